Background: an optimization exercise with open tools, aiming at small area. Do not read the settings as production practice.
RTL that was checked went through simulation tests only; none was proved equivalent to the original.
The runs stand in the order in which they began. Some may have run side by side, so a run need not build on the results above it, and the first need not be the original design.
The series may have gaps, and a smaller design here may also do less where the tests do not look.
For run 3, only the layout was checked, not whether the RTL still works.
The clock cells of runs 6 and 7 come from the design's own scripts or RTL, not from TritonCTS.
No driver is modelled on the clock port, so clock power and skew are understated where the tree is cut down; a real chip needs a root buffer or a tree.
Power and IR drop assume default switching activity.

<file path="constraint.sdc">
create_clock -name core_clock -period 10.0 [get_ports {clock}]
set_input_delay 2.0000 -clock core_clock [delete_from_list [all_inputs] [get_ports {clock}]]
set_output_delay 2.0000 -clock core_clock [all_outputs]
set_load 0.01 [all_outputs]
</file>
<file path="run.sh">
#!/bin/bash
# synth_recipe.tcl (not shown) runs the flow's synth.tcl, then flattens the netlist and writes it again
# the make line also repeats each setting of config.mk as NAME=value (left out here)
make -C /OpenROAD-flow-scripts/flow DESIGN_CONFIG=/design/flow/config.mk WORK_HOME=/design/flow/orfs CLKGATE_MAP_FILE= SYNTH_SCRIPT=/design/flow/synth_recipe.tcl finish
</file>
<file path="design.v">
`timescale 1ns / 1ps
module counter_up(   
    input clock, reset,
    input [27:0] counterPeriod,
    output [27:0] countedUpTo
    );
    reg [27:0] countedUpTo_reg;
    always@(posedge clock) begin
        if ( !reset && !(counterPeriod == 28'd0 ) && ( countedUpTo_reg < ( counterPeriod - 1) ) )
            countedUpTo_reg <= countedUpTo_reg + 1;
        else
            countedUpTo_reg <= 0;
    end
 assign countedUpTo = countedUpTo_reg;
endmodule
`timescale 1ns / 1ps
module counterUp_32bit(  
    input clock, reset,
    input [31:0] counterPeriod,
    output [31:0] countedUpTo
    );
    reg [31:0] countedUpTo_reg;
    always@(posedge clock) begin
        if ( !reset && !(counterPeriod == 32'd0 ) && ( countedUpTo_reg < ( counterPeriod - 1) ) )
            countedUpTo_reg <= countedUpTo_reg + 1;
        else
            countedUpTo_reg <= 0;
    end
 assign countedUpTo = countedUpTo_reg;
endmodule
`timescale 1ns / 1ps
module signalSync(
    input clock,
    input reset,
    input asynchronous_signal,
    output rising_edge,
    output falling_edge
);
  reg [1:3] resync;
  reg fall, rise;
  always @(posedge clock)
  begin
    if (reset) begin
      fall <= 0;
      rise <= 0;
      resync <= 0;
    end
    else begin
      fall <= resync[3] & !resync[2];
      rise <= resync[2] & !resync[3];
      resync <= {asynchronous_signal , resync[1:2]};
    end
  end
  assign rising_edge = rise;
  assign falling_edge = fall;
endmodule
`timescale 1ns / 1ps
module sync_rebuiltSignal(
    input clock,
    input reset,
    input [3:0] sensors,
    output [3:0] rebuiltSignal
    );
    reg [3:0] rebuiltSignal_reg;
    wire [3:0] rising_edge_wire;
    wire [3:0] falling_edge_wire;
    genvar k;
    generate
        for (k = 0; k < 4; k = k + 1) begin : sync_reb
            signalSync sync_bit(
                .clock(clock),
                .reset(reset),
                .asynchronous_signal(sensors[k]),
                .rising_edge(rising_edge_wire[k]),
                .falling_edge(falling_edge_wire[k])  
            );
            always@(posedge clock) begin
                if (reset)
                    rebuiltSignal_reg[k] <= 0;
                else if (rising_edge_wire[k])
                    rebuiltSignal_reg[k] <= 1;
                else if (falling_edge_wire[k])
                    rebuiltSignal_reg[k] <= 0;
            end
        end
    endgenerate
    assign rebuiltSignal = rebuiltSignal_reg;
endmodule
`timescale 1ns / 1ps
module sensor_IP_v2(
    input clock,
    input reset,
    input [3:0]  IPsensFront_in,
    input [3:0]  IPsensBack_in,
    output [3:0] IPsensFront_out,
    output [3:0] IPsensBack_out
);
    reg [3:0] IPsensFront_reg;
    reg [3:0] IPsensBack_reg;
    wire [3:0] IPsensFront_synced_wire;
    wire [3:0] IPsensBack_synced_wire;
    always@(posedge clock) begin
        if (reset) begin
            IPsensFront_reg <= 4'b0000;
            IPsensBack_reg <= 4'b0000;
        end
        else begin
            IPsensFront_reg <= ~IPsensFront_in;
            IPsensBack_reg <= ~IPsensBack_in;
        end
    end
    sync_rebuiltSignal sycIP_front(
        .clock(clock),
        .reset(reset),
        .sensors(IPsensFront_reg),
        .rebuiltSignal(IPsensFront_synced_wire)
        );
    sync_rebuiltSignal sycIP_back(
        .clock(clock),
        .reset(reset),
        .sensors(IPsensBack_reg),
        .rebuiltSignal(IPsensBack_synced_wire)
        );
    assign IPsensFront_out = IPsensFront_synced_wire; 
    assign IPsensBack_out = IPsensBack_synced_wire;
endmodule
`timescale 1ns / 1ps
module sensorIR(
    input clock,
    input reset,
    input [1:0] IR_sensors,
    output reg IR_sensed
    );
    reg [1:0] rebuiltSignal_reg;
    wire [1:0] rising_edge_wire;
    wire [1:0] falling_edge_wire;
    signalSync sync_IR0(
            .clock(clock),
            .reset(reset),
            .asynchronous_signal(~IR_sensors[0]),
            .rising_edge(rising_edge_wire[0]),
            .falling_edge(falling_edge_wire[0])  
        );
     signalSync sync_IR1(
            .clock(clock),
            .reset(reset),
            .asynchronous_signal(~IR_sensors[1]),
            .rising_edge(rising_edge_wire[1]),
            .falling_edge(falling_edge_wire[1])  
        );
    always@(posedge clock) begin
            if (reset)
                rebuiltSignal_reg[0] <= 0;
            else if (rising_edge_wire[0])
                rebuiltSignal_reg[0] <= 1;
            else if (falling_edge_wire[0])
                rebuiltSignal_reg[0] <= 0;
    end
    always@(posedge clock) begin
            if (reset)
                rebuiltSignal_reg[1] <= 0;
            else if (rising_edge_wire[1])
                rebuiltSignal_reg[1] <= 1;
            else if (falling_edge_wire[1])
                rebuiltSignal_reg[1] <= 0;
    end
    always@(posedge clock) begin
        if (reset)
            IR_sensed <= 0;
        else if ( rebuiltSignal_reg != 2'b00 )
            IR_sensed <= 1;
        else
            IR_sensed <= 0;
    end
endmodule
`timescale 1ns / 1ps
module PWM_v3 #( parameter [27:0] PERIOD = 250
    )  
    (
        input clock,
        input reset,
        input [2:0] dutyCycle,
        output PWM_pulse
    );
     parameter HALF_PERIOD = PERIOD >> 1;  
     parameter QUARTER_PERIOD = PERIOD >> 2;  
     parameter HALF_QUARTER_PERIOD = PERIOD >> 3;  
     parameter PERC38_PERIOD = HALF_PERIOD - HALF_QUARTER_PERIOD; 
     parameter PERC62_PERIOD = HALF_PERIOD + HALF_QUARTER_PERIOD;  
     parameter PERC75_PERIOD = HALF_PERIOD + QUARTER_PERIOD;  
     parameter PERC88_PERIOD = PERC75_PERIOD + HALF_QUARTER_PERIOD;  
    reg [27:0] PWM_duty_reg;
    reg PWM_high_reg;
    wire [27:0]  countedUpTo_wire;
      always@(posedge clock)
      begin
          if (reset)
              PWM_duty_reg <= 28'd0;
          else
          case(dutyCycle)
              3'b000 : PWM_duty_reg <= 28'd0;             
              3'b001 : PWM_duty_reg <= QUARTER_PERIOD;    
              3'b010 : PWM_duty_reg <= PERC38_PERIOD;     
              3'b011 : PWM_duty_reg <= HALF_PERIOD;       
              3'b100 : PWM_duty_reg <= PERC62_PERIOD;     
              3'b101 : PWM_duty_reg <= PERC75_PERIOD;     
              3'b110 : PWM_duty_reg <= PERC88_PERIOD;      
              3'b111 : PWM_duty_reg <= PERIOD;            
              default : PWM_duty_reg <= 28'd0;
          endcase
      end
      always@(posedge clock) begin
          if (reset)
            PWM_high_reg <= 0;
          else if ( countedUpTo_wire > 0 && countedUpTo_wire < PWM_duty_reg ) begin
            PWM_high_reg <= 1;
          end
          else begin
            PWM_high_reg <= 0;
          end
      end
      counter_up PWM_counterUp1(   
          .clock(clock),
          .reset(reset),
          .counterPeriod(PERIOD),
          .countedUpTo(countedUpTo_wire)
          );
assign PWM_pulse = PWM_high_reg;
endmodule
`timescale 1ns / 1ps
module turn(
    input clock,
    input reset,
    input [1:0] isTurning_leftOrRight,
    input stopLongTurning,
    output [3:0] sendToH_Bridge_turn,
    output [3:0] sendToH_Bridge_turn_long,
    output isTurning_long_out
    );
    parameter TURN_RIGHT   =       4'b0101;
    parameter TURN_LEFT    =      4'b1010;
    reg [3:0] sendToH_Bridge_turn_reg;
    reg [3:0] sendToH_Bridge_turn_long_reg;
    wire [27:0] countedUpTo_wire;
    wire [27:0] countedUpTo2_wire;
    reg isturning_long_reg;
    always@(posedge clock) begin
        if (reset)
            sendToH_Bridge_turn_reg <= 4'b0000;
        else if ( countedUpTo_wire < (28'd5000) ) begin
            if (isTurning_leftOrRight[1]) begin
                    if ( ~isTurning_leftOrRight[0]) begin
                        sendToH_Bridge_turn_reg <= TURN_LEFT;
                    end
                    else begin
                        sendToH_Bridge_turn_reg <= TURN_RIGHT;
                    end
            end
        end
    end
   always@(posedge clock) begin
        if (reset) begin
            isturning_long_reg <= 0;
            sendToH_Bridge_turn_long_reg <= 4'b0000;
        end
        else if ( countedUpTo2_wire < (28'd10000) ) begin
            if (isTurning_leftOrRight[1]) begin
                    if ( ~isTurning_leftOrRight[0]) begin
                        sendToH_Bridge_turn_long_reg <= TURN_LEFT;
                    end
                    else begin
                        sendToH_Bridge_turn_long_reg <= TURN_RIGHT;
                    end
            end
            if (stopLongTurning)
                isturning_long_reg <= 0;
            else
                isturning_long_reg <= 1;
        end
    end
    counter_up counter_turn(   
        .clock(clock),
        .reset(reset),
        .counterPeriod(28'd5000),
        .countedUpTo(countedUpTo_wire)
    );
    counter_up counter_turn_long(   
         .clock(clock),
         .reset(reset),
         .counterPeriod(28'd20000),
         .countedUpTo(countedUpTo2_wire)
     );
    assign sendToH_Bridge_turn = sendToH_Bridge_turn_reg;
    assign sendToH_Bridge_turn_long = sendToH_Bridge_turn_long_reg;
    assign isTurning_long_out = isturning_long_reg;
endmodule
`timescale 1ns / 1ps
module stopping(
        input clock,
        input reset,
        input [3:0] present_INs,
        output stoppedAndWaitingForDetection  
    );
    reg waitingForAudioSignal_reg;
    wire [27:0] countedUpTo_wire;
    reg [3:0] isStopped;
    parameter COUNT_PERIOD_HALF_SEC = 28'd100000;
    parameter P_25_MILLI_SEC = COUNT_PERIOD_HALF_SEC >> 1;
    parameter P_12_MILLI_SEC = COUNT_PERIOD_HALF_SEC >> 2;
    parameter P_38_MILLI_SEC = P_12_MILLI_SEC + P_25_MILLI_SEC;  
    always@(posedge clock)begin  
        if (reset) begin
            isStopped <= 4'b0000;
            waitingForAudioSignal_reg <= 1'b0;
        end
        else begin
        if ( countedUpTo_wire > 0 && countedUpTo_wire < P_12_MILLI_SEC ) begin
            if ( present_INs == 4'b0000 )
                isStopped[0] <= 1;
            else
                isStopped[0] <= 0;
        end
        else if ( countedUpTo_wire > P_12_MILLI_SEC && countedUpTo_wire < P_25_MILLI_SEC ) begin
            if ( present_INs == 4'b0000 )
                isStopped[1] <= 1;
            else
                isStopped[1] <= 0;
        end
        else if ( countedUpTo_wire > P_25_MILLI_SEC && countedUpTo_wire < P_38_MILLI_SEC ) begin
            if ( present_INs == 4'b0000 )
                isStopped[2] <= 1;
            else
                isStopped[2] <= 0;
        end
        else if ( P_38_MILLI_SEC > P_25_MILLI_SEC && countedUpTo_wire < COUNT_PERIOD_HALF_SEC ) begin
            if ( present_INs == 4'b0000 )
                isStopped[3] <= 1;
            else
                isStopped[3] <= 0;
        end
        if ( isStopped == 4'b1111 )
            waitingForAudioSignal_reg <= 1'b1;
        else
            waitingForAudioSignal_reg <= 1'b0;
        end
    end
    counter_up stopCounter(   
        .clock(clock),
        .reset(reset),
        .counterPeriod(COUNT_PERIOD_HALF_SEC),
        .countedUpTo(countedUpTo_wire)
    );
    assign stoppedAndWaitingForDetection = waitingForAudioSignal_reg;
endmodule
`timescale 1ns / 1ps
module freqDetect(
    input clock,
    input reset,
    input micInput,
    input stoppedAndWaitingForDetection,
    input [7:0] IP_sensors,
    output [3:0] virtual_IPsensors,
    output isStoppedAndDetecting_out,
    output reverse
    );
    parameter PERIOD = 28'd5000;
    parameter PERIOD_PREVENTING_FAST_TOGGLING = 32'd25000;
    parameter HALF_PERIOD = PERIOD >> 1;
    parameter QUARTER_PERIOD = PERIOD >> 2;
    parameter T_2X_PERIOD = PERIOD << 1;
    parameter T_3X_PERIOD = PERIOD + T_2X_PERIOD;
    parameter T_4X_PERIOD = PERIOD << 2;
    reg [3:0] virtual_IPsensors_reg;
    reg isStoppedAndDetecting_out_reg;
    reg [27:0]  micHighs_0_reg;
    reg [27:0]  micHighs_1_reg;
    reg [27:0]  micHighs_2_reg;
    reg reverse_reg;
    wire [27:0] countedUpTo_wire;
    wire rising_edge_wire, falling_edge_wire;
    wire [31:0] countedUpTo_32bit_wire;
    signalSync sync_reb1(
        .clock(clock),
        .reset(reset),
        .asynchronous_signal(micInput),
        .rising_edge(rising_edge_wire),
        .falling_edge(falling_edge_wire)
    );
    always@(posedge clock) begin
        if (reset) begin
            virtual_IPsensors_reg <= 4'b0000;
            isStoppedAndDetecting_out_reg <= 1'b0;
            micHighs_0_reg <= 28'd0;
            micHighs_1_reg <= 28'd0;
            micHighs_2_reg <= 28'd0;
            reverse_reg <= 1'b0;
        end
        else if (~IP_sensors ) begin  
            if (stoppedAndWaitingForDetection) begin
                isStoppedAndDetecting_out_reg <= 1'b1;
                if ( (countedUpTo_wire > 25 ) && (countedUpTo_wire < PERIOD ) ) begin
                     if (rising_edge_wire)
                        micHighs_0_reg <= micHighs_0_reg + 1;
                     else
                        micHighs_0_reg <= micHighs_0_reg;
                end
                else if ( (countedUpTo_wire > PERIOD ) && (countedUpTo_wire < T_2X_PERIOD ) ) begin
                     if (rising_edge_wire)
                       micHighs_1_reg <= micHighs_1_reg + 1;
                     else
                       micHighs_1_reg <= micHighs_1_reg;
                end
                else if ( (countedUpTo_wire > T_2X_PERIOD ) && (countedUpTo_wire < T_3X_PERIOD  ) ) begin
                     if (rising_edge_wire)
                       micHighs_2_reg <= micHighs_2_reg + 1;
                     else
                       micHighs_2_reg <= micHighs_2_reg;
                end
                else if ( (countedUpTo_wire > T_3X_PERIOD ) && (countedUpTo_wire < (T_4X_PERIOD-200) ) ) begin
                    if ( ( micHighs_0_reg > 28'd45 && micHighs_0_reg < 28'd60 ) && ( micHighs_1_reg > 28'd45 && micHighs_1_reg < 28'd60)  && ( micHighs_2_reg > 28'd45 && micHighs_2_reg < 28'd60) )
                    begin
                        if (~reverse_reg)
                            virtual_IPsensors_reg <= 4'b0110;
                        else
                            virtual_IPsensors_reg <= 4'b1001;  
                    end
                    else if ( ( micHighs_0_reg > 28'd85 && micHighs_0_reg < 28'd120 ) && ( micHighs_1_reg > 28'd85 && micHighs_1_reg < 28'd120) && ( micHighs_2_reg > 28'd85 && micHighs_2_reg < 28'd120)  )
                    begin
                        if (~reverse_reg)
                            virtual_IPsensors_reg <= 4'b1000;
                        else
                            virtual_IPsensors_reg <= 4'b0001;  
                    end
                    else if ( ( micHighs_0_reg > 28'd180 && micHighs_0_reg < 28'd220 ) && ( micHighs_1_reg > 28'd180 && micHighs_1_reg < 28'd220) && ( micHighs_2_reg > 28'd180 && micHighs_2_reg < 28'd220)  )
                    begin
                        if (~reverse_reg)
                            virtual_IPsensors_reg <= 4'b0001;
                        else
                            virtual_IPsensors_reg <= 4'b1000;  
                   end
                   else if ( ( micHighs_0_reg > 28'd280 && micHighs_0_reg < 28'd320 ) && ( micHighs_1_reg > 28'd280 && micHighs_1_reg < 28'd320) && ( micHighs_2_reg > 28'd280 && micHighs_2_reg < 28'd320)  )
                   begin
                        if ( countedUpTo_32bit_wire > 32'd1 && countedUpTo_32bit_wire < 32'd3  ) begin
                             if (~reverse_reg) begin
                                reverse_reg <= 1;
                                virtual_IPsensors_reg <= IP_sensors[7:4];
                            end
                            else begin
                                reverse_reg <= 0;
                                virtual_IPsensors_reg <= IP_sensors[3:0];
                            end
                        end
                        else begin
                            virtual_IPsensors_reg <= virtual_IPsensors_reg;
                            reverse_reg <= reverse_reg;
                        end
                    end
                    else begin  
                        if (~reverse_reg)
                            virtual_IPsensors_reg <= IP_sensors[3:0];
                        else
                            virtual_IPsensors_reg <= IP_sensors[7:4];
                    end
                end
                else if (  (countedUpTo_wire > (T_4X_PERIOD-199) ) && ( countedUpTo_wire < T_4X_PERIOD-100 ) ) begin
                    micHighs_0_reg <= 28'd0;
                    micHighs_1_reg <= 28'd0;
                    micHighs_2_reg <= 28'd0;
                end
            end
            else begin
                isStoppedAndDetecting_out_reg <= 1'b0;
            end
        end
    end
    counter_up counter_freqDetect(   
        .clock(clock),
        .reset(reset),
        .counterPeriod(T_4X_PERIOD),
        .countedUpTo(countedUpTo_wire)
    );
    counterUp_32bit counter_32bit_freqDetect2(   
            .clock(clock),
            .reset(reset),
            .counterPeriod(PERIOD_PREVENTING_FAST_TOGGLING),
            .countedUpTo(countedUpTo_32bit_wire)
        );
    assign virtual_IPsensors = virtual_IPsensors_reg;
   assign isStoppedAndDetecting_out = isStoppedAndDetecting_out_reg;
   assign reverse = reverse_reg;
endmodule
`timescale 1ns / 1ps
module currentSensing(
    input clock,
    input reset,
    input [1:0] currentSensA_B,
    input isTurning,
    output currentOverload
    );
    parameter [27:0] TENTH_of_PERIOD = 28'd500;
    parameter [27:0] PERIOD = ( TENTH_of_PERIOD << 3 ) + ( TENTH_of_PERIOD << 1);
    parameter [27:0] T_2X_PERIOD = PERIOD << 1;
    reg max_current_period_reg;
    wire [1:0] rising_edge_wire;
    wire [1:0] falling_edge_wire;
    reg [1:0] rebuild_Sense;
    reg [27:0] counter_currentOverlo_reg_0_0;
    reg [27:0] counter_currentOverlo_reg_0_1;
    reg currentOverloadOut;
    wire [27:0] countedUpTo_wire;
    signalSync sync_currentOver0(
        .clock(clock),
        .reset(reset),
        .asynchronous_signal(currentSensA_B[0]),
        .rising_edge(rising_edge_wire[0]),
        .falling_edge(falling_edge_wire[0])
    );
    signalSync sync_currentOver1(
        .clock(clock),
        .reset(reset),
        .asynchronous_signal(currentSensA_B[1]),
        .rising_edge(rising_edge_wire[1]),
        .falling_edge(falling_edge_wire[1])
    );
    always@(posedge clock) begin
        if (reset)
            rebuild_Sense <= 2'b00;
        else begin
        if (rising_edge_wire[0])
            rebuild_Sense[0] <= 1;
        else if (falling_edge_wire[0])
            rebuild_Sense[0] <= 0;
        else
            rebuild_Sense[0] <= rebuild_Sense[0];
        if (rising_edge_wire[1])
            rebuild_Sense[1] <= 1;
        else if (falling_edge_wire[0])
            rebuild_Sense[1] <= 0;
        else
            rebuild_Sense[1] <= rebuild_Sense[1];
        end
    end
    always@(posedge clock) begin
        if (reset) begin
            counter_currentOverlo_reg_0_0 <= 0;
            counter_currentOverlo_reg_0_1 <= 0;
            max_current_period_reg <= 0;
            currentOverloadOut <= 0;
        end
        else if ( (countedUpTo_wire > 25 ) && (countedUpTo_wire < PERIOD ) ) begin
            if (rebuild_Sense[0])
                counter_currentOverlo_reg_0_0 <= counter_currentOverlo_reg_0_0 + 1;
            else begin
                counter_currentOverlo_reg_0_0 <= counter_currentOverlo_reg_0_0;
            end
            if (rebuild_Sense[1])
                counter_currentOverlo_reg_0_1 <= counter_currentOverlo_reg_0_1 + 1;
            else begin
                counter_currentOverlo_reg_0_1 <= counter_currentOverlo_reg_0_1;
            end
        end
        else if ( (countedUpTo_wire > PERIOD ) && (countedUpTo_wire < (T_2X_PERIOD-500) ) ) begin
                 if (isTurning)
                    max_current_period_reg <= 1'b0;      
                else
                    max_current_period_reg <= 1'b0;      
            if ( ( counter_currentOverlo_reg_0_0 > {27'd0, max_current_period_reg}
                   || counter_currentOverlo_reg_0_1 > {27'd0, max_current_period_reg} ) )begin
                currentOverloadOut <= 1'b1;
            end
            else
                currentOverloadOut <= 1'b0;
        end
        else if (  (countedUpTo_wire > (T_2X_PERIOD-499) ) && ( countedUpTo_wire < T_2X_PERIOD ) ) begin
            counter_currentOverlo_reg_0_0 <= 0;
            counter_currentOverlo_reg_0_1 <= 0;
        end
    end
    counter_up currentSens_counterUp(   
        .clock(clock),
        .reset(reset),
        .counterPeriod(T_2X_PERIOD),
        .countedUpTo(countedUpTo_wire)
    );
    assign currentOverload = currentOverloadOut;
endmodule
`timescale 1ns / 1ps
module decisionMaking_v2(
    input clock,
    input reset,
    input [7:0] IPsensors,  
    input IR_sensors, mic,
    input [3:0] previousH_Bridge_INs,
    input [5:0] previousSpeeds,
    input [3:0] previous_movDirec_isTurning_leftRight_fromHBridge,
    output [3:0] sendToH_Bridge_INs,
    output [3:0] movDirec_isTurning_leftRight,
    output [5:0] previousSpeedToH_Bridge,  
    output [6:0] LED_debug
    );
    parameter INTERTIAL_STOP  =   4'b0000;
    parameter HARD_STOP    =      4'b1111;
    parameter REVERSE =           4'b0110;
    parameter FORWARD   =         4'b1001;
    reg [3:0] movDirec_isTurning_leftRight_reg;
    parameter MOVING_FORWARD = 4'b1100;
    parameter TURNING_LEFT = 4'b1110;
    parameter TURNING_RIGHT = 4'b1111;
    parameter STOPPING  =   4'b0100;  
    parameter WEIRD_COMBINATIONS  =   4'b1001;  
    parameter MOVING_REVERSE = 4'b1000;
    parameter TURNING_LEFT_REVERSE = 4'b1011;
    parameter TURNING_RIGHT_REVERSE = 4'b1010;
    reg [3:0] IPsensors_reg;
    reg [5:0] previousSpeeds_reg;
    reg [3:0] sendToH_BridgeINs_reg;
    reg [5:4] LED_debug_reg;
    reg stoppedAndWaitingForDetection_reg;
    reg reverse_wire_reg;
    reg IR_sensed;
    reg turning_long_reg;
    reg stopLongTurning_reg;
    wire [3:0] sendToH_BridgeINs_reg_turning_wire;
    wire [3:0] sendToH_Bridge_turn_long_wire;
    wire stoppedAndWaitingForDetection_wire;
    wire isStoppedAndDetecting_wire;
    wire [3:0] virtual_IPsensors_wire;
    wire reverse_wire;
    wire isTurning_long_out_wire;
    wire [3:0] IPsensors_cur = (isStoppedAndDetecting_wire && (IPsensors_reg != 4'b1111)) ?
                               virtual_IPsensors_wire : IPsensors_reg;
    always@(posedge clock) begin
      if (reset) begin
        IR_sensed <= 0;
        turning_long_reg <= 0;
        stoppedAndWaitingForDetection_reg <= 0;
        IPsensors_reg <= 4'b0000;
        reverse_wire_reg <= 0;
        movDirec_isTurning_leftRight_reg <= 4'b0000;
        sendToH_BridgeINs_reg <= 4'b0000;
        stopLongTurning_reg <= 0;
        LED_debug_reg <= 2'b00;
        previousSpeeds_reg <= 6'b000000;
      end
      else begin
        if (IR_sensors)
            IR_sensed <= 1;
        else
            IR_sensed <= 0;
        if (stoppedAndWaitingForDetection_wire)
            stoppedAndWaitingForDetection_reg <= 1'b1;
         else
            stoppedAndWaitingForDetection_reg <= 1'b0;
        if (~reverse_wire) begin
            IPsensors_reg <= IPsensors[3:0];
            reverse_wire_reg <= 0;
        end
        else begin
            reverse_wire_reg <= 1;
            IPsensors_reg <= IPsensors[7:4];
        end
     if(~isTurning_long_out_wire)
        turning_long_reg <=1;
     else
        turning_long_reg <=0;
        if(~turning_long_reg) begin
            if (~IR_sensed) begin
                case(IPsensors_cur)  
                    4'b0000 : begin
                            movDirec_isTurning_leftRight_reg <= STOPPING;
                            sendToH_BridgeINs_reg <= INTERTIAL_STOP;
                    end
                    4'b0110 : begin
                        if(reverse_wire_reg) begin
                            movDirec_isTurning_leftRight_reg <= MOVING_REVERSE;  
                            sendToH_BridgeINs_reg <= REVERSE;  
                        end
                        else begin
                            movDirec_isTurning_leftRight_reg <= MOVING_FORWARD;
                            sendToH_BridgeINs_reg <= FORWARD;  
                        end
                    end
                    4'b0010 : begin
                        if(reverse_wire_reg) begin
                            movDirec_isTurning_leftRight_reg <= TURNING_RIGHT_REVERSE;
                            sendToH_BridgeINs_reg <= sendToH_BridgeINs_reg_turning_wire;  
                        end
                        else begin
                            movDirec_isTurning_leftRight_reg <= TURNING_RIGHT;
                            sendToH_BridgeINs_reg <= sendToH_BridgeINs_reg_turning_wire;  
                        end
                    end
                    4'b0001,
                    4'b0011,
                    4'b0111,
                    4'b0101,
                    4'b1011 : begin  
                        if(reverse_wire_reg) begin
                            movDirec_isTurning_leftRight_reg <= TURNING_RIGHT_REVERSE;
                            sendToH_BridgeINs_reg <= sendToH_Bridge_turn_long_wire;  
                        end
                        else begin
                            movDirec_isTurning_leftRight_reg <= TURNING_RIGHT;
                            sendToH_BridgeINs_reg <= sendToH_Bridge_turn_long_wire;  
                        end
                    end
                    4'b0100 : begin
                        if(reverse_wire_reg) begin
                            movDirec_isTurning_leftRight_reg <= TURNING_LEFT_REVERSE;
                            sendToH_BridgeINs_reg <= sendToH_BridgeINs_reg_turning_wire;
                        end
                        else begin
                            movDirec_isTurning_leftRight_reg <= TURNING_LEFT;
                            sendToH_BridgeINs_reg <= sendToH_BridgeINs_reg_turning_wire;
                        end
                    end
                    4'b1001 : begin
                        if(reverse_wire_reg) begin
                            movDirec_isTurning_leftRight_reg <= MOVING_REVERSE;
                            sendToH_BridgeINs_reg <= REVERSE;
                        end
                        else begin
                            movDirec_isTurning_leftRight_reg <= MOVING_FORWARD;
                            sendToH_BridgeINs_reg <= FORWARD;
                        end
                    end
                    4'b1000,
                    4'b1100,
                    4'b1110,
                    4'b1101,
                    4'b1010 : begin  
                        if(reverse_wire_reg) begin
                            movDirec_isTurning_leftRight_reg <= TURNING_LEFT_REVERSE;
                            sendToH_BridgeINs_reg <= sendToH_Bridge_turn_long_wire;
                        end
                        else begin
                            movDirec_isTurning_leftRight_reg <= TURNING_LEFT;
                            sendToH_BridgeINs_reg <= sendToH_Bridge_turn_long_wire;
                        end
                    end
                    default  : begin  
                        movDirec_isTurning_leftRight_reg <= WEIRD_COMBINATIONS;
                        sendToH_BridgeINs_reg <= previousH_Bridge_INs;
                    end
                endcase
            end  
            else begin  
                sendToH_BridgeINs_reg <= HARD_STOP;
            end
        end
        else begin
          stopLongTurning_reg <= 0;
                      case(previous_movDirec_isTurning_leftRight_fromHBridge)
                          4'b1010,
                          4'b1111 : begin  
                              if(reverse_wire_reg) begin
                                      movDirec_isTurning_leftRight_reg <= TURNING_RIGHT_REVERSE;
                                      sendToH_BridgeINs_reg <= sendToH_Bridge_turn_long_wire;
                              end
                              else begin
                                      movDirec_isTurning_leftRight_reg <= TURNING_RIGHT;
                                      sendToH_BridgeINs_reg <= sendToH_Bridge_turn_long_wire;
                              end
                          end
                          4'b1110,  
                          4'b1011 : begin  
                              if(reverse_wire_reg) begin
                                      movDirec_isTurning_leftRight_reg <= TURNING_LEFT_REVERSE;
                                      sendToH_BridgeINs_reg <= sendToH_Bridge_turn_long_wire;
                              end
                              else begin
                                      movDirec_isTurning_leftRight_reg <= TURNING_LEFT;
                                      sendToH_BridgeINs_reg <= sendToH_Bridge_turn_long_wire;
                              end
                          end
                          default : begin
                             movDirec_isTurning_leftRight_reg <= previous_movDirec_isTurning_leftRight_fromHBridge;
                             sendToH_BridgeINs_reg <= previousH_Bridge_INs;
                          end
                      endcase
        end
        LED_debug_reg[4] <= stoppedAndWaitingForDetection_reg;
        LED_debug_reg[5] <= isStoppedAndDetecting_wire;
        previousSpeeds_reg <= previousSpeeds;  
      end
    end  
    turn turn_movFrwrd(
        .clock(clock),
        .reset(reset),
        .isTurning_leftOrRight(movDirec_isTurning_leftRight_reg[1:0]), 
        .stopLongTurning(stopLongTurning_reg),
        .sendToH_Bridge_turn(sendToH_BridgeINs_reg_turning_wire),
        .sendToH_Bridge_turn_long(sendToH_Bridge_turn_long_wire),
        .isTurning_long_out(isTurning_long_out_wire)
    );
    stopping stopping_inst(
        .clock(clock),
        .reset(reset),
        .present_INs(IPsensors_reg),
        .stoppedAndWaitingForDetection(stoppedAndWaitingForDetection_wire)  
    );
    freqDetect freqDetect_inst(
        .clock(clock),
        .reset(reset),
        .micInput(mic),
        .stoppedAndWaitingForDetection(stoppedAndWaitingForDetection_wire),
        .IP_sensors({4'b0000, IPsensors_reg}),
        .virtual_IPsensors(virtual_IPsensors_wire),
        .isStoppedAndDetecting_out(isStoppedAndDetecting_wire),
        .reverse(reverse_wire)
    );
    assign sendToH_Bridge_INs = sendToH_BridgeINs_reg;
    assign movDirec_isTurning_leftRight = movDirec_isTurning_leftRight_reg;
    assign previousSpeedToH_Bridge = previousSpeeds_reg;
    assign LED_debug[5:4] = LED_debug_reg[5:4];
    assign LED_debug[3:0] = virtual_IPsensors_wire;
    assign LED_debug[6] = reverse_wire;
endmodule
`timescale 1ns / 1ps
module H_Bridge_v3(
    input clock,
    input reset,
    input [1:0] currentSensing_in,
    input [3:0] INs_from_decisionMakin,
    input [2:0] forwardSpeed,
    input [5:0] turningSpeeds,
    input [3:0] movDirec_isTurning_leftRight,
    input [5:0] previousSpeedFromDecisionMaking,
    output [5:0] previousSpeedToDecisionMakin,
    output enA, enB, in1, in2, in3, in4,
    output LED_currentSense_debug,
    output[3:0]  previous_movDirec_isTurning_leftRight_toDecMak
    );
    parameter [27:0] UPDATE_PERIOD = 28'd20;  
    reg [3:0] INs_from_decisionMakin_reg;
    reg [3:0] movDirec_isTurning_leftRight_reg;
    reg [5:0] motorSpeeds_reg;
    reg currentSensing_reg;
    wire currentSensing_wire;
    wire [27:0] updateCount_wire;
    wire update_tick = (updateCount_wire == 28'd1);
    always@(posedge clock) begin
      if (reset) begin
        currentSensing_reg <= 0;
        motorSpeeds_reg <= 6'b000000;
        INs_from_decisionMakin_reg <= 4'b0000;
        movDirec_isTurning_leftRight_reg <= 4'b0000;
      end
      else if (update_tick) begin
        currentSensing_reg <= currentSensing_wire;
        movDirec_isTurning_leftRight_reg <= movDirec_isTurning_leftRight;
        if (currentSensing_reg) begin
            motorSpeeds_reg <= 6'b000000;
            INs_from_decisionMakin_reg <= 4'b0000;
        end
        else begin
            INs_from_decisionMakin_reg <= INs_from_decisionMakin;
                  case(movDirec_isTurning_leftRight)
                    4'b1110 : begin  
                        motorSpeeds_reg <= {turningSpeeds[2:0], turningSpeeds[5:3]};
                    end
                    4'b1111 : begin  
                        motorSpeeds_reg <= turningSpeeds;
                    end
                    4'b0000,
                    4'b0001,
                    4'b0010,
                    4'b0011,
                    4'b0100,  
                    4'b0101,
                    4'b0110,
                    4'b0111 : begin  
                        motorSpeeds_reg <= 6'b000000;
                    end
                    4'b1100,
                    4'b1101 : begin  
                        motorSpeeds_reg <= {forwardSpeed,forwardSpeed};
                    end
                    4'b1000 : begin  
                        motorSpeeds_reg <= {forwardSpeed,forwardSpeed};
                    end
                    4'b1001 : begin  
                        motorSpeeds_reg <= previousSpeedFromDecisionMaking;
                    end
                    4'b1011 : begin  
                        motorSpeeds_reg <= {turningSpeeds[2:0], turningSpeeds[5:3]};
                    end
                    default : begin  
                        motorSpeeds_reg <= turningSpeeds;
                    end
                  endcase
        end
      end
    end
    PWM_v3 #(.PERIOD(28'd250)) pwmH_Bridge1(
        .clock(clock),
        .reset(reset),
        .dutyCycle(motorSpeeds_reg[2:0]),
        .PWM_pulse(enA)
     );
     PWM_v3 #(.PERIOD(28'd62)) pwmH_Bridge2(
        .clock(clock),
        .reset(reset),
        .dutyCycle(motorSpeeds_reg[5:3]),
        .PWM_pulse(enB)
      );
    counter_up updateCounter(
        .clock(clock),
        .reset(reset),
        .counterPeriod(UPDATE_PERIOD),
        .countedUpTo(updateCount_wire)
    );
    currentSensing currentSense(
        .clock(clock),
        .reset(reset),
        .currentSensA_B(~currentSensing_in),
        .isTurning(movDirec_isTurning_leftRight[1]),
        .currentOverload(currentSensing_wire)
     );
      assign {in4,in3,in2,in1} = INs_from_decisionMakin_reg;
      assign previousSpeedToDecisionMakin = motorSpeeds_reg;
      assign LED_currentSense_debug = currentSensing_reg;
      assign previous_movDirec_isTurning_leftRight_toDecMak = movDirec_isTurning_leftRight_reg;
endmodule
`timescale 1ns / 1ps
module basysConnections(
    input clock,
    input reset,
    input [15:0] SW,
    input JC4,JC3,JC2,JC1,    
    input JC10,JC9,JC8,JC7,  
    input JB7, JB8,
    input JB1, 
    input JB3, JB4,  
    output JA8,JA7, 
    output JA4,JA3,JA2,JA1,  
    output [7:0] LED  
    );
    wire [3:0] IPsensFront_out_wire;
    wire [3:0] IPsensBack_out_wire;
    wire [3:0] sendToH_BridgeINs_wire;
    wire [5:0] previousSpeedFromDecisionMaking_wire;
    wire [5:0] previousSpeedToDecisionMakinFromH_Bridge_wire;
    wire [3:0] movDirec_isTurning_leftRight_wire;
    wire [3:0] previous_movDirec_isTurning_leftRight_toDecMak_wire;
    wire IR_sensed_wire;
    sensor_IP_v2 sensor_IP_v2(
        .clock(clock),
        .reset(reset),
        .IPsensFront_in({JC1,JC2,JC3,JC4}),
        .IPsensBack_in({JC10,JC9,JC8,JC7}),
        .IPsensFront_out(IPsensFront_out_wire),
        .IPsensBack_out(IPsensBack_out_wire)
    );
    sensorIR sensorIR(
        .clock(clock),
        .reset(reset),
        .IR_sensors({JB8,JB7}),
        .IR_sensed(IR_sensed_wire)
    );
    decisionMaking_v2 decisionMaking_v2(
        .clock(clock),
        .reset(reset),
        .IPsensors({IPsensBack_out_wire,IPsensFront_out_wire}),  
        .IR_sensors(IR_sensed_wire),
        .mic(JB1),
        .previousH_Bridge_INs({JA4,JA3,JA2,JA1}),
        .previousSpeeds(previousSpeedToDecisionMakinFromH_Bridge_wire),
        .previous_movDirec_isTurning_leftRight_fromHBridge(previous_movDirec_isTurning_leftRight_toDecMak_wire),
        .sendToH_Bridge_INs(sendToH_BridgeINs_wire),
        .movDirec_isTurning_leftRight(movDirec_isTurning_leftRight_wire),
        .previousSpeedToH_Bridge(previousSpeedFromDecisionMaking_wire),
        .LED_debug({LED[7],LED[5:0]})
    );
    H_Bridge_v3 H_Bridge_v3(
       .clock(clock),
       .reset(reset),
       .currentSensing_in({JB4, JB3}),
       .INs_from_decisionMakin(sendToH_BridgeINs_wire),
       .forwardSpeed(SW[2:0]), 
       .turningSpeeds({SW[8:6],SW[5:3]}),
       .movDirec_isTurning_leftRight(movDirec_isTurning_leftRight_wire),
       .previousSpeedFromDecisionMaking(previousSpeedFromDecisionMaking_wire),
       .previousSpeedToDecisionMakin(previousSpeedToDecisionMakinFromH_Bridge_wire),
       .enA(JA7),
       .enB(JA8),
       .in1(JA1),
       .in2(JA2),
       .in3(JA3),
       .in4(JA4),
       .LED_currentSense_debug(LED[6]),
       .previous_movDirec_isTurning_leftRight_toDecMak(previous_movDirec_isTurning_leftRight_toDecMak_wire)
     );
endmodule
</file>
<file path="config.mk">
export PLATFORM = sky130hd
export DESIGN_NAME = basysConnections
export DESIGN_NICKNAME = basysConnections
export VERILOG_FILES = /design/flow/design.v
export SDC_FILE = /design/flow/constraint.sdc
export NUM_CORES = 4
export LEC_CHECK = 0
export CAP_MARGIN = 20
export CORE_MARGIN = 2
export CORE_UTILIZATION = 40
export SLEW_MARGIN = 20
</file>
==> results of run 1 <==
==> metrics by stage <==
step	util	std cells
detailed placement	0.432	3188
global placement	0.432	3188
global route	0.465	3288
CTS	0.465	3288
floorplan	-	2551
finish	0.465	3288
==> placed cells by master, fill, tap and decap left out, types with 10 or more instances in the layout <==
| master | Yosys | layout |
|---|---|---|
| dfxtp_1 | 544 | 544 |
| nor2_1 | 347 | 347 |
| nand2_1 | 156 | 156 |
| conb_1 | 1 | 147 |
| nand3_1 | 128 | 128 |
| inv_1 | 106 | 106 |
| xnor2_1 | 98 | 98 |
| nor4_1 | 97 | 97 |
| xor2_1 | 93 | 93 |
| a21oi_1 | 87 | 87 |
| o21ai_0 | 65 | 65 |
| nor2b_1 | 60 | 60 |
| nor3_1 | 58 | 58 |
| nand4_1 | 57 | 57 |
| clkbuf_16 | 0 | 56 |
| ha_1 | 52 | 52 |
| clkdlybuf4s50_1 | 0 | 36 |
| and3_1 | 31 | 31 |
| or3_1 | 30 | 30 |
| mux2i_1 | 30 | 30 |
| nor3b_1 | 19 | 19 |
| and2_1 | 18 | 18 |
| nand2b_1 | 16 | 16 |
| or4_1 | 15 | 15 |
| o21a_1 | 12 | 12 |
| a211oi_1 | 12 | 12 |
| and4_1 | 11 | 11 |
| clkbuf_8 | 0 | 11 |
| a31oi_1 | 10 | 10 |
==> area by class of cell <==
type	instances	area [sq um]	share of cell area
tap	696	871	0.0347
sequential	544	10900	0.434
multi-input combinational	1798	10700	0.426
inverter	106	398	0.0159
clock buffer	75	1580	0.0631
timing repair buffer	44	420	0.0168
clock inverter	25	243	0.00967
==> worst paths after layout <==
path,to,cells past startpoint
worst max register to register,flop,8
worst min-delay path,decisionMaking_v2.freqDetect_inst.sync_reb1.rise,1
worst min register to register,decisionMaking_v2.freqDetect_inst.sync_reb1.rise,1
worst max-delay path,LED[7],1
==> layer usage <==
| layer | part of all wire | track usage | vias up |
|---|---|---|---|
| li1 | - | - | 8461 |
| met1 | 0.47 | 0.199 | 7695 |
| met2 | 0.46 | 0.256 | 296 |
| met3 | 0.042 | 0.0279 | 87 |
| met4 | 0.026 | 0.0534 | 0 |
| met5 | 0 | 0 | - |
==> cell usage after synthesis (10+ instances only) <==
master / number / area share
o21a_1: 12 / 0.0041
nand3_1: 128 / 0.029
nand4_1: 57 / 0.016
dfxtp_1: 544 / 0.50
o21ai_0: 65 / 0.015
nand2b_1: 16 / 0.0046
a211oi_1: 12 / 0.0041
buf_1: 10 / 0.0017
nor4_1: 97 / 0.028
nand2_1: 156 / 0.027
buf_2: 11 / 0.0025
a21oi_1: 87 / 0.020
xor2_1: 93 / 0.037
inv_1: 106 / 0.018
and2_1: 18 / 0.0052
clkbuf_1: 77 / 0.013
nor2b_1: 60 / 0.017
and3_1: 31 / 0.0089
or3_1: 30 / 0.0086
and4_1: 11 / 0.0044
xnor2_1: 98 / 0.039
nor3b_1: 19 / 0.0065
ha_1: 52 / 0.030
nor3_1: 58 / 0.013
nor2_1: 347 / 0.060
mux2i_1: 30 / 0.014
a31oi_1: 10 / 0.0029
or4_1: 15 / 0.0052
==> logic make-up after synthesis <==
logic type / Yosys count
xor+xnor: 191
compound gates: 270
mux: 35
simple gates: 1103
other cells: 1
fa+ha+maj: 52
buf+inv: 209
flops: 544
==> where the power goes <==
part / internal, uW / total (uW) / switching [uW]
logic: 21.2 / 60.2 / 39.0
clock network: 1170 / 2030 / 859
registers: 2210 / 2230 / 14.6
total: 3400 / 4310 / 912
==> run notes, run 1 <==
status - complete, no violations
Die Ht - 238 microns
H-tree Lvls - 2
Mapped Cells - 2,405
DR DRC count - 0
Initial Utilization - 0.405
Hold Buf Count CTS - 0
asr flop ratio synth - 0
GPL Wtd Cong - 0.877
clock slew seen by the registers of the worst setup and hold paths - 0.06 ns
drt via density - 5.03
worst min-delay path category - flop to flop
Post-CTS Resized - 0
post-synthesis xor/xnor area fraction - 0.0765
Tcrit/Tclk final - 0.408
area share of fa/ha/maj cells after synthesis - 0.0298
crit path max fanout - 12
WP data arrival - 2.08 ns
initial antenna violation count - 0
layout cell share with drive strength beyond 1 - 0.0532
detailed placer's ending HPWL - 29,600 microns
Achievable Freq - 245 MHz
max-slew violations - 0
# fillers - 5,123
post-route ant nets - 0
clk latency of the worst-skew pair - 0.61 ns
CP Cell Sequence - clkdlybuf4s50_1
final worst slack - 5.92 ns
area delta synth->final - 14.8%
worst hold slack - 0.377 ns
clock tree buffer depth - 3
final WL - 43,200 microns
setup TNS - 0 ns
Max rail drop VDD - 0.136 mV
# nets final - 2,633
synthesized flop and latch total - 544
Synthesis Warnings - 14
Pwr Total - 4310 uW
via count - 16,539
Total GRT Usage - 0.153
buffer type at the clock tree root - clkbuf_16
dpl ws - 5.58 ns
CP top delay family - buffers and inverters
sequential-to-total area share from yosys stat - 0.498
CP max stage delay - 0.74 ns
Worst-Margin Slew - 1.02 ns
grt ovf - 0
I/O pin cnt - 45
Top FF cell, synth - dfxtp_1
pin count of the biggest net entering global routing - 91
vias in the first global route - 15,784
Yosys cell types - 83
slowest CP cell - clkdlybuf4s50_1
Pleak - 0.00915 uW
crit path capture type - output port
CTS tree - done
Max Cap Viol - 0
global-route wire length before repair - 73,800 microns
WL/cell - 13.2 microns
mapped cell area - 21,900 sq um
Initial DRC Count - 924
R2R Setup Slk - 6.40 ns
Hold Vio Cnt, Final - 0
# setup viols final - 0
Mapped Avg Cell Area - 9.09 sq um
Slew HR - 0.312
ant diodes - 0
core area - 53,900 sq um
CTS sink count - 544
cell area after layout - 25,100 sq um
startpoint types - flop
First-pass DRT Iterations - 7
largest family of logic cells by synthesized area - simple AND/OR/NAND/NOR gates
Rows - 85
Post-synth EDFFs - 0
pwr dens - 172 nW/um^2
PortBufs - 37
Area after DPL - 23,300 sq um
Die W - 238 microns
simple-gate share of the synthesized area - 0.261
Critical Path RT - 8.00 ns
Buf/Inv on CP - 1
CP startpoint - decisionMaking_v2.freqDetect_inst.reverse_reg
multiplexer area fraction after synthesis - 0.0163
TritonCTS Buffers - 56
Tmin final - 4.08 ns
RSZ-0062 raised after global routing - no
Synth Area in Compound Gates - 0.0801
Setup Buffers After CTS - 0
Setup CP Type - flop to output port
clock skew - 0.0181 ns
die area - 56,500 sq um
==> run 2, diff against run 1 <==
==> design.v (replaced) <==
`timescale 1ns / 1ps
module basysConnections(
    input clock,
    input reset,
    input [15:0] SW,
    input JC4,JC3,JC2,JC1,    
    input JC10,JC9,JC8,JC7,  
    input JB7, JB8,
    input JB1, 
    input JB3, JB4,  
    output JA8,JA7, 
    output JA4,JA3,JA2,JA1,  
    output [7:0] LED  
    );
    reg [3:0] tE;    
    reg [4:0] tF;    
    reg [4:0] tA;    
    reg [4:0] tK;    
    reg [5:0] cB;    
    wire eW = tE[3] & tE[0];                  
    wire fW = tF[4] & tF[3];                  
    wire aW = tA[4] & tA[1] & tA[0];          
    wire kW = tK[4] & tK[1] & tK[0];          
    wire bW = &cB[5:2] & cB[0];               
    always @(posedge clock) begin
        if (reset) begin
            tE <= 4'd0; tF <= 5'd0; tA <= 5'd0; tK <= 5'd0; cB <= 6'd0;
        end else begin
            tE <= eW ? 4'd0 : tE + 4'd1;
            if (eW) tF <= fW ? 5'd0 : tF + 5'd1;
            if (eW & fW) tA <= aW ? 5'd0 : tA + 5'd1;
            if (eW & fW & aW) tK <= kW ? 5'd0 : tK + 5'd1;
            cB <= bW ? 6'd0 : cB + 6'd1;
        end
    end
    wire u0    = (tA == 5'd0) & (tF == 5'd0) & (tE == 4'd0);               
    wire u_le25 = (tA == 5'd0) & ((tF < 5'd2) | ((tF == 5'd2) & (tE < 4'd6)));
    wire [1:0] q = tK[1:0];                  
    wire w_f0  = (q == 2'd0) & ~u_le25;                                    
    wire w_f1  = (q == 2'd1) & ~u0;                                        
    wire w_f2  = (q == 2'd2) & ~u0;                                        
    wire w_ev  = (q == 2'd3) & ~u0 & ~((tA == 5'd19) & (tF >= 5'd5));      
    wire w_clr = (q == 2'd3) & (tA == 5'd19) &
                 (((tF == 5'd5) & (tE >= 4'd2)) | ((tF >= 5'd6) & (tF <= 5'd14)));  
    wire toggle_pt = (tK == 5'd15) & (tA == 5'd0) & (tF == 5'd0) & (tE == 4'd2);
    wire bnd = u0 & ((tK == 5'd0) | (tK == 5'd5) | (tK == 5'd10) | (tK == 5'd15));
    wire s_w0 = (tK < 5'd5) & ~bnd;
    wire s_w1 = (tK >= 5'd5) & (tK < 5'd10) & ~bnd;
    wire s_w2 = (tK >= 5'd10) & (tK < 5'd15) & ~bnd;
    wire tick = (tE == 4'd1) & (tF[0] == tA[0]);
    wire c_acc  = ~tK[0] & ~u_le25;
    wire c_load = tK[0] & (tA == 5'd0) & (tF == 5'd2) & (tE == 4'd1);
    reg F;                           
    reg [3:0] fr1, fr2, fr3, fr4, fr5;   
    reg [3:0] bk1, bk2, bk3, bk4, bk5;   
    reg ir1, ir2, ir3, ir4, ir5, ir6;    
    reg m1, m2, m3, m4;                  
    reg [3:0] ca, cb;                    
    reg reb1;                            
    always @(posedge clock) begin
        fr1 <= {JC1, JC2, JC3, JC4};
        bk1 <= {JC10, JC9, JC8, JC7};
        fr2 <= fr1; fr3 <= fr2; fr4 <= fr3; fr5 <= fr4;
        bk2 <= bk1; bk3 <= bk2; bk4 <= bk3; bk5 <= bk4;
        ir1 <= ~(JB7 & JB8);
        ir2 <= ir1; ir3 <= ir2; ir4 <= ir3; ir5 <= ir4;
        m1 <= JB1; m2 <= m1; m3 <= m2; m4 <= m3;
    end
    wire rise = m3 & ~m4;
    always @(posedge clock) begin
        if (reset) begin
            F <= 1'b0;
            ir6 <= 1'b0;
            ca <= 4'd0;
            cb <= 4'd0;
            reb1 <= 1'b0;
        end else begin
            F <= F | tE[2];
            ir6 <= F & ir5;
            ca <= {ca[2:0], ~JB3};
            cb <= {cb[2:0], ~JB4};
            if (cb[2] & ~cb[3])
                reb1 <= 1'b1;
            else if (ca[3] & ~ca[2])
                reb1 <= 1'b0;
        end
    end
    reg [3:0] IPS;           
    reg rev;                 
    reg rev_d;               
    reg [3:0] iS;            
    reg wt;                  
    reg isSD;                
    reg led45;
    reg [8:0] mh0, mh1, mh2;    
    reg [3:0] virt;          
    reg S;                   
    reg cs;                  
    reg [2:0] M;
    reg [2:0] SH;            
    reg [2:0] INs;           
    reg T1v, T1l, T2v, T2l;  
    reg [2:0] msA, msB;      
    reg pA, hA, pB, hB;      
    wire Z = (IPS == 4'd0);
    function in_band;
        input [8:0] m;
        input [8:0] lo, hi;
        in_band = (m > lo) & (m < hi);
    endfunction
    wire b0 = in_band(mh0, 9'd45, 9'd60) & in_band(mh1, 9'd45, 9'd60) & in_band(mh2, 9'd45, 9'd60);
    wire b1 = in_band(mh0, 9'd85, 9'd120) & in_band(mh1, 9'd85, 9'd120) & in_band(mh2, 9'd85, 9'd120);
    wire b2 = in_band(mh0, 9'd180, 9'd220) & in_band(mh1, 9'd180, 9'd220) & in_band(mh2, 9'd180, 9'd220);
    wire b3 = in_band(mh0, 9'd280, 9'd320) & in_band(mh1, 9'd280, 9'd320) & in_band(mh2, 9'd280, 9'd320);
    wire sat0 = mh0[8] & mh0[6];
    wire sat1 = mh1[8] & mh1[6];
    wire sat2 = mh2[8] & mh2[6];
    wire [3:0] cur = (isSD & (IPS != 4'b1111)) ? virt : IPS;
    wire cR = (cur == 4'b0010) | (cur == 4'b0001) | (cur == 4'b0011) | (cur == 4'b0111) |
              (cur == 4'b0101) | (cur == 4'b1011);
    wire cL = (cur == 4'b0100) | (cur == 4'b1000) | (cur == 4'b1100) | (cur == 4'b1110) |
              (cur == 4'b1101) | (cur == 4'b1010);
    wire cShort = (cur == 4'b0010) | (cur == 4'b0100);
    wire cFwd = (cur == 4'b0110) | (cur == 4'b1001);
    wire cW = (cur == 4'b1111);
    reg ltA, ltB;
    always @* begin
        case (msA)
            3'd0: ltA = 1'b0;
            3'd1: ltA = (tF < 5'd6)  | ((tF == 5'd6)  & (tE < 4'd1));    
            3'd2: ltA = (tF < 5'd9)  | ((tF == 5'd9)  & (tE < 4'd3));    
            3'd3: ltA = (tF < 5'd12) | ((tF == 5'd12) & (tE < 4'd4));    
            3'd4: ltA = (tF < 5'd15) | ((tF == 5'd15) & (tE < 4'd5));    
            3'd5: ltA = (tF < 5'd18) | ((tF == 5'd18) & (tE < 4'd6));    
            3'd6: ltA = (tF < 5'd21) | ((tF == 5'd21) & (tE < 4'd7));    
            default: ltA = ~(fW & eW);                                   
        endcase
        case (msB)
            3'd0: ltB = 1'b0;
            3'd1: ltB = cB < 6'd14;
            3'd2: ltB = cB < 6'd23;
            3'd3: ltB = cB < 6'd30;
            3'd4: ltB = cB < 6'd37;
            3'd5: ltB = cB < 6'd45;
            3'd6: ltB = cB < 6'd52;
            default: ltB = ~bW;
        endcase
    end
    always @(posedge clock) begin
        if (reset) begin
            IPS <= 4'd0; rev <= 1'b0; rev_d <= 1'b0;
            iS <= 4'd0; wt <= 1'b0; isSD <= 1'b0; led45 <= 1'b0;
            mh0 <= 9'd0; mh1 <= 9'd0; mh2 <= 9'd0;
            virt <= 4'd0; S <= 1'b0; cs <= 1'b0;
            M <= 3'd0; SH <= 3'd0; INs <= 3'd0;
            T1v <= 1'b0; T1l <= 1'b0; T2v <= 1'b0; T2l <= 1'b0;
            msA <= 3'd0; msB <= 3'd0;
            pA <= 1'b0; hA <= 1'b0; pB <= 1'b0; hB <= 1'b0;
        end else begin
            IPS <= F ? ~(rev ? bk5 : fr5) : 4'd0;
            rev_d <= rev;
            if (s_w0) iS[0] <= Z;
            else if (s_w1) iS[1] <= Z;
            else if (s_w2) iS[2] <= Z;
            else iS[3] <= Z;
            wt <= &iS;
            isSD <= wt;
            led45 <= isSD;
            if (wt) begin
                if (w_f0 & rise & ~sat0) mh0 <= mh0 + 9'd1;
                if (w_f1 & rise & ~sat1) mh1 <= mh1 + 9'd1;
                if (w_f2 & rise & ~sat2) mh2 <= mh2 + 9'd1;
                if (w_clr) begin
                    mh0 <= 9'd0; mh1 <= 9'd0; mh2 <= 9'd0;
                end
                if (w_ev) begin
                    if (b0)
                        virt <= rev ? 4'b1001 : 4'b0110;
                    else if (b1)
                        virt <= rev ? 4'b0001 : 4'b1000;
                    else if (b2)
                        virt <= rev ? 4'b1000 : 4'b0001;
                    else if (b3) begin
                        if (toggle_pt) begin
                            rev <= ~rev;
                            virt <= rev ? IPS : 4'b0000;
                        end
                    end
                    else
                        virt <= rev ? 4'b0000 : IPS;
                end
            end
            if (c_load) begin
                cs <= S;
                S <= 1'b0;
            end else if (c_acc)
                S <= S | ca[3] | reb1;
            if (ir6)
                SH <= 3'b011;                        
            else if (cFwd)
                SH <= {1'b1, ~rev_d, rev_d};         
            else if (cShort)
                SH <= {T1v, T1l, T1l};
            else if (cR | cL)
                SH <= {T2v, T2l, T2l};
            else if (cW)
                SH <= INs;
            else
                SH <= 3'b000;
            if (~ir6) begin
                if (cR)
                    M <= {2'b11, ~rev_d};
                else if (cL)
                    M <= {2'b10, rev_d};
                else if (cFwd)
                    M <= 3'b001;
                else if (cW)
                    M <= 3'b010;
                else
                    M <= 3'b000;
            end
            if (M[2]) begin
                T1v <= 1'b1; T1l <= ~M[0];
                if (~tK[1]) begin
                    T2v <= 1'b1; T2l <= ~M[0];
                end
            end
            if (tick) begin
                if (cs) begin
                    INs <= 3'b000;
                    msA <= 3'd0; msB <= 3'd0;
                end else begin
                    INs <= SH;
                    if (M[2]) begin
                        if (M[1]) begin msA <= SW[5:3]; msB <= SW[8:6]; end
                        else      begin msA <= SW[8:6]; msB <= SW[5:3]; end
                    end else if (M[0]) begin
                        msA <= SW[2:0]; msB <= SW[2:0];
                    end else if (~M[1]) begin
                        msA <= 3'd0; msB <= 3'd0;
                    end
                end
            end
            pA <= ltA; hA <= pA;
            pB <= ltB; hB <= pB;
        end
    end
    assign JA7 = hA;
    assign JA8 = hB;
    assign JA4 = INs[1];
    assign JA3 = INs[1] ^ INs[2];
    assign JA2 = INs[0];
    assign JA1 = INs[0] ^ INs[2];
    assign LED = {rev, cs, led45, led45, virt};
endmodule
==> run 2 against run 1 <==
Effect of this change:
- still clean on timing, DRC and antenna
- combinational power fell by 11%
- via count decreased by 67%
- clock-buffer cell count decreased by 57
- flip-flop and latch count is 390 lower
- wire length fell by 66%
- area after synthesis is 68% lower
- worst setup slack better by 0.39 ns
- register-to-register slack better by 0.76 ns
- clock skew decreased by 0.0088 ns
- power decreased by 69%
- critical endpoint unchanged
==> run notes, run 2 <==
status - complete, no violations
buffer type at the clock tree root - clkbuf_16
CTS tree - done
Sequential Power Share - 0.482
dominant cell type by area after synthesis - dfxtp_1
commonest cells after routing, fill and taps aside - dfxtp_1, nor2_1, a21oi_1
sequential-to-total area share from yosys stat - 0.438
Critical Path RT - 8.00 ns
Setup Buffers After CTS - 0
Mapped Cells - 773
Total GRT Usage - 0.164
core area - 17,200 sq um
GRT met1 Usage - 0.216
global-route wire length before repair - 24,200 microns
crit path max fanout - 13
vias in the first global route - 5,048
synth cell count leaders - dfxtp_1, nor2_1, a21oi_1
Die Ht - 137 microns
Gate power share - 0.040
Die W - 137 microns
TritonCTS Buffers - 17
# fillers - 1,622
CP startpoint - rev
Post-CTS Resized - 0
Area contributors post-synth - dfxtp_1, nor2_1, ha_1
beginning of the worst hold path - bk4[2]
crit path capture type - output port
Levels on crit path - 1
met3 usage - 0.0419
CP max stage delay - 0.64 ns
RSZ-0062 raised after global routing - no
clk latency of the worst-skew pair - 0.43 ns
asr flop ratio synth - 0
Mapped Avg Cell Area - 9.11 sq um
Hold Path Depth - 0
WL/cell - 14.2 microns
Initial Utilization - 0.409
pin count of the biggest net entering global routing - 77
via count - 5,527
most common cell after layout, fill and taps aside - dfxtp_1
clock slew seen by the registers of the worst setup and hold paths - 0.07 ns
CP top delay family - buffers and inverters
Top FF cell, synth - dfxtp_1
Clk pwr share - 0.478
Rows - 48
mapped cell area - 7040 sq um
Hold Vio Cnt, Final - 0
WP data arrival - 1.69 ns
Synthesis Warnings - 1
Achievable Freq - 271 MHz
most frequent cell after synthesis - dfxtp_1
Switching Power - 333 uW
die area - 18,700 sq um
Reg2Reg Depth - 6
Int Power - 1000 uW
worst min-delay path category - flop to flop
top cell type's share of synthesized area - 0.438
Pleak - 0.00291 uW
GRT Max-Usage Layer - met2
Slew HR - 0.441
max-slew violations - 0
Tcrit/Tclk final - 0.369
pwr dens - 166 nW/um^2
Max rail drop VDD - 0.127 mV
# setup viols final - 0
Final Util - 0.466
PortBufs - 37
Post-synth EDFFs - 0
worst r2r src - tA[0]
area delta synth->final - 14.0%
Tmin final - 3.69 ns
DR DRC count - 0
ant diodes - 0
CTS sink count - 154
Buf/Inv on CP - 1
GPL Wtd Cong - 0.879
Worst-Margin Slew - 0.836 ns
synthesized flop and latch total - 154
H-tree Lvls - 4
Top Registers - mh0: 9 flops, mh1: 9 flops, mh2: 9 flops
Hold Buf Count CTS - 0
# nets final - 838
final WL - 14,500 microns
layout cell share with drive strength beyond 1 - 0.0942
I/O pin cnt - 45
detailed placer's ending HPWL - 10,400 microns
switch share - 0.249
startpoint types - flop
clock tree buffer depth - 2
Initial DRC Count - 350
post-route ant nets - 0
Max Cap Viol - 0
setup TNS - 0 ns
initial antenna violation count - 0
First-pass DRT Iterations - 4
clock skew - 0.00926 ns
CP Cell Sequence - clkdlybuf4s50_1
Yosys cell types - 87
Setup CP Type - flop to output port
met2 usage - 0.254
drt via density - 5.41
grt ovf - 0
slowest CP cell - clkdlybuf4s50_1
-- run 2: cell count changes after synthesis, moves of 60 or more --
cell      change
clkbuf_1     -60
nand3_1     -110
dfxtp_1     -390
nor4_1       -93
inv_1        -72
xnor2_1      -77
xor2_1       -80
nor2_1      -253
nand2_1     -116
-- run 2: power groups by stage --
stage,Sequential [uW],Combinational [uW],Clock [uW]
floorplan,652,40.0,0
global placement,657,52.1,0
detailed placement,658,53.9,0
CTS,644,54.1,656
global route,646,60.1,684
finish,644,53.5,637
-- run 2: per-stage QoR --
step,cell area [sq um],std cells,hold WS [ns],setup WS (ns),total power (uW)
final,8030,1021,0.327,6.31,1330
after CTS,8030,1021,0.329,6.28,1350
after detailed placement,7420,989,0.312,6.12,712
after global placement,7420,989,0.310,6.16,709
after global routing,8030,1021,0.331,6.22,1390
after floorplan,7040,773,0.310,7.30,692
-- run 2: cell type report --
| cell class | count | area (sq um) | area share |
|---|---|---|---|
| multi-input cells | 537 | 3550 | 0.442 |
| inverters | 34 | 128 | 0.0159 |
| well taps | 225 | 282 | 0.0351 |
| repair buffers | 39 | 380 | 0.0474 |
| clock inverters | 14 | 166 | 0.0207 |
| clock buffers | 18 | 439 | 0.0547 |
| flip-flops and latches | 154 | 3080 | 0.384 |
-- run 2: cells by family after synthesis --
family,Yosys count,synth area share
simple gates,287,0.217
compound gates,176,0.178
fa+ha+maj,25,0.0441
flops,154,0.438
xor+xnor,34,0.0423
buf+inv,82,0.0583
mux,15,0.0224
-- run 2: worst register-to-register path, stage by stage (launching register included) --
cell and delay (ns):
dfxtp_1 0.47, ha_1 0.27, or4bb_1 0.64, nor3_4 0.37
or2_0 0.52, buf_4 0.29, o21ba_2 0.17
-- run 2: path summary, 6_finish.rpt --
path            end  slack (ns)
min          bk5[2]        0.33
max          LED[7]        6.31
min reg2reg  bk5[2]        0.33
max reg2reg  mh0[8]        7.16
-- run 2: per-layer routing --
layer,part of all wire,vias up
li1,-,2767
met1,0.47,2596
met2,0.45,139
met3,0.047,25
met4,0.024,0
met5,0,-
==> run 3, diff against run 2 <==
--- a/design.v
+++ b/design.v
@@ -34,14 +34,17 @@
         end
     end
-    wire u0    = (tA == 5'd0) & (tF == 5'd0) & (tE == 4'd0);               
-    wire u_le25 = (tA == 5'd0) & ((tF < 5'd2) | ((tF == 5'd2) & (tE < 4'd6)));
+    wire a0    = (tA == 5'd0);
+    wire u0    = a0 & (tF == 5'd0) & (tE == 4'd0);                         
     wire [1:0] q = tK[1:0];                  
-    wire w_f0  = (q == 2'd0) & ~u_le25;                                    
-    wire w_f1  = (q == 2'd1) & ~u0;                                        
-    wire w_f2  = (q == 2'd2) & ~u0;                                        
-    wire w_ev  = (q == 2'd3) & ~u0 & ~((tA == 5'd19) & (tF >= 5'd5));      
-    wire w_clr = (q == 2'd3) & (tA == 5'd19) &
-                 (((tF == 5'd5) & (tE >= 4'd2)) | ((tF >= 5'd6) & (tF <= 5'd14)));  
-    wire toggle_pt = (tK == 5'd15) & (tA == 5'd0) & (tF == 5'd0) & (tE == 4'd2);
+    wire u_le23 = a0 & ((tF < 5'd2) | ((tF == 5'd2) & (tE < 4'd4)));       
+    wire u_ge4998 = aW & fW & tE[3];                                       
+    wire u_4999 = aW & fW & eW;                                            
+    wire w_f0  = (q == 2'd0) & ~u_le23 & ~u_ge4998;                        
+    wire w_f1  = ((q == 2'd0) & u_4999) | ((q == 2'd1) & ~u_ge4998);       
+    wire w_f2  = ((q == 2'd1) & u_4999) | ((q == 2'd2) & ~u_ge4998);       
+    wire w_clr = (q == 2'd3) & aW &
+                 ((tF >= 5'd5) & ((tF <= 5'd13) | ((tF == 5'd14) & (tE <= 4'd7))));  
+    wire w_ev  = (q == 2'd3) & ~u0 & ~(aW & (tF >= 5'd5));                 
+    wire toggle_pt = (tK == 5'd15) & a0 & (tF == 5'd0) & (tE == 4'd2);
     wire bnd = u0 & ((tK == 5'd0) | (tK == 5'd5) | (tK == 5'd10) | (tK == 5'd15));
     wire s_w0 = (tK < 5'd5) & ~bnd;
@@ -49,12 +52,11 @@
     wire s_w2 = (tK >= 5'd10) & (tK < 5'd15) & ~bnd;
     wire tick = (tE == 4'd1) & (tF[0] == tA[0]);
-    wire c_acc  = ~tK[0] & ~u_le25;
-    wire c_load = tK[0] & (tA == 5'd0) & (tF == 5'd2) & (tE == 4'd1);
+    wire c_load = tK[0] & a0 & (tF == 5'd2) & (tE == 4'd1);
     reg F;                           
     reg [3:0] fr1, fr2, fr3, fr4, fr5;   
     reg [3:0] bk1, bk2, bk3, bk4, bk5;   
     reg ir1, ir2, ir3, ir4, ir5, ir6;    
-    reg m1, m2, m3, m4;                  
-    reg [3:0] ca, cb;                    
+    reg m1, m2;                          
+    reg ca1, cb1;                        
     reg reb1;                            
     always @(posedge clock) begin
@@ -65,22 +67,22 @@
         ir1 <= ~(JB7 & JB8);
         ir2 <= ir1; ir3 <= ir2; ir4 <= ir3; ir5 <= ir4;
-        m1 <= JB1; m2 <= m1; m3 <= m2; m4 <= m3;
-    end
-    wire rise = m3 & ~m4;
+        m1 <= JB1; m2 <= m1;
+    end
+    wire rise = m1 & ~m2;
     always @(posedge clock) begin
         if (reset) begin
             F <= 1'b0;
             ir6 <= 1'b0;
-            ca <= 4'd0;
-            cb <= 4'd0;
+            ca1 <= 1'b0;
+            cb1 <= 1'b0;
             reb1 <= 1'b0;
         end else begin
             F <= F | tE[2];
             ir6 <= F & ir5;
-            ca <= {ca[2:0], ~JB3};
-            cb <= {cb[2:0], ~JB4};
-            if (cb[2] & ~cb[3])
+            ca1 <= ~JB3;
+            cb1 <= ~JB4;
+            if (~JB4 & ~cb1)
                 reb1 <= 1'b1;
-            else if (ca[3] & ~ca[2])
+            else if (ca1 & JB3)
                 reb1 <= 1'b0;
         end
@@ -89,5 +91,6 @@
     reg rev;                 
     reg rev_d;               
-    reg [3:0] iS;            
+    reg iS0, iS1, iS3;       
+    reg iS2;
     reg wt;                  
     reg isSD;                
@@ -97,5 +100,6 @@
     reg S;                   
     reg cs;                  
-    reg [2:0] M;
+    reg Mt;                  
+    reg [1:0] M;
     reg [2:0] SH;            
     reg [2:0] INs;           
@@ -104,4 +108,6 @@
     reg pA, hA, pB, hB;      
     wire Z = (IPS == 4'd0);
+    wire s_w3 = ~s_w0 & ~s_w1 & ~s_w2;
+    wire wt2 = (s_w0 ? Z : iS0) & (s_w1 ? Z : iS1) & (s_w2 ? Z : iS2) & (s_w3 ? Z : iS3);
     function in_band;
         input [8:0] m;
@@ -148,10 +154,40 @@
     end
     always @(posedge clock) begin
+        if (s_w0) iS0 <= Z;
+        if (s_w1) iS1 <= Z;
+        if (s_w3) iS3 <= Z;
+        if (~tK[0] & ~u_ge4998) S <= ~u_le23 & (S | ca1 | reb1);
+        if (ir6)
+            SH <= 3'b011;                        
+        else if (cFwd)
+            SH <= {1'b1, ~rev_d, rev_d};         
+        else if (cShort)
+            SH <= {T1v, T1l, T1l};
+        else if (cR | cL)
+            SH <= {T2v, T2l, T2l};
+        else if (cW)
+            SH <= INs;
+        else
+            SH <= 3'b000;
+        if (~ir6) begin
+            if (cR)
+                M <= {1'b1, ~rev_d};
+            else if (cL)
+                M <= {1'b0, rev_d};
+            else if (cFwd)
+                M <= 2'b01;
+            else if (cW)
+                M <= 2'b10;
+            else
+                M <= 2'b00;
+        end
+    end
+    always @(posedge clock) begin
         if (reset) begin
             IPS <= 4'd0; rev <= 1'b0; rev_d <= 1'b0;
-            iS <= 4'd0; wt <= 1'b0; isSD <= 1'b0; led45 <= 1'b0;
+            iS2 <= 1'b0; wt <= 1'b0; isSD <= 1'b0; led45 <= 1'b0;
             mh0 <= 9'd0; mh1 <= 9'd0; mh2 <= 9'd0;
-            virt <= 4'd0; S <= 1'b0; cs <= 1'b0;
-            M <= 3'd0; SH <= 3'd0; INs <= 3'd0;
+            virt <= 4'd0; cs <= 1'b0;
+            Mt <= 1'b0; INs <= 3'd0;
             T1v <= 1'b0; T1l <= 1'b0; T2v <= 1'b0; T2l <= 1'b0;
             msA <= 3'd0; msB <= 3'd0;
@@ -160,12 +196,9 @@
             IPS <= F ? ~(rev ? bk5 : fr5) : 4'd0;
             rev_d <= rev;
-            if (s_w0) iS[0] <= Z;
-            else if (s_w1) iS[1] <= Z;
-            else if (s_w2) iS[2] <= Z;
-            else iS[3] <= Z;
-            wt <= &iS;
+            if (s_w2) iS2 <= Z;
+            wt <= iS0 & iS1 & iS2 & iS3;
             isSD <= wt;
             led45 <= isSD;
-            if (wt) begin
+            if (wt2) begin
                 if (w_f0 & rise & ~sat0) mh0 <= mh0 + 9'd1;
                 if (w_f1 & rise & ~sat1) mh1 <= mh1 + 9'd1;
@@ -174,4 +207,6 @@
                     mh0 <= 9'd0; mh1 <= 9'd0; mh2 <= 9'd0;
                 end
+            end
+            if (wt) begin
                 if (w_ev) begin
                     if (b0)
@@ -191,34 +226,9 @@
                 end
             end
-            if (c_load) begin
+            if (c_load)
                 cs <= S;
-                S <= 1'b0;
-            end else if (c_acc)
-                S <= S | ca[3] | reb1;
-            if (ir6)
-                SH <= 3'b011;                        
-            else if (cFwd)
-                SH <= {1'b1, ~rev_d, rev_d};         
-            else if (cShort)
-                SH <= {T1v, T1l, T1l};
-            else if (cR | cL)
-                SH <= {T2v, T2l, T2l};
-            else if (cW)
-                SH <= INs;
-            else
-                SH <= 3'b000;
-            if (~ir6) begin
-                if (cR)
-                    M <= {2'b11, ~rev_d};
-                else if (cL)
-                    M <= {2'b10, rev_d};
-                else if (cFwd)
-                    M <= 3'b001;
-                else if (cW)
-                    M <= 3'b010;
-                else
-                    M <= 3'b000;
-            end
-            if (M[2]) begin
+            if (~ir6)
+                Mt <= cR | cL;
+            if (Mt) begin
                 T1v <= 1'b1; T1l <= ~M[0];
                 if (~tK[1]) begin
@@ -232,5 +242,5 @@
                 end else begin
                     INs <= SH;
-                    if (M[2]) begin
+                    if (Mt) begin
                         if (M[1]) begin msA <= SW[5:3]; msB <= SW[8:6]; end
                         else      begin msA <= SW[8:6]; msB <= SW[5:3]; end
==> flow/run.sh (new file) <==
#!/bin/bash
# Layout flow: the standard synthesis, then an area-oriented re-mapping of
# its combinational logic (the registers, their cells and names, are kept),
# then the standard ORFS layout with one-cell port buffers and a clock
# tree built from small buffers without dummy loads.
set -euo pipefail
W=$(pwd)
R=$W/orfs/results/$FLOW_PLATFORM/basysConnections/base
YOSYS=$FLOW_HOME/../tools/install/yosys/bin/yosys
command -v yosys >/dev/null 2>&1 && YOSYS=$(command -v yosys)

bash standard.sh synth > $W/1_synth_standard.log 2>&1
cp $R/1_2_yosys.v $W/1_2_yosys_standard.v

REMAP_LIB=$FLOW_HOME/platforms/$FLOW_PLATFORM/lib/sky130_fd_sc_hd__tt_025C_1v80.lib \
REMAP_IN=$W/1_2_yosys_standard.v REMAP_OUT=$W/1_2_yosys_remap.v \
REMAP_ABC=$W/flow/area.abc REMAP_STAT=$W/1_remap_stat.txt \
  $YOSYS -c $W/flow/remap.tcl > $W/1_remap.log 2>&1
cp $W/1_2_yosys_remap.v $R/1_2_yosys.v

bash standard.sh \
  "BUFFER_PORTS_ARGS=-buffer_cell sky130_fd_sc_hd__buf_1" \
  "CTS_ARGS=-sink_clustering_enable -repair_clock_nets -dont_use_dummy_load -buf_list sky130_fd_sc_hd__clkbuf_2 sky130_fd_sc_hd__clkbuf_4 sky130_fd_sc_hd__clkbuf_8" \
  finish > $W/2_layout.log 2>&1
==> flow/area.abc (new file) <==
strash
&get -n
&deepsyn -T 30
&put
&get -n
&nf -a -p -R 1000
&put
topo
==> flow/remap.tcl (new file) <==
# Re-map the combinational logic of the standard synthesis for area.
# Registers (their cells and instance names) are kept as they are.
set lib $::env(REMAP_LIB)
set top $::env(FLOW_TOP)
yosys read_verilog $::env(REMAP_IN)
yosys read_liberty -ignore_miss_func $lib
yosys hierarchy -top $top
# keep every sequential cell as an instance; inline the combinational ones
foreach m [list sky130_fd_sc_hd__dfxtp_1 sky130_fd_sc_hd__dfxtp_2 sky130_fd_sc_hd__dfxtp_4 \
             sky130_fd_sc_hd__dfrtp_1 sky130_fd_sc_hd__dfstp_1 sky130_fd_sc_hd__dfxbp_1 \
             sky130_fd_sc_hd__edfxtp_1 sky130_fd_sc_hd__dfrtp_2 sky130_fd_sc_hd__dfrtp_4] {
  yosys setattr -mod -set keep_hierarchy 1 $m
}
yosys flatten
# nets named after the inlined cells' pins: let write_verilog number them
yosys rename -hide w:*.*
yosys opt -purge
yosys techmap
yosys opt -fast -purge
yosys abc -liberty $lib -script $::env(REMAP_ABC) \
  -dont_use sky130_fd_sc_hd__probe_p_8 -dont_use sky130_fd_sc_hd__probec_p_8 \
  -dont_use *lpflow*
yosys opt_clean -purge
yosys hilomap -singleton -hicell sky130_fd_sc_hd__conb_1 HI -locell sky130_fd_sc_hd__conb_1 LO
yosys splitnets
yosys insbuf -buf sky130_fd_sc_hd__buf_2 A X
yosys opt_clean -purge
yosys hierarchy -top $top
yosys select -module $top
yosys tee -o $::env(REMAP_STAT) stat -liberty $lib
yosys write_verilog -noattr -nohex -nodec -selected $::env(REMAP_OUT)
==> standard.sh (new file) <==
#!/bin/bash
# synth_recipe.tcl (not shown) runs the flow's synth.tcl, then flattens the netlist and writes it again
# the make line also repeats each setting of config.mk as NAME=value (left out here)
make -C /OpenROAD-flow-scripts/flow DESIGN_CONFIG=/design/flow/config.mk WORK_HOME=/design/flow/orfs CLKGATE_MAP_FILE= SYNTH_SCRIPT=/design/flow/synth_recipe.tcl "${@:-finish}"
--- a/config.mk
+++ b/config.mk
@@ -8,4 +8,4 @@
 export CAP_MARGIN = 20
 export CORE_MARGIN = 2
-export CORE_UTILIZATION = 40
+export CORE_UTILIZATION = 65
 export SLEW_MARGIN = 20
removed: run.sh
==> run 3 against run 2 <==
Effect of this change:
- area after synthesis down 24%
- the run now fails in clock tree synthesis (4_1_cts)
- synthesized cell count down 27%
==> run notes, run 3 <==
stop err - [ERROR STA-0564] clock_tree_synthesis positional arguments not supported.
PortBufs - 37
Area after DPL - 5590 sq um
status - aborted with a tool error
Synthesis Warnings - 1
Die W - 94.6 microns
Mapped Cells - 561
detailed placer's ending HPWL - 7480 microns
Initial Utilization - 0.659
GPL Wtd Cong - 0.865
Rows - 33
Die Ht - 94.6 microns
Mapped Avg Cell Area - 9.50 sq um
placed insts - 700
Last stage - clock tree synthesis (4_1_cts)
mapped cell area - 5330 sq um
I/O pin cnt - 45
==> run 3: through the flow <==
stage,utilization,setup WS [ns]
2_1_floorplan,-,6.29
3_3_place_gp,0.691,5.56
3_5_place_dp,0.691,5.41
==> run 3: worst min path at each step <==
stage,startpoint,endpoint,slack [ns],depth (start not counted)
3_5_place_dp,fr1[3],fr2[3],0.31,0
3_3_place_gp,ir3,ir4,0.31,0
2_1_floorplan,bk1[0],bk2[0],0.31,0
==> run 3: power groups by stage <==
stage | sequential, uW | clock [uW] | combinational, uW
2_1_floorplan | 622 | 0 | 24.8
3_3_place_gp | 624 | 0 | 35.5
3_5_place_dp | 625 | 0 | 37.1
==> run 4, diff against run 3 <==
--- a/design.v
+++ b/design.v
@@ -47,4 +47,8 @@
     wire w_ev  = (q == 2'd3) & ~u0 & ~(aW & (tF >= 5'd5));                 
     wire toggle_pt = (tK == 5'd15) & a0 & (tF == 5'd0) & (tE == 4'd2);
+    wire x74998 = (tK == 5'd14) & aW & fW & (tE == 4'd8);
+    wire x74999 = (tK == 5'd14) & u_4999;
+    wire x75000 = (tK == 5'd15) & u0;
+    wire x75001 = (tK == 5'd15) & a0 & (tF == 5'd0) & (tE == 4'd1);
     wire bnd = u0 & ((tK == 5'd0) | (tK == 5'd5) | (tK == 5'd10) | (tK == 5'd15));
     wire s_w0 = (tK < 5'd5) & ~bnd;
@@ -54,6 +58,6 @@
     wire c_load = tK[0] & a0 & (tF == 5'd2) & (tE == 4'd1);
     reg F;                           
-    reg [3:0] fr1, fr2, fr3, fr4, fr5;   
-    reg [3:0] bk1, bk2, bk3, bk4, bk5;   
+    reg [3:0] st1, st2, st3, st4, st5;   
+    wire rev5;                           
     reg ir1, ir2, ir3, ir4, ir5, ir6;    
     reg m1, m2;                          
@@ -61,8 +65,6 @@
     reg reb1;                            
     always @(posedge clock) begin
-        fr1 <= {JC1, JC2, JC3, JC4};
-        bk1 <= {JC10, JC9, JC8, JC7};
-        fr2 <= fr1; fr3 <= fr2; fr4 <= fr3; fr5 <= fr4;
-        bk2 <= bk1; bk3 <= bk2; bk4 <= bk3; bk5 <= bk4;
+        st1 <= rev5 ? {JC10, JC9, JC8, JC7} : {JC1, JC2, JC3, JC4};
+        st2 <= st1; st3 <= st2; st4 <= st3; st5 <= st4;
         ir1 <= ~(JB7 & JB8);
         ir2 <= ir1; ir3 <= ir2; ir4 <= ir3; ir5 <= ir4;
@@ -119,4 +121,11 @@
     wire b2 = in_band(mh0, 9'd180, 9'd220) & in_band(mh1, 9'd180, 9'd220) & in_band(mh2, 9'd180, 9'd220);
     wire b3 = in_band(mh0, 9'd280, 9'd320) & in_band(mh1, 9'd280, 9'd320) & in_band(mh2, 9'd280, 9'd320);
+    wire tog_pred = b3 & iS0 & iS1 &
+                    ((x74998 & (&st5) & (&st4)) |
+                     (x74999 & Z & (&st5)) |
+                     (x75000 & iS2 & Z) |
+                     (x75001 & iS2 & iS3) |
+                     (toggle_pt & wt));
+    assign rev5 = rev ^ tog_pred;
     wire sat0 = mh0[8] & mh0[6];
     wire sat1 = mh1[8] & mh1[6];
@@ -194,5 +203,5 @@
             pA <= 1'b0; hA <= 1'b0; pB <= 1'b0; hB <= 1'b0;
         end else begin
-            IPS <= F ? ~(rev ? bk5 : fr5) : 4'd0;
+            IPS <= F ? ~st5 : 4'd0;
             rev_d <= rev;
             if (s_w2) iS2 <= Z;
--- a/flow/run.sh
+++ b/flow/run.sh
@@ -21,4 +21,4 @@
 bash standard.sh \
   "BUFFER_PORTS_ARGS=-buffer_cell sky130_fd_sc_hd__buf_1" \
-  "CTS_ARGS=-sink_clustering_enable -repair_clock_nets -dont_use_dummy_load -buf_list sky130_fd_sc_hd__clkbuf_2 sky130_fd_sc_hd__clkbuf_4 sky130_fd_sc_hd__clkbuf_8" \
+  "CTS_ARGS=-sink_clustering_enable -repair_clock_nets -dont_use_dummy_load -buf_list {sky130_fd_sc_hd__clkbuf_4 sky130_fd_sc_hd__clkbuf_8}" \
   finish > $W/2_layout.log 2>&1
==> run 4 against run 3 <==
Effect of this change:
- now clean on timing, DRC and antenna
- synthesized cell count unchanged
- area after synthesis is 6.1% lower
==> run notes, run 4 <==
Max rail drop VDD - 0.143 mV
detailed placer's ending HPWL - 7420 microns
Reg2Reg Depth - 19
Total GRT Usage - 0.253
Synthesis Warnings - 1
clock skew - 0.0341 ns
final WL - 10,200 microns
Setup Buffers After CTS - 0
Hold Vio Cnt, Final - 0
Clk pwr share - 0.348
DR DRC count - 0
ant diodes - 0
met2 WL - 4930 microns
Top Registers - mh0: 9 flops, mh1: 9 flops, mh2: 9 flops
Sequential Power Share - 0.606
Pwr Total - 872 uW
uppermost layer routed - met4
Mapped Cells - 561
Final Util - 0.723
Die W - 91.8 microns
# nets final - 646
core area - 7610 sq um
Tcrit/Tclk final - 0.541
setup TNS - 0 ns
grt ovf - 0
Tmin final - 5.41 ns
Setup CP Type - flop to flop
global-route wire length before repair - 17,300 microns
max-slew violations - 0
GPL Wtd Cong - 0.883
Slew HR - 0.363
status - complete, no violations
PortBufs - 37
CP startpoint - tF[2]
pwr dens - 158 nW/um^2
clock tree buffer depth - 2
worst r2r src - tF[2]
pin count of the biggest net entering global routing - 36
M1 WL - 4690 microns
Int Power - 684 uW
most common cell after layout, fill and taps aside - dfxtp_1
area delta synth->final - 9.90%
crit path max fanout - 12
Die Ht - 91.8 microns
post-route ant nets - 0
H-tree Lvls - 4
initial antenna violation count - 0
Pleak - 0.00204 uW
Hold Path Depth - 0
via count - 4,279
Max Cap Viol - 0
CTS tree - done
worst setup path end - mh0[7]
Gate power share - 0.047
CTS sink count - 126
Initial DRC Count - 246
Critical Path RT - 10.29 ns
WL/cell - 14.3 microns
Mapped Avg Cell Area - 8.92 sq um
# setup viols final - 0
R2R Setup Slk - 4.59 ns
dpl ws - 4.65 ns
Initial Utilization - 0.658
vias in the first global route - 3,859
drt via density - 5.98
buffer type at the clock tree root - clkbuf_8
final worst slack - 4.59 ns
crit path capture type - flop
Rows - 32
switch share - 0.215
reg2reg end - mh0[7]
I/O pin cnt - 45
RSZ-0062 raised after global routing - no
First-pass DRT Iterations - 6
Post-CTS Resized - 0
Switching Power - 188 uW
layout cell share with drive strength beyond 1 - 0.0310
worst min-delay path category - flop to flop
met3 wire length - 441 microns
Achievable Freq - 185 MHz
Worst-Margin Slew - 0.956 ns
die area - 8420 sq um
# fillers - 611
TritonCTS Buffers - 17
WP data arrival - 5.70 ns
startpoint types - flop
clk latency of the worst-skew pair - 0.42 ns
Hold Buf Count CTS - 0
clock slew seen by the registers of the worst setup and hold paths - 0.08 ns
commonest cells after routing, fill and taps aside - dfxtp_1, nor2_1, nor3_1
mapped cell area - 5010 sq um
-- run 4: metal layers --
metal | up-vias | global-route usage
met5 | - | 0
met4 | 0 | 0.0684
met3 | 18 | 0.0600
met2 | 101 | 0.434
met1 | 1998 | 0.319
li1 | 2162 | -
-- run 4: final cells by class --
class | instances | area, sq um | share of cell area
Tap cell | 102 | 128 | 0.0232
Multi-Input combinational cell | 416 | 2380 | 0.432
Timing Repair Buffer | 39 | 154 | 0.0280
Clock buffer | 17 | 234 | 0.0425
Sequential cell | 126 | 2550 | 0.464
Inverter | 15 | 56.3 | 0.0102
-- run 4: metrics by stage --
step,area (sq um),hold slack (ns),instances
2_1_floorplan,5010,0.310,561
3_3_place_gp,5270,0.311,698
3_5_place_dp,5270,0.313,698
4_1_cts,5500,0.318,715
5_1_grt,5500,0.328,715
6_report,5500,0.318,715
-- run 4: worst max-delay path, stage by stage, from the launching register on --
cell       delay, ns
dfxtp_1         0.41
nor4_1          0.30
nand2_1         0.14
nor3_1          0.39
nand2_1         0.17
or3_1           0.34
nand2_1         0.07
a21oi_1         0.08
o21a_1          0.16
nor3b_1         0.24
mux2i_1         0.13
nor4_1          0.66
nand4bb_1       0.24
a2111oi_0       0.63
and2_0          0.32
and3_1          0.28
nor2b_1         0.23
and2_0          0.25
a21oi_1         0.10
o21a_1          0.15
-- run 4: how the worst min path moves through the flow --
stage / startpoint / slack, ns / endpoint
3_3_place_gp: st1[1] / 0.31 / st2[1]
4_1_cts: st3[2] / 0.32 / st4[2]
5_1_grt: st3[2] / 0.33 / st4[2]
2_1_floorplan: ir1 / 0.31 / ir2
6_report: st3[2] / 0.32 / st4[2]
3_5_place_dp: st3[3] / 0.31 / st4[3]
-- run 4: power by group through the flow --
stage	Clock, uW	Combinational, uW	Sequential, uW
after global placement	0	38.8	538
final	303	40.9	528
after CTS	311	40.8	528
after global routing	332	46.3	530
after floorplan	0	27.5	536
after detailed placement	0	40.5	539
==> run 5, diff against run 4 <==
--- a/flow/run.sh
+++ b/flow/run.sh
@@ -21,4 +21,4 @@
 bash standard.sh \
   "BUFFER_PORTS_ARGS=-buffer_cell sky130_fd_sc_hd__buf_1" \
-  "CTS_ARGS=-sink_clustering_enable -repair_clock_nets -dont_use_dummy_load -buf_list {sky130_fd_sc_hd__clkbuf_4 sky130_fd_sc_hd__clkbuf_8}" \
+  "CTS_ARGS=-sink_clustering_enable -repair_clock_nets -dont_use_dummy_load -buf_list sky130_fd_sc_hd__clkbuf_4 -sink_buffer_max_cap_derate 0.6" \
   finish > $W/2_layout.log 2>&1
==> run 5 against run 4 <==
Effect of this change:
- cell count unchanged
- maximum frequency rose by 0.12%
- power shrank 9.5%
- clock power shrank 27%
- utilization is 1.4 points lower
- critical path depth unchanged
- worst setup slack improved by 0.0064 ns
- register-to-register slack about the same
- global-route usage is 0.083 points lower
- design area shrank 1.9%
- flip-flop and latch count unchanged
- clock skew rose by 0.020 ns
- critical endpoint unchanged
- largest power group unchanged
==> run notes, run 5 <==
status - complete, no violations
final WL - 10,100 microns
startpoint types - flop
layout cell share with drive strength beyond 1 - 0.0310
PortBufs - 37
clock tree buffer depth - 2
crit path max fanout - 12
Buf/Inv on CP - 0
Setup CP Type - flop to flop
First-pass DRT Iterations - 5
Max Cap Viol - 0
crit path capture type - flop
Hold Vio Cnt, Final - 0
CP Cell Sequence - nor4_1 > nand2_1 > nor3_1 > nand2_1 > or3_1 > nand2_1 > a21oi_1 > o21a_1 > nor3b_1 > mux2i_1 > nor4_1 > nand4bb_1 > a2111oi_0 > and2_0 > and3_1 > nor2b_1 > and2_0 > a21oi_1 > o21a_1
H-tree Lvls - 4
slowest CP cell - nor4_1
Die Ht - 91.8 microns
dpl ws - 4.65 ns
setup TNS - 0 ns
vias in the first global route - 3,825
drt via density - 5.97
Achievable Freq - 185 MHz
Hold Buf Count CTS - 0
# nets final - 646
pin count of the biggest net entering global routing - 36
clk latency of the worst-skew pair - 0.50 ns
grt ovf - 0
via count - 4,271
Critical Path RT - 10.37 ns
Initial DRC Count - 239
CP max stage delay - 0.66 ns
WL/cell - 14.1 microns
worst r2r src - tF[2]
max-slew violations - 0
area delta synth->final - 7.77%
Pleak - 0.00199 uW
met2 usage - 0.427
Reg2Reg Depth - 19
most common cell after layout, fill and taps aside - dfxtp_1
R2R Setup Slk - 4.60 ns
CTS tree - done
GPL Wtd Cong - 0.883
ant diodes - 0
I/O pin cnt - 45
Max rail drop VDD - 0.108 mV
reg2reg end - mh0[7]
buffer type at the clock tree root - clkbuf_4
Total GRT Usage - 0.252
Worst-Margin Slew - 0.898 ns
Mapped Avg Cell Area - 8.92 sq um
CP top delay family - simple AND/OR/NAND/NOR gates
Setup Buffers After CTS - 0
Tmin final - 5.40 ns
post-route ant nets - 0
mapped cell area - 5010 sq um
clock slew seen by the registers of the worst setup and hold paths - 0.12 ns
GRT Max-Usage Layer - met2
detailed placer's ending HPWL - 7420 microns
CTS sink count - 126
WP data arrival - 5.77 ns
GRT met1 Usage - 0.316
Slew HR - 0.396
Worst Hold End - st3[0]
core area - 7610 sq um
Tcrit/Tclk final - 0.540
clock skew - 0.0544 ns
Most common cell on crit path - nand2_1
met3 usage - 0.0682
final worst slack - 4.60 ns
die area - 8420 sq um
Die W - 91.8 microns
Top Registers - mh0: 9 flops, mh1: 9 flops, mh2: 9 flops
DR DRC count - 0
initial antenna violation count - 0
RSZ-0062 raised after global routing - no
Hold Path Depth - 0
Rows - 32
Synthesis Warnings - 1
# setup viols final - 0
pwr dens - 146 nW/um^2
Post-CTS Resized - 0
Mapped Cells - 561
global-route wire length before repair - 17,100 microns
worst min-delay path category - flop to flop
Initial Utilization - 0.658
beginning of the worst hold path - st2[0]
commonest cells after routing, fill and taps aside - dfxtp_1, nor2_1, nor3_1
TritonCTS Buffers - 17
run 5: cell count changes in the layout (fill, tap and decap cells not counted):
| cell | previous run | this run |
|---|---|---|
| clkbuf_8 | 17 | 0 |
| clkbuf_4 | 0 | 17 |
run 5: how the worst max path moves through the flow:
stage           from     end  slack [ns]  cells after the start
5_1_grt        tF[2]  mh0[7]        3.95                     19
2_1_floorplan  tE[3]  mh0[7]        5.68                     18
4_1_cts        tF[2]  mh0[7]        4.62                     19
3_5_place_dp   tF[2]  mh0[7]        4.65                     19
6_report       tF[2]  mh0[7]        4.60                     19
3_3_place_gp   tF[2]  mh0[7]        4.79                     19
run 5: layout make-up:
type	instances	area [sq um]
sequential	126	2550
multi-input combinational	416	2380
fill	628	2210
timing repair buffer	39	154
clock buffer	17	128
tap	102	128
inverter	15	56.3
run 5: where the power goes:
part           leakage [uW]  internal, uW  total [uW]  switching, uW
logic              0.000876          16.5        40.8           24.3
registers           0.00104           518         527           9.58
clock network     0.0000782          77.8         221            144
total               0.00199           612         789            177
run 5: metrics by stage:
step | area, sq um | cells | hold slack, ns | utilization | total power, uW
floorplan | 5010 | 561 | 0.310 | - | 563
global placement | 5270 | 698 | 0.311 | 0.692 | 577
detailed placement | 5270 | 698 | 0.313 | 0.692 | 579
CTS | 5400 | 715 | 0.317 | 0.709 | 798
global route | 5400 | 715 | 0.324 | 0.709 | 825
finish | 5400 | 715 | 0.312 | 0.709 | 789
run 5: worst reg2reg max path, delay by kind of cell, from the launching register on:
kind,cells,cell delay (ns)
compound gates,5,1.12
flops,1,0.43
mux,1,0.13
simple gates,13,3.63
run 5: routing by layer:
layer  vias to the layer above  wire [microns]
li1                       2163               -
met1                      1988            4610
met2                       109            4880
met3                        11             516
met4                         0              95
met5                         -               0
==> run 6, diff against run 5 <==
==> flow/run.sh (replaced) <==
#!/bin/bash
# Layout flow:
#  1. the standard synthesis (bash standard.sh synth), unchanged;
#  2. an area-oriented re-mapping of its combinational logic with ABC
#     (deepsyn with a few random seeds, the smallest result is kept); the
#     registers, their cells and instance names, are left as they are;
#  3. the standard ORFS floorplan and placement, with one-cell port buffers;
#  4. a two-level clock tree (flow/cts.tcl) in place of TritonCTS;
#  5. the standard ORFS routing and finishing.
# Every tool writes its full output to a log file of its own in this folder.
set -euo pipefail
W=$(pwd)
R=$W/orfs/results/$FLOW_PLATFORM/basysConnections/base
LIB=$FLOW_HOME/platforms/$FLOW_PLATFORM/lib/sky130_fd_sc_hd__tt_025C_1v80.lib
YOSYS=$FLOW_HOME/../tools/install/yosys/bin/yosys
command -v yosys >/dev/null 2>&1 && YOSYS=$(command -v yosys)

bash standard.sh synth > $W/1_synth_standard.log 2>&1
cp $R/1_2_yosys.v $W/1_2_yosys_standard.v

best=""; best_area=""
for seed in 0 7 13 42; do
  printf 'strash\n&get -n\n&deepsyn -T 30 -S %s\n&put\n&get -n\n&nf -a -p -R 1000\n&put\ntopo\n' $seed > $W/1_remap_s$seed.abc
  REMAP_LIB=$LIB REMAP_IN=$W/1_2_yosys_standard.v REMAP_OUT=$W/1_2_yosys_remap_s$seed.v \
  REMAP_ABC=$W/1_remap_s$seed.abc REMAP_STAT=$W/1_remap_stat_s$seed.txt \
    $YOSYS -c $W/flow/remap.tcl > $W/1_remap_s$seed.log 2>&1 &
done
wait
for seed in 0 7 13 42; do
  a=$(awk '/Chip area for module/ {print $NF}' $W/1_remap_stat_s$seed.txt || true)
  [[ -z "$a" ]] && continue
  if [[ -z "$best_area" ]] || awk -v a=$a -v b=$best_area 'BEGIN{exit !(a<b)}'; then
    best=$seed; best_area=$a
  fi
done
echo "remap: seed $best, area $best_area" > $W/1_remap_choice.txt
cp $W/1_2_yosys_remap_s$best.v $R/1_2_yosys.v

bash standard.sh "BUFFER_PORTS_ARGS=-buffer_cell sky130_fd_sc_hd__buf_1" place > $W/2_place.log 2>&1

RESULTS_DIR=$R LIB_FILES=$LIB PLATFORM_DIR=$FLOW_HOME/platforms/$FLOW_PLATFORM \
CTS_MAX_SINKS=18 CTS_LEAF_BUF=sky130_fd_sc_hd__clkbuf_8 CTS_ROOT_BUF=sky130_fd_sc_hd__clkbuf_4 \
CTS_CLOCK_NET=clock \
  openroad -no_init -exit $W/flow/cts.tcl > $W/3_cts.log 2>&1

bash standard.sh "BUFFER_PORTS_ARGS=-buffer_cell sky130_fd_sc_hd__buf_1" finish > $W/4_route_finish.log 2>&1
==> flow/cts.tcl (new file) <==
# Clock tree: the clock port drives one root buffer, which drives one leaf
# buffer per cluster of at most CTS_MAX_SINKS flip-flops, placed at the
# cluster's centre. Clusters come from recursive bisection of the flip-flops'
# placement along the longer side.
set res $::env(RESULTS_DIR)
foreach lib $::env(LIB_FILES) { read_liberty $lib }
read_db $res/3_place.odb
read_sdc $res/3_place.sdc
source $::env(PLATFORM_DIR)/setRC.tcl
set cap $::env(CTS_MAX_SINKS)
set leaf_master $::env(CTS_LEAF_BUF)
set root_master $::env(CTS_ROOT_BUF)

set db [ord::get_db]
set block [ord::get_db_block]
set clk [$block findNet $::env(CTS_CLOCK_NET)]
$clk setSigType CLOCK

set sinks {}
foreach it [$clk getITerms] {
  set inst [$it getInst]
  set bb [$inst getBBox]
  lappend sinks [list $it [expr {([$bb xMin] + [$bb xMax]) / 2}] [expr {([$bb yMin] + [$bb yMax]) / 2}]]
}
set n [llength $sinks]
set k [expr {($n + $cap - 1) / $cap}]

proc split_groups {s k} {
  if {$k <= 1} { return [list $s] }
  set xs {}; set ys {}
  foreach e $s { lappend xs [lindex $e 1]; lappend ys [lindex $e 2] }
  set xs [lsort -integer $xs]; set ys [lsort -integer $ys]
  set dx [expr {[lindex $xs end] - [lindex $xs 0]}]
  set dy [expr {[lindex $ys end] - [lindex $ys 0]}]
  set idx [expr {$dx >= $dy ? 1 : 2}]
  set s [lsort -integer -index $idx $s]
  set k1 [expr {$k / 2}]
  set n1 [expr {([llength $s] * $k1 + $k / 2) / $k}]
  return [concat [split_groups [lrange $s 0 [expr {$n1 - 1}]] $k1] \
                 [split_groups [lrange $s $n1 end] [expr {$k - $k1}]]]
}
set groups [split_groups $sinks $k]

set lm [$db findMaster $leaf_master]
set rm [$db findMaster $root_master]
proc pin_of {inst name} { return [$inst findITerm $name] }

# root buffer at the centre of all sinks
set sx 0; set sy 0
foreach e $sinks { set sx [expr {$sx + [lindex $e 1]}]; set sy [expr {$sy + [lindex $e 2]}] }
set root [odb::dbInst_create $block $rm clkbuf_root]
$root setLocation [expr {$sx / $n}] [expr {$sy / $n}]
$root setPlacementStatus PLACED
[pin_of $root A] connect $clk
set rnet [odb::dbNet_create $block clknet_root]
$rnet setSigType CLOCK
[pin_of $root X] connect $rnet

set i 0
foreach g $groups {
  set gx 0; set gy 0
  foreach e $g { set gx [expr {$gx + [lindex $e 1]}]; set gy [expr {$gy + [lindex $e 2]}] }
  set m [llength $g]
  set b [odb::dbInst_create $block $lm clkbuf_leaf_$i]
  $b setLocation [expr {$gx / $m}] [expr {$gy / $m}]
  $b setPlacementStatus PLACED
  [pin_of $b A] connect $rnet
  set net [odb::dbNet_create $block clknet_leaf_$i]
  $net setSigType CLOCK
  [pin_of $b X] connect $net
  foreach e $g {
    set it [lindex $e 0]
    $it disconnect
    $it connect $net
  }
  puts "leaf $i: $m sinks"
  incr i
}

detailed_placement
check_placement -verbose
set_propagated_clock [all_clocks]
estimate_parasitics -placement
report_clock_skew
report_worst_slack -min
report_worst_slack -max
write_db $res/4_1_cts.odb
write_sdc $res/4_cts.sdc
removed: flow/area.abc
==> run 6 against run 5 <==
Effect of this change:
- design area down 0.44%
- highest routed layer unchanged
- global-route usage decreased by 1.7 points
- worst hold slack gained 0.024 ns
- sequential share of layout area is 0.21 points higher
- die area unchanged
- register-to-register slack improved by 0.04 ns
- flip-flop and latch count unchanged
- utilization fell by 0.31 points
- via count shrank 1.3%
==> run notes, run 6 <==
# nets final - 637
status - complete, no violations
Initial DRC Count - 273
mapped cell area - 5010 sq um
Synthesis Warnings - 1
Top Registers - mh0: 9 flops, mh1: 9 flops, mh2: 9 flops
R2R Setup Slk - 4.64 ns
worst r2r src - tF[2]
initial antenna violation count - 0
Total GRT Usage - 0.235
CP top delay family - simple AND/OR/NAND/NOR gates
post-route ant nets - 0
Critical Path RT - 10.34 ns
crit path max fanout - 12
Worst-Margin Slew - 0.934 ns
pin count of the biggest net entering global routing - 36
Die Ht - 91.8 microns
Pwr Total - 774 uW
WL/cell - 14.2 microns
vias in the first global route - 3,735
I/O pin cnt - 45
WP data arrival - 5.71 ns
setup TNS - 0 ns
First-pass DRT Iterations - 4
CP startpoint - tF[2]
commonest cells after routing, fill and taps aside - dfxtp_1, nor2_1, nor3_1
max-slew violations - 0
layout cell share with drive strength beyond 1 - 0.0166
Mapped Cells - 561
global-route wire length before repair - 17,000 microns
register area - 2550 sq um
Reg2Reg Depth - 19
Tmin final - 5.36 ns
clock skew - 0.0134 ns
worst min-delay path category - flop to flop
reg2reg end - mh0[7]
GPL Wtd Cong - 0.883
grt ovf - 0
via count - 4,214
CP Cell Sequence - nor4_1 > nand2_1 > nor3_1 > nand2_1 > or3_1 > nand2_1 > a21oi_1 > o21a_1 > nor3b_1 > mux2i_1 > nor4_1 > nand4bb_1 > a2111oi_0 > and2_0 > and3_1 > nor2b_1 > and2_0 > a21oi_1 > o21a_1
Pleak - 0.00197 uW
Max Cap Viol - 0
placed insts - 698
Slew HR - 0.377
clk latency of the worst-skew pair - 0.45 ns
dpl ws - 4.65 ns
Mapped Avg Cell Area - 8.92 sq um
Hold Vio Cnt, Final - 0
Die W - 91.8 microns
slowest CP cell - nor4_1
pwr dens - 144 nW/um^2
CP max stage delay - 0.64 ns
Most common cell on crit path - nand2_1
PortBufs - 37
Levels on crit path - 19
area delta synth->final - 7.30%
detailed placer's ending HPWL - 7420 microns
fin cells - 706
crit path capture type - flop
startpoint types - flop
core area - 7610 sq um
final WL - 10,100 microns
Initial Utilization - 0.658
final worst slack - 4.64 ns
most common cell after layout, fill and taps aside - dfxtp_1
Tcrit/Tclk final - 0.536
drt via density - 5.97
# setup viols final - 0
Multi-input gate area - 2380 sq um
# fillers - 628
Rows - 32
Setup CP Type - flop to flop
Max rail drop VDD - 0.117 mV
ant diodes - 0
clock slew seen by the registers of the worst setup and hold paths - 0.10 ns
DR DRC count - 0
RSZ-0062 raised after global routing - no
worst setup path end - mh0[7]
Buf/Inv on CP - 0
Achievable Freq - 186 MHz
die area - 8420 sq um
## run 6: cell types whose count changed in the layout (fill, tap and decap cells not counted)
cell / change
clkbuf_4: -16
clkbuf_8: +7
## run 6: power breakdown
| part | switching (uW) | internal (uW) |
|---|---|---|
| Sequential | 9.62 | 518 |
| Clock | 139 | 67.6 |
| Combinational | 24.2 | 16.5 |
| Total | 172 | 602 |
## run 6: cell type report
type	count	area share
repair buffers	39	0.0287
well taps	102	0.0238
flip-flops and latches	126	0.475
plain buffers	8	0.0193
multi-input cells	416	0.443
inverters	15	0.0105
## run 6: layer usage
layer / track usage / share of wire
met5: 0 / 0
met4: 0.0274 / 0.013
met3: 0.0205 / 0.046
met2: 0.418 / 0.47
met1: 0.323 / 0.47
## run 6: per-stage QoR
stage | util | area (sq um) | hold slack [ns]
finish | 0.706 | 5370 | 0.337
global route | 0.706 | 5370 | 0.341
detailed placement | 0.692 | 5270 | 0.313
global placement | 0.692 | 5270 | 0.311
floorplan | - | 5010 | 0.310
## run 6: worst min-delay path by stage
| stage | from | to | cells past startpoint |
|---|---|---|---|
| 3_3_place_gp | st1[1] | st2[1] | 0 |
| 2_1_floorplan | ir1 | ir2 | 0 |
| 3_5_place_dp | st3[3] | st4[3] | 0 |
| 6_report | st1[1] | st2[1] | 0 |
| 5_1_grt | st3[3] | st4[3] | 0 |
==> run 7, diff against run 6 <==
--- a/flow/run.sh
+++ b/flow/run.sh
@@ -3,5 +3,6 @@
 #  1. the standard synthesis (bash standard.sh synth), unchanged;
 #  2. an area-oriented re-mapping of its combinational logic with ABC
-#     (deepsyn with a few random seeds, the smallest result is kept); the
+#     (deepsyn with a few random seeds, then mapping and don't-care resubstitution;
+#     the smallest result is kept); the
 #     registers, their cells and instance names, are left as they are;
 #  3. the standard ORFS floorplan and placement, with one-cell port buffers;
@@ -21,5 +22,5 @@
 best=""; best_area=""
 for seed in 0 7 13 42; do
-  printf 'strash\n&get -n\n&deepsyn -T 30 -S %s\n&put\n&get -n\n&nf -a -p -R 1000\n&put\ntopo\n' $seed > $W/1_remap_s$seed.abc
+  printf 'strash\n&get -n\n&deepsyn -T 30 -S %s\n&put\n&get -n\n&nf -a -p -R 1000\n&put\nmfs3 -ae -H 8 -K 8 -R 4\nmfs3 -aer -H 8\ntopo\n' $seed > $W/1_remap_s$seed.abc
   REMAP_LIB=$LIB REMAP_IN=$W/1_2_yosys_standard.v REMAP_OUT=$W/1_2_yosys_remap_s$seed.v \
   REMAP_ABC=$W/1_remap_s$seed.abc REMAP_STAT=$W/1_remap_stat_s$seed.txt \
==> run 7 against run 6 <==
Effect of this change:
- combinational power increased by 1%
- first-iteration DRC count down 18%
- global-route usage rose by 1.1 points
- clock skew shrank 0.0021 ns
- synthesized cell count stayed put
- worst setup slack gained 0.34 ns
- critical endpoint unchanged
- highest routed layer unchanged
==> run notes, run 7 <==
ant diodes - 0
# fillers - 574
clk latency of the worst-skew pair - 0.46 ns
Gate power share - 0.053
pwr dens - 146 nW/um^2
Synthesis Warnings - 1
I/O pin cnt - 45
core area - 7330 sq um
mapped cell area - 4960 sq um
die area - 8350 sq um
commonest cells after routing, fill and taps aside - dfxtp_1, nor2_1, nor3_1
# nets final - 636
status - complete, no violations
layout cell share with drive strength beyond 1 - 0.0166
Pleak - 0.00198 uW
Initial DRC Count - 223
Mapped Cells - 561
Int Power - 602 uW
clock slew seen by the registers of the worst setup and hold paths - 0.11 ns
met2 WL - 4970 microns
register area - 2550 sq um
Setup CP Type - flop to flop
DR DRC count - 0
global-route wire length before repair - 17,600 microns
M1 WL - 4640 microns
Rows - 31
initial antenna violation count - 0
met3 wire length - 490 microns
startpoint types - flop
RSZ-0062 raised after global routing - no
Mapped Avg Cell Area - 8.85 sq um
Hold Vio Cnt, Final - 0
final worst slack - 4.98 ns
WL/cell - 14.6 microns
Max Cap Viol - 0
Final Util - 0.726
crit path capture type - flop
Slew HR - 0.380
setup TNS - 0 ns
Critical Path RT - 10.37 ns
GPL Wtd Cong - 0.880
max-slew violations - 0
Worst-Margin Slew - 0.930 ns
final WL - 10,300 microns
pin count of the biggest net entering global routing - 37
dpl ws - 5.04 ns
switch share - 0.224
Clk pwr share - 0.266
Achievable Freq - 199 MHz
drt via density - 6.02
worst min-delay path category - flop to flop
vias in the first global route - 3,889
# setup viols final - 0
grt ovf - 0
post-route ant nets - 0
Tmin final - 5.02 ns
Sequential Power Share - 0.681
Max rail drop VDD - 0.115 mV
clock skew - 0.0113 ns
uppermost layer routed - met4
detailed placer's ending HPWL - 7450 microns
Total GRT Usage - 0.246
PortBufs - 37
WP data arrival - 5.39 ns
Switching Power - 174 uW
First-pass DRT Iterations - 5
Top Registers - mh0: 9 flops, mh1: 9 flops, mh2: 9 flops
Multi-input gate area - 2330 sq um
Die W - 91.4 microns
most common cell after layout, fill and taps aside - dfxtp_1
area delta synth->final - 7.16%
Tcrit/Tclk final - 0.502
Die Ht - 91.4 microns
Initial Utilization - 0.677
via count - 4,227
crit path max fanout - 12
## run 7: changes by cell type in the layout (fill, tap and decap cells not counted), moves of 2 or more
cell	delta
nand2b_1	-3
nor3b_1	-4
nor2b_1	-2
nand3_1	+2
nor2_1	+10
and2_0	-2
o21ai_0	+3
o21a_1	-2
## run 7: through the flow
| stage | cell area (sq um) | cells | hold slack [ns] | power [uW] |
|---|---|---|---|---|
| 2_1_floorplan | 4960 | 561 | 0.310 | 564 |
| 3_3_place_gp | 5220 | 694 | 0.310 | 578 |
| 3_5_place_dp | 5220 | 694 | 0.314 | 580 |
| 5_1_grt | 5320 | 702 | 0.342 | 807 |
| 6_report | 5320 | 702 | 0.335 | 775 |
## run 7: path summary, 6_finish.rpt
kind | from | end | slack, ns | depth (start not counted)
setup / recovery | tF[2] | mh0[7] | 4.98 | 17
hold / removal | ir3 | ir4 | 0.34 | 0
setup reg to reg | tF[2] | mh0[7] | 4.98 | 17
hold reg to reg | ir3 | ir4 | 0.34 | 0
## run 7: power groups by stage
stage | Clock, uW | Combinational, uW | Sequential [uW]
2_1_floorplan | 0 | 28.2 | 536
3_3_place_gp | 0 | 39.4 | 539
3_5_place_dp | 0 | 40.9 | 539
5_1_grt | 229 | 47.5 | 530
6_report | 206 | 41.2 | 528
## run 7: worst max-delay path, stage by stage (launching register included)
cell and delay (ns):
dfxtp_1 0.43, nor4_1 0.30, nand2_1 0.12, nor3_1 0.33
nand2_1 0.16, or3_1 0.33, a21oi_1 0.23, nand3b_1 0.15
mux2i_1 0.10, nor4_1 0.61, nand3_1 0.18, a2111oi_0 0.65
and2_0 0.33, and3_1 0.29, nor2b_1 0.24, and2_0 0.24
a21oi_1 0.09, o21a_1 0.15
## run 7: final cells by class
| cell class | count | share of cell area |
|---|---|---|
| Buffer | 8 | 0.0195 |
| Inverter | 16 | 0.0113 |
| Multi-Input combinational cell | 415 | 0.438 |
| Sequential cell | 126 | 0.480 |
| Tap cell | 99 | 0.0233 |
| Timing Repair Buffer | 38 | 0.0278 |
## run 7: layer usage
layer  up-vias  global-route usage
met2       111               0.448
met1      1959               0.323
li1       2141                   -
met3        16              0.0216
met5         -                   0
met4         0              0.0379

==> afterwards: timing with drivers on the ports <==
The results above use ideal ports. As a check the final layouts listed here were re-extracted and re-timed, cells and wires unchanged. Step 1 (the two cells are an assumption about what drives the block):
set clk [get_ports {clock}]
set_driving_cell -lib_cell sky130_fd_sc_hd__clkbuf_16 $clk
set_driving_cell -lib_cell sky130_fd_sc_hd__buf_2 [delete_from_list [all_inputs] $clk]
Step 2 also shifts input and output timing later by t, the mid clock arrival at the registers, as if the neighbouring blocks saw the same clock. a / b / c = ideal / step 1 / step 2; a / b = the first two.
| run | t, ns | slack for setup (ns) | clock arrival spread, ns | slew at the worst register clock pin (ns) | pins driven straight from the clock port |
|---|---|---|---|---|---|
| run 1 | 0.657 | 5.921 / 5.866 / 5.656 | 0.024 / 0.025 | 0.06 / 0.06 | 1 |
| run 2 | 0.470 | 6.308 / 6.261 / 6.178 | 0.009 / 0.010 | 0.07 / 0.07 | 1 |
| run 4 | 0.429 | 4.594 / 4.594 / 4.594 | 0.034 / 0.034 | 0.08 / 0.08 | 1 |
| run 5 | 0.503 | 4.600 / 4.600 / 4.600 | 0.054 / 0.054 | 0.12 / 0.12 | 1 |
| run 6 | 0.471 | 4.636 / 4.636 / 4.636 | 0.014 / 0.014 | 0.11 / 0.11 | 1 |
| run 7 | 0.484 | 4.981 / 4.981 / 4.981 | 0.012 / 0.012 | 0.11 / 0.11 | 1 |
After both steps every run listed still meets setup and hold. The setup slack of run 1, which loses most, moves by -0.055 ns with the drivers and by -0.265 ns with both steps.
